Background: an optimization exercise with open tools, aiming at small area. Do not read the settings as production practice. In this exercise RTL edits were held to simulation tests only and were not proved equivalent to the original. The runs stand in the order in which they began. Some may have run side by side, so a run need not build on the results above it, and the first need not be the original design. The series may have gaps, and a smaller design here may also do less where the tests do not look. In runs 6 to 10 the design's own scripts or RTL, not TritonCTS, make the clock network. The clock input has no modelled driver; a real chip could not lean on it and would need a root buffer or a full tree.

[config.mk]
export PLATFORM = sky130hd
export DESIGN_NAME = cpu
export DESIGN_NICKNAME = cpu
export VERILOG_FILES = /design/flow/design.v
export SDC_FILE = /design/flow/constraint.sdc
export NUM_CORES = 4
export LEC_CHECK = 0
export CAP_MARGIN = 20
export CORE_MARGIN = 2
export CORE_UTILIZATION = 40
export PLACE_DENSITY = 0.6
export SLEW_MARGIN = 20
[constraint.sdc]
create_clock -name core_clock -period 5.0 [get_ports {clk}]
set_input_delay 1.0000 -clock core_clock [delete_from_list [all_inputs] [get_ports {clk}]]
set_output_delay 1.0000 -clock core_clock [all_outputs]
set_load 0.01 [all_outputs]
[design.v]
`timescale 1ns/10ps
module cpu(clk,reset,memdata,memread,memwrite,adr,writedata,groundconstant);
input        clk;
input        reset;
input  [7:0] memdata;
input        groundconstant;
output       memread;
output       memwrite;
output [7:0] adr;
output [7:0] writedata;
localparam C_NOP = 3'd0, C_J = 3'd1, C_BEQ = 3'd2, C_SB = 3'd3, C_LB = 3'd4, C_R = 3'd5;
reg  [2:0] ph;       
reg  [1:0] rnd;      
reg  [2:0] cls;      
reg  [5:0] pc;       
reg  [7:0] ar;       
reg  [7:0] wd;       
reg  [2:0] f;        
reg        c;        
reg        z;        
reg  [7:0] rf [1:7];
wire last = (cls == C_NOP || cls == C_J) ? (rnd == 2'd0) :
            (cls == C_BEQ || cls == C_SB) ? (rnd == 2'd2) : (rnd == 2'd3);
wire upd  = last && ph == 3'd6;
wire opc  = last && ph == 3'd7;
wire       use_ar = rnd == 2'd2 && (cls == C_LB || (cls == C_SB && ph == 3'd0));
reg  [1:0] idx;
always @(*)
  if (ph == 3'd7 && last) idx = 2'd0;
  else if (rnd == 2'd0 && cls != C_NOP && cls != C_J) idx = 2'd1;
  else if (rnd == 2'd2 && cls == C_R) idx = 2'd2;
  else idx = 2'd3;
assign adr       = use_ar ? ar : {pc, idx};
assign memwrite  = cls == C_SB && rnd == 2'd2 && ph == 3'd0;
assign memread   = ~memwrite;
assign writedata = wd;
wire [2:0] ra = memdata[7:5];
wire       pa = (ra == 3'd0) ? 1'b0 : rf[ra][0];
wire       pb = (f == 3'd0) ? 1'b0 : rf[f][0];
wire       mb = memdata[ph];
wire [5:0] fn = memdata[5:0];
wire       r2    = cls == C_R && rnd == 2'd1;
wire       f_slt = fn == 6'b101010;
wire       f_sub = fn == 6'b100010 || f_slt;
wire       f_add = fn == 6'b100000;
wire       f_and = fn == 6'b100100;
wire       sub   = r2 && f_sub;
wire       lor   = r2 && !f_sub && !f_add && !f_and;
wire       land  = r2 && f_and;
wire       x  = (rnd == 2'd0) ? pa : ar[0];
wire       y  = (rnd == 2'd0) ? 1'b0 : (cls == C_R) ? pb : mb;
wire       yy = y ^ sub;
wire       ci = (ph == 3'd0) ? sub : c;
wire       s  = x ^ yy ^ ci;
wire       co = (x & yy) | (ci & (x ^ yy));
wire       res = land ? (x & y) : lor ? (x | y) : s;
wire       is_lb = cls == C_LB;
wire       we = rnd == 2'd2 && (is_lb || cls == C_R);
wire [2:0] wa = is_lb ? f : memdata[5:3];
wire       wb = is_lb ? mb : z ? (ph == 3'd0 && ar[7]) : ar[0];
wire       taken = (cls == C_BEQ && z) || cls == C_J;
wire [5:0] pcn = ((cls == C_J) ? 6'd0 : pc) + (taken ? memdata[5:0] : 6'd0) + {5'd0, cls != C_J};
integer i;
always @(posedge clk) begin
  for (i = 1; i < 8; i = i + 1)
    rf[i] <= {(we && wa == i) ? wb : rf[i][0], rf[i][7:1]};
  wd <= {pb, wd[7:1]};
  if (!(is_lb && rnd == 2'd2)) ar <= {res, ar[7:1]};
  c <= co;
  if (rnd == 2'd0) f <= memdata[2:0];
  if (r2) z <= f_slt;
  else if (cls == C_BEQ && rnd == 2'd1) z <= (ph == 3'd0 || z) && (ar[0] == pb);
  if (reset) begin
    ph  <= 3'd7;
    rnd <= 2'd0;
    cls <= C_NOP;
    pc  <= 6'd0;
  end else begin
    ph <= ph + 3'd1;
    if (upd) pc <= pcn;
    if (opc) begin
      rnd <= 2'd0;
      case (memdata[7:2])
        6'b100000: cls <= C_LB;
        6'b101000: cls <= C_SB;
        6'b000000: cls <= C_R;
        6'b000100: cls <= C_BEQ;
        6'b000010: cls <= C_J;
        default:   cls <= C_NOP;
      endcase
    end else if (ph == 3'd7)
      rnd <= rnd + 2'd1;
  end
end
endmodule
[run.sh]
#!/bin/bash
# synth_recipe.tcl (not shown) runs the flow's synth.tcl, then flattens the netlist and writes it again
# the make line also repeats each setting of config.mk as NAME=value (left out here)
make -C /OpenROAD-flow-scripts/flow DESIGN_CONFIG=/design/flow/config.mk WORK_HOME=/design/flow/orfs CLKGATE_MAP_FILE= SYNTH_SCRIPT=/design/flow/synth_recipe.tcl finish
==> Implementation_results.wiki, run 1 <==
{| class="wikitable"
! Metric !! Value
|-
| Routed wire per std cell || 14.8 um
|-
| Worst Path Arrival || 2.83 ns
|-
| Outcome || no timing/DRC/antenna violations
|-
| Vias after detailed routing || 2,296
|-
| Critical Path RT || 4.00 ns
|-
| Worst hold start || rf[6][3]$_DFF_P_
|-
| Syn nets || 331
|-
| Global-route wire length before repair || 11,200 um
|-
| Die Wd || 97.8 um
|-
| Vias in the first global route || 2,260
|-
| Pre-antenna DRT Iters || 4
|-
| Fraction of synthesized area in multiplexers || 0.0974
|-
| Launch point of the worst reg-to-reg path || cls[0]$_SDFFE_PP0P_
|-
| Number of antenna violations at the first check in global routing || 0
|-
| DRC violation count after routing || 0
|-
| Final instance area || 4090 um^2
|-
| Core box area || 8640 um^2
|-
| Total inserted antenna cells || 0
|-
| Gr ovfl total || 0
|-
| Number of rows created at floorplan || 34
|-
| # IOs || 29
|-
| Max Clock Freq || ~0.26 GHz
|-
| Worst-case headroom to the max-slew limit || 0.335
|-
| Clock buffer count from CTS || 9
|-
| Count of hold buffers inserted by post-cts repair || 0
|-
| Clock-pin slew reported for the worst setup and hold paths after clock tree synthesis || 0.10 ns
|-
| Type of the tightest min-delay check || flip-flop to flip-flop
|-
| Min Clock Period, post-route || 3.83 ns
|-
| FILL cells || 824
|-
| Post-synthesis sequential area ratio || 0.552
|-
| Synth-to-Final Area Change || 16.3%
|-
| Post-synthesis cell area || 3520 um^2
|-
| Final setup fails || 0
|-
| Unrepaired setup endpoints after global routing || no
|-
| Number of nets with antenna violations after routing || 0
|-
| CP Capture Type || output pin
|-
| Number of violations reported at the end of detailed-routing iteration 0 || 73
|-
| Cell area reported after detailed placement || 3890 um^2
|-
| Number of levels in the clock H-tree || 3
|-
| Post-Route Setup TNS || 0 ns
|-
| Starting Density || 0.407
|-
| Number of enable-type register cells in the synthesized netlist || 12
|-
| Post-Syn Area per Cell || 11.5 um^2
|-
| Cell at the root of the clock tree || sky130_fd_sc_hd__clkbuf_8
|-
| Most frequent cells in the layout || sky130_fd_sc_hd__dfxtp_1 (79), sky130_fd_sc_hd__clkdlybuf4s50_1 (27), sky130_fd_sc_hd__nand2_1 (19)
|-
| Buffer levels on the longest clock path || 2
|-
| Maximum Capacitance Violations || 0
|-
| Die height || slightly below 100 um
|-
| Crit path kind || flip-flop to output pin
|-
| Instance count of the mapped netlist || 305
|-
| Slew of the pin with the lowest slew margin || 0.997 ns
|-
| Top cell type's share of synthesized area || 0.450
|-
| Die area || about 9600 um^2
|-
| Maximum number of pins on one net before global-route repair || 20
|-
| Clk sink count || 91
|-
| Maximum clock skew at final layout || around 0.013 ns
|-
| Average via count per standard cell || approximately 5
|-
| Final layout net count || ~360
|-
| Worst-path maximum fanout || 9
|-
| Cell count of the worst reg-to-reg path || 10
|-
| Combinational family with the most area after synthesis || simple AND/OR/NAND/NOR gates
|-
| Top FF cell, synth || sky130_fd_sc_hd__dfxtp_1
|-
| Aggregate global-route resource usage || 0.147
|-
| Sort of element at the start of the critical path || flip-flop
|-
| Area fraction in and, or, nand and nor cells after synthesis || 0.173
|-
| Total count of max-transition violations in the final report || 0
|-
| Adder and majority gate portion of the synthesized area || 0.0597
|-
| Weighted congestion reported at the end of routability-driven placement || between 0.8 and 0.9
|-
| Count of state elements after synthesis || 91
|-
| Worst setup slack after placement || 0.951 ns
|-
| Synth Area in Compound Gates || 0.0829
|-
| Insertion delay of the later-clocked pin in the worst-skew pair || roughly 0.36 ns
|-
| Minimum setup slack among reg-to-reg paths || 1.96 ns
|-
| Wirelength, routed || 6630 um
|-
| Yosys warning count || 10
|-
| Number of buffer cells added on primary ports || 27
|-
| FFs w/ async S/R, synth || 0
|-
| Cell taking the most area after synthesis || sky130_fd_sc_hd__dfxtp_1
|-
| Most common library cell in the layout ignoring fill and taps || sky130_fd_sc_hd__dfxtp_1
|-
| CTS resizes || 0
|-
| End of the worst register-to-register path || pc[4]$_SDFFE_PP0P_
|-
| Post-CTS Setup Bufs || 0
|-
| Number of different library cells in the post-synthesis netlist || 56
|-
| Clock tree from TritonCTS || yes
|-
| Final worst-path cycle share || 0.765
|-
| Least setup slack across all paths after layout || 1.17 ns
|-
| Final count of hold timing violations || 0
|-
| Top cells by area in the synthesized netlist || sky130_fd_sc_hd__dfxtp_1 (45%), sky130_fd_sc_hd__edfxtp_1 (10%), sky130_fd_sc_hd__mux2_2 (5.4%)
|-
| Hold Path Depth || 0
|-
| Hold worst-path end || rf[6][2]$_DFF_P_
|-
| Total half-perimeter wirelength after legalization and detailed placement || 4660 um
|-
| Post-synthesis share of cell area spent on xor and xnor gates || 0.00747
|-
| Share of final-layout standard cells stronger than drive strength 1 || 0.152
|}
## through the flow
step / utilization / instances / hold WS (ns)
after global placement: 0.451 / 433 / 0.311
after detailed placement: 0.451 / 433 / 0.312
final: 0.474 / 449 / 0.328
after CTS: 0.474 / 449 / 0.321
after global routing: 0.474 / 449 / 0.332
after floorplan: - / 305 / 0.310
## cell usage after synthesis (2+ instances only)
master / number
sky130_fd_sc_hd__nand2b_1: 7
sky130_fd_sc_hd__and3b_2: 2
sky130_fd_sc_hd__xor2_1: 2
sky130_fd_sc_hd__nor2b_1: 10
sky130_fd_sc_hd__mux4_1: 3
sky130_fd_sc_hd__or2_2: 3
sky130_fd_sc_hd__nor3_1: 9
sky130_fd_sc_hd__inv_1: 13
sky130_fd_sc_hd__o21ai_0: 12
sky130_fd_sc_hd__and2_1: 9
sky130_fd_sc_hd__mux2_2: 17
sky130_fd_sc_hd__edfxtp_1: 12
sky130_fd_sc_hd__dfxtp_1: 79
sky130_fd_sc_hd__nand3_1: 4
sky130_fd_sc_hd__ha_1: 12
sky130_fd_sc_hd__buf_2: 2
sky130_fd_sc_hd__a31oi_1: 2
sky130_fd_sc_hd__o21bai_1: 2
sky130_fd_sc_hd__nand3b_1: 3
sky130_fd_sc_hd__fa_1: 3
sky130_fd_sc_hd__a21oi_1: 15
sky130_fd_sc_hd__mux2i_1: 5
sky130_fd_sc_hd__nor2_1: 18
sky130_fd_sc_hd__clkbuf_1: 4
sky130_fd_sc_hd__buf_4: 3
sky130_fd_sc_hd__nor3b_1: 4
sky130_fd_sc_hd__a211oi_1: 2
sky130_fd_sc_hd__or3b_2: 2
sky130_fd_sc_hd__nand2_1: 19
## state kept, by name, summed over array words and instances, names as in the netlist
register	count
f	3
ph	3
ar	8
rf	56
pc	6
c	1
cls	3
rnd	2
z	1
wd	8
## critical path: stages, from the launching register on
cell                              delay, ns
sky130_fd_sc_hd__dfxtp_1               0.38
sky130_fd_sc_hd__inv_1                 0.09
sky130_fd_sc_hd__ha_1                  0.34
sky130_fd_sc_hd__mux2_2                0.33
sky130_fd_sc_hd__o21ai_1               0.22
sky130_fd_sc_hd__nand2b_4              0.22
sky130_fd_sc_hd__o21ai_0               0.16
sky130_fd_sc_hd__a21oi_1               0.18
sky130_fd_sc_hd__clkdlybuf4s50_1       0.54
## how the worst max path moves through the flow
stage / startpoint / cells after the start / end
6_report: rnd[0]$_SDFFE_PP0N_ / 8 / adr[0]
5_1_grt: rnd[1]$_SDFFE_PP0N_ / 8 / adr[0]
4_1_cts: rnd[0]$_SDFFE_PP0N_ / 8 / adr[0]
3_5_place_dp: memdata[5] / 10 / ar[7]$_DFFE_PN_
3_3_place_gp: memdata[5] / 10 / ar[7]$_DFFE_PN_
2_1_floorplan: memdata[6] / 9 / ar[7]$_DFFE_PN_
## logic make-up (layout without fill, tap and decap cells)
kind of cell	after synthesis	count (layout)
AO/OA/AOI/OAI	46	46
XOR/XNOR	3	3
flip-flops	91	91
adder cells (fa/ha/maj)	15	15
AND/OR/NAND/NOR	102	102
multiplexers	26	26
buffers and inverters	22	58
## routing by layer
| metal | vias to the layer above | wire (um) | part of all wire | global-route usage |
|---|---|---|---|---|
| li1 | 1129 | - | - | - |
| met1 | 1104 | 3220 | 0.49 | 0.193 |
| met2 | 53 | 3020 | 0.46 | 0.232 |
| met3 | 10 | 304 | 0.046 | 0.0487 |
| met4 | 0 | 90 | 0.014 | 0.0470 |
| met5 | - | 0 | 0 | 0 |
## final cells by class
cell class | instances | area (um^2) | area share
clock buffer | 9 | 124 | 0.0303
clock inverter | 7 | 76.3 | 0.0187
inverter | 13 | 48.8 | 0.0119
multi-input combinational | 192 | 1480 | 0.362
sequential | 91 | 1940 | 0.475
tap | 108 | 135 | 0.0330
timing repair buffer | 29 | 285 | 0.0697
Power of run 1 is not shown: the default activity estimate is doubtful for this run.
==> inputs of run 2 (changes only) <==
==> design.v (replaced) <==
`timescale 1ns/10ps
module cpu(clk,reset,memdata,memread,memwrite,adr,writedata,groundconstant);
input        clk;
input        reset;
input  [7:0] memdata;
input        groundconstant;
output       memread;
output       memwrite;
output [7:0] adr;
output [7:0] writedata;
localparam C_NOP = 3'd0, C_J = 3'd1, C_BEQ = 3'd2, C_SB = 3'd3, C_LB = 3'd4, C_R = 3'd5;
reg  [2:0] ph;       
reg  [1:0] rnd;      
reg  [2:0] cls;      
reg  [5:0] pc;       
reg  [7:0] ar;       
reg  [7:0] wd;       
reg  [2:0] f;        
reg        c;        
reg        z;        
reg  [7:0] rf [1:7];
wire is_j = cls == C_J, is_beq = cls == C_BEQ, is_lb = cls == C_LB, is_r = cls == C_R;
wire last = (cls == C_NOP || is_j) ? (rnd == 2'd0) && !is_j || (rnd == 2'd1) && is_j :
            (is_beq || cls == C_SB) ? (rnd == 2'd2) : (rnd == 2'd3);
wire opc  = last && ph == 3'd7;
wire pcs  = last && (ph < 3'd6);    
wire r0   = rnd == 2'd0 && !last;   
wire       use_ar = rnd == 2'd2 && (is_lb || (cls == C_SB && ph == 3'd0));
reg  [1:0] idx;
always @(*)
  if (last) idx = 2'd0;
  else if (r0 && !is_j) idx = 2'd1;
  else if (rnd == 2'd2 && is_r) idx = 2'd2;
  else idx = 2'd3;
assign adr       = use_ar ? ar : {pc, idx};
assign memwrite  = cls == C_SB && rnd == 2'd2 && ph == 3'd0;
assign memread   = ~memwrite;
assign writedata = wd;
wire [2:0] ra = memdata[7:5];
wire       pa = (ra == 3'd0) ? 1'b0 : rf[ra][0];
wire       pb = (f == 3'd0) ? 1'b0 : rf[f][0];
wire       mb = memdata[ph];
wire [5:0] fn = memdata[5:0];
wire       r2    = is_r && rnd == 2'd1;
wire       f_slt = fn == 6'b101010;
wire       f_sub = fn == 6'b100010 || f_slt;
wire       f_add = fn == 6'b100000;
wire       f_and = fn == 6'b100100;
wire       sub   = r2 && f_sub;
wire       lor   = r2 && !f_sub && !f_add && !f_and;
wire       land  = r2 && f_and;
wire       x  = (is_j || is_beq && rnd == 2'd1) ? 1'b0 : last ? pc[0] : r0 ? pa : ar[0];
wire       y  = last ? ((is_j || is_beq && z) ? ar[0] : 1'b0) :
                r0 ? (is_j ? mb : 1'b0) : is_r ? pb : mb;
wire       yy = y ^ sub;
wire       ci = (ph == 3'd0) ? (sub || last && !is_j) : c;
wire       s  = x ^ yy ^ ci;
wire       co = (x & yy) | (ci & (x ^ yy));
wire       res = land ? (x & y) : lor ? (x | y) : s;
wire       we = rnd == 2'd2 && (is_lb || is_r);
wire [2:0] wa = is_lb ? f : memdata[5:3];
wire       wb = is_lb ? mb : c ? (ph == 3'd0 && ar[7]) : ar[0];
integer i;
always @(posedge clk) begin
  for (i = 1; i < 8; i = i + 1)
    rf[i] <= {(we && wa == i) ? wb : rf[i][0], rf[i][7:1]};
  wd <= {pb, wd[7:1]};
  if (!(is_lb && rnd == 2'd2)) ar <= {res, ar[7:1]};
  if (r2 && ph == 3'd7) c <= f_slt;
  else if (!(is_r && rnd == 2'd2)) c <= co;
  if (r0) f <= memdata[2:0];
  if (is_beq && rnd == 2'd1) z <= (ph == 3'd0 || z) && (ar[0] == pb);
  if (reset) begin
    ph  <= 3'd7;
    rnd <= 2'd0;
    cls <= C_NOP;
    pc  <= 6'd0;
  end else begin
    ph <= ph + 3'd1;
    if (pcs) pc <= {s, pc[5:1]};
    if (opc) begin
      rnd <= 2'd0;
      case (memdata[7:2])
        6'b100000: cls <= C_LB;
        6'b101000: cls <= C_SB;
        6'b000000: cls <= C_R;
        6'b000100: cls <= C_BEQ;
        6'b000010: cls <= C_J;
        default:   cls <= C_NOP;
      endcase
    end else if (ph == 3'd7)
      rnd <= rnd + 2'd1;
  end
end
endmodule
==> run 2 against run 1 <==
Clock skew fell by 0.0027 ns. Global-route usage is 0.57 points lower. First-iteration DRC count rose by 5.5%. Largest cell class unchanged.
==> Implementation_results.wiki, run 2 <==
{| class="wikitable"
! Metric !! Value
|-
| Commonest cells in the synthesized netlist || sky130_fd_sc_hd__dfxtp_1 (78), sky130_fd_sc_hd__nor2_1 (22), sky130_fd_sc_hd__nand2_1 (19) (was sky130_fd_sc_hd__dfxtp_1 (79), sky130_fd_sc_hd__nand2_1 (19), sky130_fd_sc_hd__nor2_1 (18))
|-
| Worst-case headroom to the max-slew limit || 0.569 (was 0.335)
|-
| Maximum cell stage delay along the critical path || 0.53 ns (was 0.54 ns)
|-
| Number of antenna violations at the first check in global routing || 0 (unchanged)
|-
| Final worst-path cycle share || 0.802 (was 0.765)
|-
| Number of enable-type register cells in the synthesized netlist || 13 (was 12)
|-
| Registers with the most flip-flops || rf: 56 flops, ar: 8 flops, wd: 8 flops (unchanged)
|-
| Least setup slack across all paths after layout || 0.989 ns (was 1.17 ns)
|-
| Cell at the root of the clock tree || sky130_fd_sc_hd__clkbuf_8 (unchanged)
|-
| Top cell type's share of synthesized area || 0.491 (was 0.450)
|-
| Number of rows created at floorplan || 32 (was 34)
|-
| # IOs || 29 (unchanged)
|-
| Clk sink count || 91 (unchanged)
|-
| CP Capture Type || output pin (unchanged)
|-
| Share of final-layout standard cells stronger than drive strength 1 || 0.133 (was 0.152)
|-
| Vias in the first global route || 1,866 (was 2,260)
|-
| DRC violation count after routing || 0 (unchanged)
|-
| Clock buffer count from CTS || 9 (unchanged)
|-
| Post-CTS Setup Bufs || 0 (unchanged)
|-
| Cell count of the worst reg-to-reg path || 10 (unchanged)
|-
| Worst setup slack after placement || 1.13 ns (was 0.951 ns)
|-
| Core box area || 7730 um^2 (was 8640 um^2)
|-
| End of the worst register-to-register path || ar[7]$_DFFE_PN_ (was pc[4]$_SDFFE_PP0P_)
|-
| Post-synthesis cell area || 3180 um^2 (was 3520 um^2)
|-
| Die Wd || 93.2 um (was 97.8 um)
|-
| Category of cells accounting for the largest share of critical-path delay || simple AND/OR/NAND/NOR gates (was buffers and inverters)
|-
| Die height || 93.2 um (was 97.8 um)
|-
| Top cells by area in the synthesized netlist || sky130_fd_sc_hd__dfxtp_1 (49%), sky130_fd_sc_hd__edfxtp_1 (12%), sky130_fd_sc_hd__mux2_1 (3.5%) (was sky130_fd_sc_hd__dfxtp_1 (45%), sky130_fd_sc_hd__edfxtp_1 (10%), sky130_fd_sc_hd__mux2_2 (5.4%))
|-
| Number of different library cells in the post-synthesis netlist || 46 (was 56)
|-
| FFs w/ async S/R, synth || 0 (unchanged)
|-
| Count of state elements after synthesis || 91 (unchanged)
|-
| Most common library cell in the layout ignoring fill and taps || sky130_fd_sc_hd__dfxtp_1 (unchanged)
|-
| Weighted congestion reported at the end of routability-driven placement || 0.827 (was 0.886)
|-
| Type of the tightest min-delay check || flip-flop to flip-flop (unchanged)
|-
| Largest Register || rf (unchanged)
|-
| Hold worst-path end || rf[6][3]$_DFF_P_ (was rf[6][2]$_DFF_P_)
|-
| Critical Path RT || 4.00 ns (about the same)
|-
| Worst hold start || rf[6][4]$_DFF_P_ (was rf[6][3]$_DFF_P_)
|-
| Average via count per standard cell || 4.78 (was 5.11)
|-
| Total count of max-transition violations in the final report || 0 (unchanged)
|-
| Min Clock Period, post-route || 4.01 ns (was 3.83 ns)
|-
| Yosys warning count || 10 (unchanged)
|-
| Launch point of the worst reg-to-reg path || rnd[0]$_SDFFE_PP0P_ (was cls[0]$_SDFFE_PP0P_)
|-
| Post-synthesis sequential area ratio || 0.613 (was 0.552)
|-
| Most frequent cells in the layout || sky130_fd_sc_hd__dfxtp_1 (78), sky130_fd_sc_hd__clkdlybuf4s50_1 (27), sky130_fd_sc_hd__nor2_1 (22) (was sky130_fd_sc_hd__dfxtp_1 (79), sky130_fd_sc_hd__clkdlybuf4s50_1 (27), sky130_fd_sc_hd__nand2_1 (19))
|-
| Cell taking the most area after synthesis || sky130_fd_sc_hd__dfxtp_1 (unchanged)
|-
| Clock-pin slew reported for the worst setup and hold paths after clock tree synthesis || 0.09 ns (was 0.10 ns)
|-
| CTS resizes || 0 (unchanged)
|-
| Clock tree from TritonCTS || yes (unchanged)
|-
| Routed wire per std cell || 13.8 um (was 14.8 um)
|-
| Insertion delay of the later-clocked pin in the worst-skew pair || 0.36 ns (about the same)
|-
| Starting Density || 0.412 (was 0.407)
|-
| Max Clock Freq || 0.249 GHz (was 0.261 GHz)
|-
| Final count of hold timing violations || 0 (unchanged)
|-
| Total inserted antenna cells || 0 (unchanged)
|-
| Unrepaired setup endpoints after global routing || no (unchanged)
|-
| Global-route wire length before repair || 9240 um (was 11,200 um)
|-
| Final instance area || 3770 um^2 (was 4090 um^2)
|-
| Gr ovfl total || 0 (unchanged)
|-
| Final setup fails || 0 (unchanged)
|-
| Post-Syn Area per Cell || 12.4 um^2 (was 11.5 um^2)
|-
| Wirelength, routed || 5440 um (was 6630 um)
|-
| Count of hold buffers inserted by post-cts repair || 0 (unchanged)
|-
| Buffer levels on the longest clock path || 2 (unchanged)
|-
| Die area || 8680 um^2 (was 9560 um^2)
|-
| Synth-to-Final Area Change || 18.5% (was 16.3%)
|-
| Hold Path Depth || 0 (unchanged)
|-
| Maximum Capacitance Violations || 0 (unchanged)
|-
| Outcome || no timing/DRC/antenna violations (unchanged)
|-
| Top FF cell, synth || sky130_fd_sc_hd__dfxtp_1 (unchanged)
|-
| Sort of element at the start of the critical path || flip-flop (unchanged)
|-
| Number of violations reported at the end of detailed-routing iteration 0 || 77 (was 73)
|-
| Final core utilization || 0.488 (was 0.474)
|-
| Minimum setup slack among reg-to-reg paths || 1.95 ns (was 1.96 ns)
|-
| Number of buffer cells added on primary ports || 27 (unchanged)
|-
| Pre-antenna DRT Iters || 4 (unchanged)
|-
| Most frequently used cell type in the post-synthesis netlist || sky130_fd_sc_hd__dfxtp_1 (unchanged)
|-
| Max reg flops || 56 (unchanged)
|-
| Number of nets with antenna violations after routing || 0 (unchanged)
|-
| Slew of the pin with the lowest slew margin || 0.645 ns (was 0.997 ns)
|-
| Slowest cell on the critical path || sky130_fd_sc_hd__clkdlybuf4s50_1 (unchanged)
|-
| Count of buffer and inverter cells on the critical path || 2 (unchanged)
|-
| Vias after detailed routing || 1,887 (was 2,296)
|-
| Instance count of the mapped netlist || 256 (was 305)
|-
| Maximum number of pins on one net before global-route repair || 19 (was 20)
|-
| Worst Path Arrival || 3.01 ns (was 2.83 ns)
|-
| Cell area reported after detailed placement || 3550 um^2 (was 3890 um^2)
|-
| Post-Route Setup TNS || 0 ns (unchanged)
|-
| Total half-perimeter wirelength after legalization and detailed placement || 3930 um (was 4660 um)
|-
| Cells traversed along the worst timing path || inv_1 -> ha_1 -> nand3b_1 -> or2_1 -> nand2_1 -> a211oi_1 -> a21o_1 -> clkdlybuf4s50_1 (was inv_1 -> ha_1 -> mux2_2 -> o21ai_1 -> nand2b_4 -> o21ai_0 -> a21oi_1 -> clkdlybuf4s50_1)
|-
| Number of levels in the clock H-tree || 3 (unchanged)
|-
| Aggregate global-route resource usage || 0.142 (was 0.147)
|-
| Crit path kind || flip-flop to output pin (unchanged)
|-
| Worst-path maximum fanout || 10 (was 9)
|-
| Final layout net count || 307 (was 362)
|-
| Syn nets || 275 (was 331)
|-
| Maximum clock skew at final layout || 0.00977 ns (was 0.0125 ns)
|}
[run 2: changes by cell type after synthesis, sizes merged, moves of 4 or more]
| cell | before | now |
|---|---|---|
| ha | 12 | 7 |
| mux2i | 5 | 10 |
| a21oi | 15 | 5 |
| inv | 13 | 8 |
| nor2 | 18 | 22 |
| and2 | 9 | 2 |
| nor2b | 10 | 5 |
| o21ai | 14 | 6 |
[run 2: cell families after synthesis]
logic type,synth area share
simple gates,0.132
compound gates,0.0669
buf+inv,0.0181
flops,0.613
fa+ha+maj,0.0338
xor+xnor,0.00551
mux,0.131
[run 2: stage by stage]
| stage | hold WS (ns) | cells |
|---|---|---|
| after floorplan | 0.310 | 256 |
| after global placement | 0.310 | 379 |
| after detailed placement | 0.312 | 379 |
| after CTS | 0.330 | 395 |
| after global routing | 0.330 | 395 |
| final | 0.325 | 395 |
[run 2: worst max path at each step]
stage | startpoint | end | slack, ns | cells after the start
finish | rnd[0]$_SDFFE_PP0P_ | adr[1] | 0.99 | 8
global route | rnd[0]$_SDFFE_PP0P_ | adr[1] | 0.73 | 8
CTS | rnd[0]$_SDFFE_PP0P_ | adr[1] | 0.95 | 8
detailed placement | memdata[5] | ar[7]$_DFFE_PN_ | 1.13 | 9
global placement | memdata[3] | ar[7]$_DFFE_PN_ | 1.17 | 9
floorplan | memdata[3] | ar[7]$_DFFE_PN_ | 1.76 | 9
[run 2: layout make-up]
class,instances,area (um^2)
repair buffers,27,270
multi-input cells,151,1170
inverters,8,30.0
clock buffers,9,124
flip-flops and latches,91,1950
well taps,102,128
clock inverters,7,95.1
fillers,705,3960
[run 2: worst reg2reg max path: stages (launching register included)]
cell and delay, ns:
sky130_fd_sc_hd__dfxtp_1 0.34, sky130_fd_sc_hd__inv_1 0.11, sky130_fd_sc_hd__ha_1 0.33, sky130_fd_sc_hd__mux2i_1 0.16, sky130_fd_sc_hd__a221oi_2 0.56, sky130_fd_sc_hd__nand4b_1 0.22
sky130_fd_sc_hd__o21ai_2 0.17, sky130_fd_sc_hd__xnor2_1 0.19, sky130_fd_sc_hd__fa_1 0.50, sky130_fd_sc_hd__o32ai_1 0.14, sky130_fd_sc_hd__nor3_1 0.07
[run 2: per-layer routing]
layer,vias up,track usage,routed length (um)
met1,880,0.201,2860
met4,0,0.0441,29
met2,42,0.196,2260
li1,963,-,-
met5,-,0,0
met3,2,0.0580,292
Power of run 2 is not shown: the default activity estimate is doubtful for this run.
==> inputs of run 3 (changes only) <==
==> design.v (replaced) <==
`timescale 1ns/10ps
module cpu(clk,reset,memdata,memread,memwrite,adr,writedata,groundconstant);
input        clk;
input        reset;
input  [7:0] memdata;
input        groundconstant;
output       memread;
output       memwrite;
output [7:0] adr;
output [7:0] writedata;
localparam C_NOP = 3'd0, C_J = 3'd1, C_BEQ = 3'd2, C_SB = 3'd3, C_LB = 3'd4, C_R = 3'd5;
reg  [2:0] ph;       
reg  [1:0] rnd;      
reg  [2:0] cls;      
reg  [5:0] pc;       
reg  [7:0] ar;       
reg  [7:0] wd;       
reg  [2:0] f;        
reg        c;        
reg        z;        
reg  [7:0] rf [1:7];
wire is_j = cls == C_J, is_beq = cls == C_BEQ, is_lb = cls == C_LB, is_r = cls == C_R, is_sb = cls == C_SB;
wire r0 = rnd == 2'd0, r1 = rnd == 2'd1, r2 = rnd == 2'd2, r3 = rnd == 2'd3;
wire       use_ar = r2 && (is_lb || (is_sb && ph == 3'd0));
wire [1:0] idx = r0 ? 2'd1 : r1 ? 2'd3 : r2 ? (is_r ? 2'd2 : 2'd3) : 2'd0;
assign adr       = use_ar ? ar : {pc, idx};
assign memwrite  = is_sb && r2 && ph == 3'd0;
assign memread   = ~memwrite;
assign writedata = wd;
wire [2:0] ra = r0 ? memdata[7:5] : f;
wire       pr = (ra == 3'd0) ? 1'b0 : rf[ra][0];
wire       mb = memdata[ph];
wire [5:0] fn = memdata[5:0];
wire       rr    = is_r && r1;
wire       f_slt = fn == 6'b101010;
wire       f_sub = fn == 6'b100010 || f_slt;
wire       f_add = fn == 6'b100000;
wire       f_and = fn == 6'b100100;
wire       sub   = rr && f_sub;
wire       lor   = rr && !f_sub && !f_add && !f_and;
wire       land  = rr && f_and;
wire       x  = r3 ? (!is_j && pc[0]) : r0 ? pr : (is_j || is_beq) ? 1'b0 : ar[0];
wire       y  = r0 ? 1'b0 : r3 ? ((is_j || is_beq && z) && ar[0]) : is_r ? pr : mb;
wire       yy = y ^ sub;
wire       ci = (ph == 3'd0) ? (sub || r3 && !is_j) : c;
wire       s  = x ^ yy ^ ci;
wire       co = (x & yy) | (ci & (x ^ yy));
wire       res = land ? (x & y) : lor ? (x | y) : s;
wire       we = r2 && (is_lb || is_r);
wire [2:0] wa = is_lb ? f : memdata[5:3];
wire       wb = is_lb ? mb : c ? (ph == 3'd0 && ar[7]) : ar[0];
integer i;
always @(posedge clk) begin
  for (i = 1; i < 8; i = i + 1)
    rf[i] <= {(we && wa == i) ? wb : rf[i][0], rf[i][7:1]};
  wd <= {pr, wd[7:1]};
  if (!(is_lb && r2)) ar <= {res, ar[7:1]};
  if (rr && ph == 3'd7) c <= f_slt;
  else if (!(is_r && r2)) c <= co;
  if (r0) f <= memdata[2:0];
  if (is_beq && r1) z <= (ph == 3'd0 || z) && (ar[0] == pr);
  if (reset) begin
    ph  <= 3'd7;
    rnd <= 2'd3;
    cls <= C_NOP;
    pc  <= 6'd0;
  end else begin
    {rnd, ph} <= {rnd, ph} + 5'd1;
    if (r3 && ph < 3'd6) pc <= {s, pc[5:1]};
    if (r3 && ph == 3'd7)
      case (memdata[7:2])
        6'b100000: cls <= C_LB;
        6'b101000: cls <= C_SB;
        6'b000000: cls <= C_R;
        6'b000100: cls <= C_BEQ;
        6'b000010: cls <= C_J;
        default:   cls <= C_NOP;
      endcase
  end
end
endmodule
--- a/config.mk
+++ b/config.mk
@@ -7,6 +7,6 @@
 export LEC_CHECK = 0
 export CAP_MARGIN = 20
 export CORE_MARGIN = 2
-export CORE_UTILIZATION = 40
-export PLACE_DENSITY = 0.6
+export CORE_UTILIZATION = 70
+export PLACE_DENSITY = 0.85
 export SLEW_MARGIN = 20
==> run 3 against run 2 <==
Global-route usage up 11 points. Fmax grew 0.92%. Non-clock buffer count stayed put. Sequential share of layout area rose by 2.2 points. Largest cell class unchanged. Final cell count down 15%. Still clean on timing, DRC and antenna.
==> Implementation_results.wiki, run 3 <==
{| class="wikitable"
! Metric !! Value
|-
| Outcome || no timing/DRC/antenna violations (unchanged)
|-
| Clock buffer count from CTS || 9 (unchanged)
|-
| Final setup fails || 0 (unchanged)
|-
| Crit path launch || rnd[0]$_SDFF_PP1_ (was rnd[0]$_SDFFE_PP0P_)
|-
| Slowest cell on the critical path || sky130_fd_sc_hd__clkdlybuf4s50_1 (unchanged)
|-
| Starting Density || 0.718 (was 0.412)
|-
| Cell at the root of the clock tree || sky130_fd_sc_hd__clkbuf_8 (unchanged)
|-
| Post-CTS Setup Bufs || 0 (unchanged)
|-
| CTS resizes || 0 (unchanged)
|-
| Worst setup slack after placement || 0.899 ns (was 1.13 ns)
|-
| Registers with the most flip-flops || rf: 56 flops, ar: 8 flops, wd: 8 flops (unchanged)
|-
| Top cell type's share of synthesized area || 0.507 (was 0.491)
|-
| Critical Path RT || 4.00 ns (about the same)
|-
| Core box area || 4290 um^2 (was 7730 um^2)
|-
| # IOs || 29 (unchanged)
|-
| Clock-pin slew reported for the worst setup and hold paths after clock tree synthesis || 0.10 ns (was 0.09 ns)
|-
| Synth-to-Final Area Change || 17.5% (was 18.5%)
|-
| Number of rows created at floorplan || 24 (was 32)
|-
| Final count of hold timing violations || 0 (unchanged)
|-
| Share of final-layout standard cells stronger than drive strength 1 || 0.151 (was 0.133)
|-
| Stages on worst setup path || 7 (was 8)
|-
| Number of enable-type register cells in the synthesized netlist || 13 (unchanged)
|-
| Wirelength, routed || 5760 um (was 5440 um)
|-
| Average via count per standard cell || 5.72 (was 4.78)
|-
| Launch point of the worst reg-to-reg path || rnd[0]$_SDFF_PP1_ (was rnd[0]$_SDFFE_PP0P_)
|-
| Crit path kind || flip-flop to output pin (unchanged)
|-
| Maximum clock skew at final layout || 0.0102 ns (was 0.00977 ns)
|-
| Syn nets || 264 (was 275)
|-
| Sort of element at the start of the critical path || flip-flop (unchanged)
|-
| Clk sink count || 91 (unchanged)
|-
| Post-synthesis sequential area ratio || 0.633 (was 0.613)
|-
| Die Wd || 70.4 um (was 93.2 um)
|-
| Total inserted antenna cells || 0 (unchanged)
|-
| Commonest cells in the synthesized netlist || sky130_fd_sc_hd__dfxtp_1 (78), sky130_fd_sc_hd__nor2_1 (20), sky130_fd_sc_hd__mux2_2 (15) (was sky130_fd_sc_hd__dfxtp_1 (78), sky130_fd_sc_hd__nor2_1 (22), sky130_fd_sc_hd__nand2_1 (19))
|-
| FFs w/ async S/R, synth || 0 (unchanged)
|-
| Most common library cell in the layout ignoring fill and taps || sky130_fd_sc_hd__dfxtp_1 (unchanged)
|-
| Number of nets with antenna violations after routing || 0 (unchanged)
|-
| Count of buffer and inverter cells on the critical path || 2 (unchanged)
|-
| Number of antenna violations at the first check in global routing || 0 (unchanged)
|-
| Insertion delay of the later-clocked pin in the worst-skew pair || 0.36 ns (about the same)
|-
| Top FF cell, synth || sky130_fd_sc_hd__dfxtp_1 (unchanged)
|-
| Pre-antenna DRT Iters || 4 (unchanged)
|-
| Final layout net count || 300 (was 307)
|-
| Count of hold buffers inserted by post-cts repair || 0 (unchanged)
|-
| Cell count of the worst reg-to-reg path || 11 (was 10)
|-
| Number of violations reported at the end of detailed-routing iteration 0 || 105 (was 77)
|-
| Minimum setup slack among reg-to-reg paths || 1.48 ns (was 1.95 ns)
|-
| Routed wire per std cell || 17.1 um (was 13.8 um)
|-
| Count of state elements after synthesis || 91 (unchanged)
|-
| Max reg flops || 56 (unchanged)
|-
| Most frequently used cell type in the post-synthesis netlist || sky130_fd_sc_hd__dfxtp_1 (unchanged)
|-
| Largest Register || rf (unchanged)
|-
| Number of buffer cells added on primary ports || 27 (unchanged)
|-
| Vias after detailed routing || 1,929 (was 1,887)
|-
| Type of the tightest min-delay check || flip-flop to flip-flop (unchanged)
|-
| Gr ovfl total || 0 (unchanged)
|-
| Least setup slack across all paths after layout || 1.03 ns (was 0.989 ns)
|-
| Most frequent cells in the layout || sky130_fd_sc_hd__dfxtp_1 (78), sky130_fd_sc_hd__clkdlybuf4s50_1 (27), sky130_fd_sc_hd__nor2_1 (20) (was sky130_fd_sc_hd__dfxtp_1 (78), sky130_fd_sc_hd__clkdlybuf4s50_1 (27), sky130_fd_sc_hd__nor2_1 (22))
|-
| Post-Syn Area per Cell || 12.6 um^2 (was 12.4 um^2)
|-
| Aggregate global-route resource usage || 0.253 (was 0.142)
|-
| Total half-perimeter wirelength after legalization and detailed placement || 4070 um (was 3930 um)
|-
| Buffer levels on the longest clock path || 2 (unchanged)
|-
| Final core utilization || 0.843 (was 0.488)
|-
| Maximum Capacitance Violations || 0 (unchanged)
|-
| Die area || 4950 um^2 (was 8680 um^2)
|-
| Cell taking the most area after synthesis || sky130_fd_sc_hd__dfxtp_1 (unchanged)
|-
| Number of levels in the clock H-tree || 3 (unchanged)
|-
| Max Clock Freq || 0.252 GHz (was 0.249 GHz)
|-
| Worst Path Arrival || 2.97 ns (was 3.01 ns)
|-
| Worst-case headroom to the max-slew limit || 0.460 (was 0.569)
|-
| Slew of the pin with the lowest slew margin || 0.808 ns (was 0.645 ns)
|-
| Cells traversed along the worst timing path || inv_1 -> ha_1 -> nand3b_1 -> or2_2 -> nand2_1 -> mux2_2 -> clkdlybuf4s50_1 (was inv_1 -> ha_1 -> nand3b_1 -> or2_1 -> nand2_1 -> a211oi_1 -> a21o_1 -> clkdlybuf4s50_1)
|-
| Top cells by area in the synthesized netlist || sky130_fd_sc_hd__dfxtp_1 (51%), sky130_fd_sc_hd__edfxtp_1 (13%), sky130_fd_sc_hd__mux2_2 (5.5%) (was sky130_fd_sc_hd__dfxtp_1 (49%), sky130_fd_sc_hd__edfxtp_1 (12%), sky130_fd_sc_hd__mux2_1 (3.5%))
|-
| Post-synthesis cell area || 3080 um^2 (was 3180 um^2)
|-
| Maximum cell stage delay along the critical path || 0.50 ns (was 0.53 ns)
|-
| Min Clock Period, post-route || 3.97 ns (was 4.01 ns)
|-
| Die height || 70.4 um (was 93.2 um)
|-
| Weighted congestion reported at the end of routability-driven placement || 0.880 (was 0.827)
|-
| Number of different library cells in the post-synthesis netlist || 42 (was 46)
|-
| Worst-path maximum fanout || 9 (was 10)
|-
| Unrepaired setup endpoints after global routing || no (unchanged)
|-
| Post-Route Setup TNS || 0 ns (unchanged)
|-
| Maximum number of pins on one net before global-route repair || 18 (was 19)
|-
| Clock tree from TritonCTS || yes (unchanged)
|-
| Category of cells accounting for the largest share of critical-path delay || simple AND/OR/NAND/NOR gates (unchanged)
|-
| End of the worst register-to-register path || ar[7]$_DFFE_PN_ (unchanged)
|-
| Final worst-path cycle share || 0.795 (was 0.802)
|-
| DRC violation count after routing || 0 (unchanged)
|-
| Hold Path Depth || 0 (unchanged)
|-
| CP endpoint || adr[4] (was adr[1])
|-
| CP Capture Type || output pin (unchanged)
|-
| Instance count of the mapped netlist || 244 (was 256)
|-
| Vias in the first global route || 1,935 (was 1,866)
|-
| Global-route wire length before repair || 9320 um (was 9240 um)
|-
| Yosys warning count || 10 (unchanged)
|-
| Total count of max-transition violations in the final report || 0 (unchanged)
|}
==> run 3: layer usage <==
metal  share of wire  vias up  track usage
met5               0        -            0
met2            0.50       69        0.414
met4           0.014        0        0.105
met1            0.43      921        0.304
met3           0.058        8       0.0895
li1                -      931            -
==> run 3: worst min path at each step <==
| stage | start | endpoint |
|---|---|---|
| 4_1_cts | rf[1][5]$_DFF_P_ | rf[1][4]$_DFF_P_ |
| 5_1_grt | rf[6][7]$_DFF_P_ | rf[6][6]$_DFF_P_ |
| 6_report | rf[1][5]$_DFF_P_ | rf[1][4]$_DFF_P_ |
| 3_5_place_dp | rf[3][5]$_DFF_P_ | rf[3][4]$_DFF_P_ |
| 2_1_floorplan | rf[1][1]$_DFF_P_ | rf[1][0]$_DFF_P_ |
| 3_3_place_gp | rf[6][6]$_DFF_P_ | rf[6][5]$_DFF_P_ |
==> run 3: cells by family after synthesis <==
kind of cell,Yosys count,synth area share
adders and majority gates,9,0.0390
AOI/OAI and AO/OA,26,0.0589
xor gates and xnor gates,5,0.0142
buffers and inverters,12,0.0150
DFF,91,0.633
and+or+nand+nor,70,0.118
muxes,31,0.121
==> run 3: area by class of cell <==
type / instances / area, um^2
Fill cell: 227 / 674
Clock inverter: 5 / 48.8
Tap cell: 52 / 65.1
Clock buffer: 11 / 163
Multi-Input combinational cell: 141 / 1080
Sequential cell: 91 / 1950
Timing Repair Buffer: 27 / 270
Inverter: 10 / 37.5
==> run 3: through the flow <==
stage	hold WS, ns	area (um^2)	std cells
finish	0.331	3620	337
detailed placement	0.312	3410	321
global route	0.339	3620	337
CTS	0.328	3620	337
global placement	0.311	3410	321
floorplan	0.310	3080	244
Power of run 3 is not shown: the default activity estimate is doubtful for this run.
==> inputs of run 4 (changes only) <==
--- a/design.v
+++ b/design.v
@@ -17,7 +17,6 @@
 reg  [7:0] wd;       
 reg  [2:0] f;        
 reg        c;        
-reg        z;        
 reg  [7:0] rf [1:7];
 wire is_j = cls == C_J, is_beq = cls == C_BEQ, is_lb = cls == C_LB, is_r = cls == C_R, is_sb = cls == C_SB;
 wire r0 = rnd == 2'd0, r1 = rnd == 2'd1, r2 = rnd == 2'd2, r3 = rnd == 2'd3;
@@ -28,7 +27,18 @@
 assign memread   = ~memwrite;
 assign writedata = wd;
 wire [2:0] ra = r0 ? memdata[7:5] : f;
-wire       pr = (ra == 3'd0) ? 1'b0 : rf[ra][0];
+reg        pr;
+always @(*)
+  case (ra)
+    3'd1: pr = rf[1][0];
+    3'd2: pr = rf[2][0];
+    3'd3: pr = rf[3][0];
+    3'd4: pr = rf[4][0];
+    3'd5: pr = rf[5][0];
+    3'd6: pr = rf[6][0];
+    3'd7: pr = rf[7][0];
+    default: pr = 1'b0;
+  endcase
 wire       mb = memdata[ph];
 wire [5:0] fn = memdata[5:0];
 wire       rr    = is_r && r1;
@@ -38,9 +48,9 @@
 wire       f_and = fn == 6'b100100;
 wire       sub   = rr && f_sub;
 wire       lor   = rr && !f_sub && !f_add && !f_and;
-wire       land  = rr && f_and;
-wire       x  = r3 ? (!is_j && pc[0]) : r0 ? pr : (is_j || is_beq) ? 1'b0 : ar[0];
-wire       y  = r0 ? 1'b0 : r3 ? ((is_j || is_beq && z) && ar[0]) : is_r ? pr : mb;
+wire       land  = rr && f_and || is_beq && r2;
+wire       x  = r3 ? (!is_j && pc[0]) : r0 ? pr : is_beq ? c : is_j ? 1'b0 : ar[0];
+wire       y  = r0 ? 1'b0 : r3 ? ((is_j || is_beq) && ar[0]) : is_r ? pr : mb;
 wire       yy = y ^ sub;
 wire       ci = (ph == 3'd0) ? (sub || r3 && !is_j) : c;
 wire       s  = x ^ yy ^ ci;
@@ -55,10 +65,10 @@
     rf[i] <= {(we && wa == i) ? wb : rf[i][0], rf[i][7:1]};
   wd <= {pr, wd[7:1]};
   if (!(is_lb && r2)) ar <= {res, ar[7:1]};
-  if (rr && ph == 3'd7) c <= f_slt;
-  else if (!(is_r && r2)) c <= co;
+  if (is_beq && r1) c <= (ph == 3'd0 || c) && (ar[0] == pr);
+  else if (rr && ph == 3'd7) c <= f_slt;
+  else if (!((is_r || is_beq) && r2)) c <= co;
   if (r0) f <= memdata[2:0];
-  if (is_beq && r1) z <= (ph == 3'd0 || z) && (ar[0] == pr);
   if (reset) begin
     ph  <= 3'd7;
     rnd <= 2'd3;
==> flow/run.sh (new file) <==
#!/bin/bash
set -euo pipefail
here=$(pwd)
sed "s#log_cmd abc {\*}\$abc_args#log_cmd abc -script $here/flow/abc_area.script {*}\$lib_args {*}\$lib_dont_use_args -constr \$::env(OBJECTS_DIR)/abc.constr#" \
  "$FLOW_HOME/scripts/synth.tcl" > synth_core.tcl
grep -q "flow/abc_area.script" synth_core.tcl
sed "s#source \$::env(SCRIPTS_DIR)/synth.tcl#source $here/synth_core.tcl#" synth_recipe.tcl > my_synth.tcl
grep -q "synth_core.tcl" my_synth.tcl
sed "s#SYNTH_SCRIPT=[^ ]*#SYNTH_SCRIPT=$here/my_synth.tcl#" standard.sh > my_standard.sh
grep -q "my_synth.tcl" my_standard.sh
export BUFFER_PORTS_ARGS="-buffer_cell sky130_fd_sc_hd__buf_1"
export CTS_ARGS="-sink_clustering_enable -repair_clock_nets -dont_use_dummy_load"
bash my_standard.sh > standard.log 2>&1
==> flow/abc_area.script (new file) <==
strash
dch
map -a
topo
==> standard.sh (new file) <==
#!/bin/bash
# synth_recipe.tcl (not shown) runs the flow's synth.tcl, then flattens the netlist and writes it again
# the make line also repeats each setting of config.mk as NAME=value (left out here)
make -C /OpenROAD-flow-scripts/flow DESIGN_CONFIG=/design/flow/config.mk WORK_HOME=/design/flow/orfs CLKGATE_MAP_FILE= SYNTH_SCRIPT=/design/flow/synth_recipe.tcl "${@:-finish}"
--- a/config.mk
+++ b/config.mk
@@ -7,6 +7,6 @@
 export LEC_CHECK = 0
 export CAP_MARGIN = 20
 export CORE_MARGIN = 2
-export CORE_UTILIZATION = 70
-export PLACE_DENSITY = 0.85
+export CORE_UTILIZATION = 75
+export PLACE_DENSITY = 0.9
 export SLEW_MARGIN = 20
removed: run.sh
==> run 4 against run 3 <==
First-iteration DRC count grew 91%. Hold slack lost 0.024 ns. Sequential share of layout area grew 4.8 points. Global-route usage grew 11 points. Final cell count grew 15%. Synthesized cell count grew 24%. Via count grew 24%. Cell area shrank 9.6%.
==> Implementation_results.wiki, run 4 <==
{| class="wikitable"
! Metric !! Value
|-
| Share of final-layout standard cells stronger than drive strength 1 || 0.0444 (was 0.151)
|-
| DRC violation count after routing || 0 (unchanged)
|-
| Minimum setup slack among reg-to-reg paths || 0.75 ns (was 1.48 ns)
|-
| Global-route wire length before repair || 11,300 um (was 9320 um)
|-
| Total count of max-transition violations in the final report || 0 (unchanged)
|-
| Post-synthesis cell area || 2990 um^2 (was 3080 um^2)
|-
| Pre-antenna DRT Iters || 5 (was 4)
|-
| Insertion delay of the later-clocked pin in the worst-skew pair || 0.37 ns (was 0.36 ns)
|-
| Starting Density || 0.797 (was 0.718)
|-
| Hold worst-path end || rf[7][6]$_DFF_P_ (was rf[1][4]$_DFF_P_)
|-
| Clk sink count || 90 (was 91)
|-
| Die height || 67.1 um (was 70.4 um)
|-
| Number of levels in the clock H-tree || 3 (unchanged)
|-
| Vias in the first global route || 2,259 (was 1,935)
|-
| Total half-perimeter wirelength after legalization and detailed placement || 4420 um (was 4070 um)
|-
| Instance count of the mapped netlist || 302 (was 244)
|-
| Maximum Capacitance Violations || 0 (unchanged)
|-
| Max Clock Freq || 0.235 GHz (was 0.252 GHz)
|-
| Maximum clock skew at final layout || 0.0302 ns (was 0.0102 ns)
|-
| CTS resizes || 0 (unchanged)
|-
| Worst Path Arrival || 4.33 ns (was 2.97 ns)
|-
| Number of violations reported at the end of detailed-routing iteration 0 || 201 (was 105)
|-
| Number of buffer cells added on primary ports || 27 (unchanged)
|-
| Worst hold start || rf[7][7]$_DFF_P_ (was rf[1][5]$_DFF_P_)
|-
| Top cells by area in the synthesized netlist || sky130_fd_sc_hd__dfxtp_1 (52%), sky130_fd_sc_hd__edfxtp_1 (12%), sky130_fd_sc_hd__clkinv_1 (5.0%) (was sky130_fd_sc_hd__dfxtp_1 (51%), sky130_fd_sc_hd__edfxtp_1 (13%), sky130_fd_sc_hd__mux2_2 (5.5%))
|-
| Number of nets with antenna violations after routing || 0 (unchanged)
|-
| Clock tree from TritonCTS || yes (unchanged)
|-
| Largest Register || rf (unchanged)
|-
| Post-Route Setup TNS || 0 ns (unchanged)
|-
| Number of antenna violations at the first check in global routing || 0 (unchanged)
|-
| Registers with the most flip-flops || rf: 56 flops, ar: 8 flops, wd: 8 flops (unchanged)
|-
| Crit path kind || flip-flop to flip-flop (was flip-flop to output pin)
|-
| Cell at the root of the clock tree || sky130_fd_sc_hd__clkbuf_8 (unchanged)
|-
| Final non-filler cell total || 386 (was 337)
|-
| Total inserted antenna cells || 0 (unchanged)
|-
| Cell count of the worst reg-to-reg path || 17 (was 11)
|-
| Top cell type's share of synthesized area || 0.523 (was 0.507)
|-
| Hold Path Depth || 0 (unchanged)
|-
| Yosys warning count || 2 (was 10)
|-
| Most frequently used cell type in the post-synthesis netlist || sky130_fd_sc_hd__dfxtp_1 (unchanged)
|-
| Final worst-path cycle share || 0.849 (was 0.795)
|-
| Clock buffer count from CTS || 9 (unchanged)
|-
| Outcome || no timing/DRC/antenna violations (unchanged)
|-
| FFs w/ async S/R, synth || 0 (unchanged)
|-
| Number of cells after detailed placement || 377 (was 321)
|-
| Number of enable-type register cells in the synthesized netlist || 12 (was 13)
|-
| Commonest cells in the synthesized netlist || sky130_fd_sc_hd__dfxtp_1 (78), sky130_fd_sc_hd__clkinv_1 (40), sky130_fd_sc_hd__nor2_1 (37) (was sky130_fd_sc_hd__dfxtp_1 (78), sky130_fd_sc_hd__nor2_1 (20), sky130_fd_sc_hd__mux2_2 (15))
|-
| Slew of the pin with the lowest slew margin || 0.828 ns (was 0.808 ns)
|-
| Top FF cell, synth || sky130_fd_sc_hd__dfxtp_1 (unchanged)
|-
| Post-CTS Setup Bufs || 0 (unchanged)
|-
| Critical Path RT || 5.08 ns (was 4.00 ns)
|-
| Final count of hold timing violations || 0 (unchanged)
|-
| Post-Syn Area per Cell || 9.89 um^2 (was 12.6 um^2)
|-
| Vias after detailed routing || 2,383 (was 1,929)
|-
| Count of hold buffers inserted by post-cts repair || 0 (unchanged)
|-
| # IOs || 29 (unchanged)
|-
| Aggregate global-route resource usage || 0.360 (was 0.253)
|-
| Core box area || 3740 um^2 (was 4290 um^2)
|-
| Clock-pin slew reported for the worst setup and hold paths after clock tree synthesis || 0.09 ns (was 0.10 ns)
|-
| Worst-case headroom to the max-slew limit || 0.444 (was 0.460)
|-
| Weighted congestion reported at the end of routability-driven placement || 0.899 (was 0.880)
|-
| Average via count per standard cell || 6.17 (was 5.72)
|-
| Number of different library cells in the post-synthesis netlist || 29 (was 42)
|-
| Type of the tightest min-delay check || flip-flop to flip-flop (unchanged)
|-
| Routed wire per std cell || 17.9 um (was 17.1 um)
|-
| Most frequent cells in the layout || sky130_fd_sc_hd__dfxtp_1 (78), sky130_fd_sc_hd__clkinv_1 (40), sky130_fd_sc_hd__nor2_1 (37) (was sky130_fd_sc_hd__dfxtp_1 (78), sky130_fd_sc_hd__clkdlybuf4s50_1 (27), sky130_fd_sc_hd__nor2_1 (20))
|-
| Syn nets || 321 (was 264)
|-
| Maximum number of pins on one net before global-route repair || 16 (was 18)
|-
| Max reg flops || 56 (unchanged)
|-
| Count of state elements after synthesis || 90 (was 91)
|-
| Die area || 4500 um^2 (was 4950 um^2)
|-
| Final layout net count || 359 (was 300)
|-
| CP Capture Type || flip-flop (was output pin)
|-
| Wirelength, routed || 6900 um (was 5760 um)
|-
| Cell taking the most area after synthesis || sky130_fd_sc_hd__dfxtp_1 (unchanged)
|-
| Post-synthesis sequential area ratio || 0.644 (was 0.633)
|-
| Unrepaired setup endpoints after global routing || no (unchanged)
|-
| Most common library cell in the layout ignoring fill and taps || sky130_fd_sc_hd__dfxtp_1 (unchanged)
|-
| Die Wd || 67.1 um (was 70.4 um)
|-
| Sort of element at the start of the critical path || flip-flop (unchanged)
|-
| Number of rows created at floorplan || 22 (was 24)
|-
| End of the worst register-to-register path || ar[7]$_DFFE_PN_ (unchanged)
|-
| Gr ovfl total || 0 (unchanged)
|-
| Synth-to-Final Area Change || 9.56% (was 17.5%)
|-
| Final setup fails || 0 (unchanged)
|-
| Launch point of the worst reg-to-reg path || rnd[0]$_SDFF_PP1_ (unchanged)
|-
| Buffer levels on the longest clock path || 2 (unchanged)
|-
| Worst-path maximum fanout || 9 (unchanged)
|-
| Min Clock Period, post-route || 4.25 ns (was 3.97 ns)
|}
run 4: critical path, stage by stage, from the launching register on:
cell and delay [ns]:
sky130_fd_sc_hd__dfxtp_1 0.35, sky130_fd_sc_hd__clkinv_1 0.10, sky130_fd_sc_hd__ha_1 0.36, sky130_fd_sc_hd__clkinv_1 0.26, sky130_fd_sc_hd__a21boi_0 0.50, sky130_fd_sc_hd__clkinv_1 0.24, sky130_fd_sc_hd__nor2_1 0.23, sky130_fd_sc_hd__nand2_1 0.08
sky130_fd_sc_hd__a211oi_1 0.27, sky130_fd_sc_hd__nor2_1 0.13, sky130_fd_sc_hd__clkinv_1 0.11, sky130_fd_sc_hd__a21oi_1 0.07, sky130_fd_sc_hd__o22ai_1 0.17, sky130_fd_sc_hd__nand2_1 0.13, sky130_fd_sc_hd__xor2_1 0.20, sky130_fd_sc_hd__fa_1 0.48
sky130_fd_sc_hd__o21ai_0 0.18, sky130_fd_sc_hd__o32ai_1 0.10
run 4: worst max path at each step:
stage,end,slack [ns],startpoint
after floorplan,ar[7]$_DFFE_PN_,1.63,memdata[5]
after global placement,ar[7]$_DFFE_PN_,1.21,memdata[5]
after detailed placement,ar[7]$_DFFE_PN_,0.95,memdata[5]
after CTS,adr[1],0.91,cls[2]$_SDFFE_PP0P_
after global routing,ar[7]$_DFFE_PN_,0.47,rnd[0]$_SDFF_PP1_
final,ar[7]$_DFFE_PN_,0.75,rnd[0]$_SDFF_PP1_
run 4: cells by family after synthesis:
logic type	synth area share
compound gates	0.130
mux	0.00377
buf+inv	0.0503
fa+ha+maj	0.0360
xor+xnor	0.00293
flops	0.644
simple gates	0.134
run 4: layer usage:
metal / track usage / part of all wire / vias up
li1: - / - / 1085
met1: 0.433 / 0.38 / 1076
met2: 0.592 / 0.47 / 177
met3: 0.130 / 0.11 / 45
met4: 0.133 / 0.044 / 0
met5: 0 / 0 / -
run 4: stage by stage:
stage | util | hold slack, ns | setup slack (ns) | instance area [um^2]
CTS | 0.874 | 0.309 | 0.912 | 3270
detailed placement | 0.841 | 0.312 | 0.954 | 3150
global route | 0.874 | 0.303 | 0.475 | 3270
global placement | 0.841 | 0.310 | 1.21 | 3150
floorplan | - | 0.310 | 1.63 | 2990
finish | 0.874 | 0.306 | 0.754 | 3270
run 4: area by class of cell:
type,count,area [um^2]
Inverter,40,150
Timing Repair Buffer,27,101
Fill cell,177,473
Multi-Input combinational cell,172,913
Clock buffer,9,124
Sequential cell,90,1920
Tap cell,48,60.1
Power of run 4 is not shown: the default activity estimate is doubtful for this run.
==> inputs of run 5 (changes only) <==
--- a/design.v
+++ b/design.v
@@ -20,7 +20,7 @@
 reg  [7:0] rf [1:7];
 wire is_j = cls == C_J, is_beq = cls == C_BEQ, is_lb = cls == C_LB, is_r = cls == C_R, is_sb = cls == C_SB;
 wire r0 = rnd == 2'd0, r1 = rnd == 2'd1, r2 = rnd == 2'd2, r3 = rnd == 2'd3;
-wire       use_ar = r2 && (is_lb || (is_sb && ph == 3'd0));
+wire       use_ar = r2 && (is_lb || is_sb);
 wire [1:0] idx = r0 ? 2'd1 : r1 ? 2'd3 : r2 ? (is_r ? 2'd2 : 2'd3) : 2'd0;
 assign adr       = use_ar ? ar : {pc, idx};
 assign memwrite  = is_sb && r2 && ph == 3'd0;
@@ -69,23 +69,22 @@
   else if (rr && ph == 3'd7) c <= f_slt;
   else if (!((is_r || is_beq) && r2)) c <= co;
   if (r0) f <= memdata[2:0];
+  if (r3 && ph == 3'd7)
+    case (memdata[7:2])
+      6'b100000: cls <= C_LB;
+      6'b101000: cls <= C_SB;
+      6'b000000: cls <= C_R;
+      6'b000100: cls <= C_BEQ;
+      6'b000010: cls <= C_J;
+      default:   cls <= C_NOP;
+    endcase
   if (reset) begin
     ph  <= 3'd7;
     rnd <= 2'd3;
-    cls <= C_NOP;
     pc  <= 6'd0;
   end else begin
     {rnd, ph} <= {rnd, ph} + 5'd1;
     if (r3 && ph < 3'd6) pc <= {s, pc[5:1]};
-    if (r3 && ph == 3'd7)
-      case (memdata[7:2])
-        6'b100000: cls <= C_LB;
-        6'b101000: cls <= C_SB;
-        6'b000000: cls <= C_R;
-        6'b000100: cls <= C_BEQ;
-        6'b000010: cls <= C_J;
-        default:   cls <= C_NOP;
-      endcase
   end
 end
 endmodule
==> flow/abc_area.script (replaced) <==
strash
dch
amap
topo
==> run 5 against run 4 <==
Largest cell class unchanged. Utilization down 1.1 points. Clock skew down 0.0039 ns. Register-to-register slack worse by 0.38 ns.
==> Implementation_results.wiki, run 5 <==
{| class="wikitable"
! Metric !! Value
|-
| Most frequent cells in the layout || sky130_fd_sc_hd__dfxtp_1 (75), sky130_fd_sc_hd__nor2_1 (32), sky130_fd_sc_hd__clkinv_1 (29) (was sky130_fd_sc_hd__dfxtp_1 (78), sky130_fd_sc_hd__clkinv_1 (40), sky130_fd_sc_hd__nor2_1 (37))
|-
| Clock-pin slew reported for the worst setup and hold paths after clock tree synthesis || 0.08 ns (was 0.09 ns)
|-
| Aggregate global-route resource usage || 0.321 (was 0.360)
|-
| Synth-to-Final Area Change || 9.77% (was 9.56%)
|-
| Maximum cell stage delay along the critical path || 0.50 ns (about the same)
|-
| Number of rows created at floorplan || 22 (unchanged)
|-
| Final worst-path cycle share || 0.925 (was 0.849)
|-
| Number of buffer cells added on primary ports || 27 (unchanged)
|-
| Cell area reported after detailed placement || 3080 um^2 (was 3150 um^2)
|-
| Cells traversed along the worst timing path || clkinv_1 -> ha_1 -> clkinv_1 -> o22ai_1 -> clkinv_1 -> and3_1 -> a311oi_1 -> o2111ai_1 -> clkinv_1 -> a21oi_1 -> o21ai_0 -> nor2_1 -> a21oi_1 -> fa_1 -> o211ai_1 -> o31ai_1 (was clkinv_1 -> ha_1 -> clkinv_1 -> a21boi_0 -> clkinv_1 -> nor2_1 -> nand2_1 -> a211oi_1 -> nor2_1 -> clkinv_1 -> a21oi_1 -> o22ai_1 -> nand2_1 -> xor2_1 -> fa_1 -> o21ai_0 -> o32ai_1)
|-
| Cell taking the most area after synthesis || sky130_fd_sc_hd__dfxtp_1 (unchanged)
|-
| Number of different library cells in the post-synthesis netlist || 34 (was 29)
|-
| Worst-path maximum fanout || 8 (was 9)
|-
| Vias in the first global route || 2,065 (was 2,259)
|-
| Number of nets with antenna violations after routing || 0 (unchanged)
|-
| Max reg flops || 56 (unchanged)
|-
| Clock tree from TritonCTS || yes (unchanged)
|-
| Weighted congestion reported at the end of routability-driven placement || 0.953 (was 0.899)
|-
| Post-Route Setup TNS || 0 ns (unchanged)
|-
| Most common library cell in the layout ignoring fill and taps || sky130_fd_sc_hd__dfxtp_1 (unchanged)
|-
| Total inserted antenna cells || 0 (unchanged)
|-
| Slowest cell on the critical path || sky130_fd_sc_hd__o22ai_1 (was sky130_fd_sc_hd__a21boi_0)
|-
| Final count of hold timing violations || 0 (unchanged)
|-
| Count of state elements after synthesis || 90 (unchanged)
|-
| Clk sink count || 90 (unchanged)
|-
| CTS resizes || 0 (unchanged)
|-
| Vias after detailed routing || 2,237 (was 2,383)
|-
| Final layout net count || 319 (was 359)
|-
| Cell count of the worst reg-to-reg path || 16 (was 17)
|-
| Post-CTS Setup Bufs || 0 (unchanged)
|-
| Buffer levels on the longest clock path || 2 (unchanged)
|-
| Most frequent cell on the critical path || sky130_fd_sc_hd__clkinv_1 (unchanged)
|-
| Yosys warning count || 2 (unchanged)
|-
| Syn nets || 281 (was 321)
|-
| Die height || 66.4 um (was 67.1 um)
|-
| Die Wd || 66.4 um (was 67.1 um)
|-
| Maximum clock skew at final layout || 0.0263 ns (was 0.0302 ns)
|-
| Routed wire per std cell || 18.6 um (was 17.9 um)
|-
| Number of enable-type register cells in the synthesized netlist || 15 (was 12)
|-
| Average via count per standard cell || 6.47 (was 6.17)
|-
| Type of the tightest min-delay check || flip-flop to flip-flop (unchanged)
|-
| Largest Register || rf (unchanged)
|-
| Post-synthesis cell area || 2920 um^2 (was 2990 um^2)
|-
| Maximum Capacitance Violations || 0 (unchanged)
|-
| Starting Density || 0.786 (was 0.797)
|-
| Wirelength, routed || 6440 um (was 6900 um)
|-
| Top FF cell, synth || sky130_fd_sc_hd__dfxtp_1 (unchanged)
|-
| Min Clock Period, post-route || 4.63 ns (was 4.25 ns)
|-
| Crit path kind || flip-flop to flip-flop (unchanged)
|-
| Worst-case headroom to the max-slew limit || 0.306 (was 0.444)
|-
| Maximum number of pins on one net before global-route repair || 15 (was 16)
|-
| Unrepaired setup endpoints after global routing || no (unchanged)
|-
| Max Clock Freq || 0.216 GHz (was 0.235 GHz)
|-
| Post-synthesis sequential area ratio || 0.668 (was 0.644)
|-
| Registers with the most flip-flops || rf: 56 flops, ar: 8 flops, wd: 8 flops (unchanged)
|-
| Final instance area || 3210 um^2 (was 3270 um^2)
|-
| Critical Path RT || 5.08 ns (about the same)
|-
| Gr ovfl total || 0 (unchanged)
|-
| FFs w/ async S/R, synth || 0 (unchanged)
|-
| Hold Path Depth || 0 (unchanged)
|-
| Final setup fails || 0 (unchanged)
|-
| Die area || 4410 um^2 (was 4500 um^2)
|-
| Insertion delay of the later-clocked pin in the worst-skew pair || 0.34 ns (was 0.37 ns)
|-
| Top cell type's share of synthesized area || 0.514 (was 0.523)
|-
| Most frequently used cell type in the post-synthesis netlist || sky130_fd_sc_hd__dfxtp_1 (unchanged)
|-
| Total count of max-transition violations in the final report || 0 (unchanged)
|-
| CP Capture Type || flip-flop (unchanged)
|-
| Fin Hold WS || 0.311 ns (was 0.306 ns)
|-
| Top cells by area in the synthesized netlist || sky130_fd_sc_hd__dfxtp_1 (51%), sky130_fd_sc_hd__edfxtp_1 (15%), sky130_fd_sc_hd__nor2_1 (4.1%) (was sky130_fd_sc_hd__dfxtp_1 (52%), sky130_fd_sc_hd__edfxtp_1 (12%), sky130_fd_sc_hd__clkinv_1 (5.0%))
|-
| Post-Syn Area per Cell || 11.1 um^2 (was 9.89 um^2)
|-
| Share of final-layout standard cells stronger than drive strength 1 || 0.0302 (was 0.0444)
|-
| Least setup slack across all paths after layout || 0.373 ns (was 0.754 ns)
|-
| Slew of the pin with the lowest slew margin || 1.03 ns (was 0.828 ns)
|-
| Commonest cells in the synthesized netlist || sky130_fd_sc_hd__dfxtp_1 (75), sky130_fd_sc_hd__nor2_1 (32), sky130_fd_sc_hd__clkinv_1 (29) (was sky130_fd_sc_hd__dfxtp_1 (78), sky130_fd_sc_hd__clkinv_1 (40), sky130_fd_sc_hd__nor2_1 (37))
|-
| Worst Path Arrival || 4.71 ns (was 4.33 ns)
|-
| Number of antenna violations at the first check in global routing || 0 (unchanged)
|-
| Clock buffer count from CTS || 9 (unchanged)
|-
| DRC violation count after routing || 0 (unchanged)
|-
| # IOs || 29 (unchanged)
|-
| Outcome || no timing/DRC/antenna violations (unchanged)
|-
| Worst setup slack after placement || 0.493 ns (was 0.954 ns)
|-
| Global-route wire length before repair || 10,000 um (was 11,300 um)
|-
| Total half-perimeter wirelength after legalization and detailed placement || 4490 um (was 4420 um)
|-
| Number of violations reported at the end of detailed-routing iteration 0 || 228 (was 201)
|-
| Number of levels in the clock H-tree || 3 (unchanged)
|-
| Core box area || 3720 um^2 (was 3740 um^2)
|-
| Pre-antenna DRT Iters || 5 (unchanged)
|-
| Instance count of the mapped netlist || 262 (was 302)
|-
| Sort of element at the start of the critical path || flip-flop (unchanged)
|-
| Cell at the root of the clock tree || sky130_fd_sc_hd__clkbuf_8 (unchanged)
|-
| Count of hold buffers inserted by post-cts repair || 0 (unchanged)
|}
run 5: cell types whose count changed after synthesis, sizes merged, moves of 5 or more:
cell / previous run / this run
o21ai: 30 / 8
nand2: 35 / 14
clkinv: 40 / 29
a21oi: 18 / 12
a22o: 0 / 6
nor2: 37 / 32
o22ai: 2 / 7
run 5: final timing paths:
path / from / to / slack (ns)
max: rnd[1]$_SDFF_PP1_ / ar[7]$_DFFE_PN_ / 0.37
min: rf[6][6]$_DFF_P_ / rf[6][5]$_DFF_P_ / 0.31
max reg2reg: rnd[1]$_SDFF_PP1_ / ar[7]$_DFFE_PN_ / 0.37
min reg2reg: rf[6][6]$_DFF_P_ / rf[6][5]$_DFF_P_ / 0.31
run 5: cells by family after synthesis:
kind of cell,synth area share
flip-flops,0.668
AND/OR/NAND/NOR,0.121
AO/OA/AOI/OAI,0.136
buffers and inverters,0.0373
adder cells (fa/ha/maj),0.0368
run 5: critical path, delay by kind of cell, from the launching register on:
family / cells / cell delay (ns)
buffers and inverters: 4 / 0.75
adder cells (fa/ha/maj): 2 / 0.86
AND/OR/NAND/NOR: 2 / 0.30
flip-flops: 1 / 0.36
AO/OA/AOI/OAI: 8 / 2.09
run 5: metrics by stage:
step / instances / utilization
after floorplan: 262 / -
after global placement: 337 / 0.829
after detailed placement: 337 / 0.829
after CTS: 346 / 0.863
after global routing: 346 / 0.863
final: 346 / 0.863
run 5: layer usage:
metal  part of all wire  vias to the layer above  track usage
li1                   -                     1002            -
met1               0.38                     1021        0.381
met2               0.49                      185        0.534
met3              0.098                       29       0.0784
met4              0.033                        0        0.179
met5                  0                        -            0
run 5: layout make-up:
cell class,count,area (um^2)
well taps,48,60.1
inverters,29,109
repair buffers,27,101
fillers,182,510
clock buffers,9,124
flip-flops and latches,90,1950
multi-input cells,143,860
Power of run 5 is not shown: the default activity estimate is doubtful for this run.
==> inputs of run 6 (changes only) <==
--- a/design.v
+++ b/design.v
@@ -83,7 +83,10 @@
     rnd <= 2'd3;
     pc  <= 6'd0;
   end else begin
-    {rnd, ph} <= {rnd, ph} + 5'd1;
+    ph[0] <= ~ph[0];
+    ph[1] <= ph[1] ^ ph[0];
+    ph[2] <= ph[2] ^ (ph[1] & ph[0]);
+    if (ph == 3'd7) rnd <= {rnd[1] ^ rnd[0], ~rnd[0]};
     if (r3 && ph < 3'd6) pc <= {s, pc[5:1]};
   end
 end
--- a/flow/run.sh
+++ b/flow/run.sh
@@ -9,5 +9,7 @@
 sed "s#SYNTH_SCRIPT=[^ ]*#SYNTH_SCRIPT=$here/my_synth.tcl#" standard.sh > my_standard.sh
 grep -q "my_synth.tcl" my_standard.sh
 export BUFFER_PORTS_ARGS="-buffer_cell sky130_fd_sc_hd__buf_1"
-export CTS_ARGS="-sink_clustering_enable -repair_clock_nets -dont_use_dummy_load"
+export PRE_CTS_TCL="$here/flow/cts_grid.tcl"
+export CLK_COLS=3 CLK_ROWS=2
+export CLK_LEAF_BUF=sky130_fd_sc_hd__clkbuf_8 CLK_ROOT_BUF=sky130_fd_sc_hd__clkbuf_4
 bash my_standard.sh > standard.log 2>&1
==> flow/cts_grid.tcl (new file) <==
# Replace TritonCTS with a two-level clock tree.  The flip-flops are split
# into CLK_COLS x CLK_ROWS groups of equal size (by x, then by y within each
# column); each group is driven by one CLK_LEAF_BUF at its centre, and one
# CLK_ROOT_BUF at the centre of those buffers drives them from the clock
# port.  Every flip-flop is two buffers from the clock port.
rename clock_tree_synthesis __tritoncts
proc clock_tree_synthesis {args} {
  set block [ord::get_db_block]
  set dbu [$block getDbUnitsPerMicron]
  set sinks {}
  foreach it [[$block findNet clk] getITerms] {
    set inst [$it getInst]
    set bb [$inst getBBox]
    lappend sinks [list "[$inst getName]/[[$it getMTerm] getName]" \
      [expr {([$bb xMin] + [$bb xMax]) / 2.0 / $dbu}] \
      [expr {([$bb yMin] + [$bb yMax]) / 2.0 / $dbu}]]
  }
  set n [llength $sinks]
  set cols $::env(CLK_COLS); set rows $::env(CLK_ROWS)
  set byx [lsort -real -index 1 $sinks]
  set groups {}
  for {set c 0} {$c < $cols} {incr c} {
    set a [expr {$c * $n / $cols}]; set b [expr {($c + 1) * $n / $cols - 1}]
    set col [lsort -real -index 2 [lrange $byx $a $b]]
    set m [llength $col]
    for {set r 0} {$r < $rows} {incr r} {
      lappend groups [lrange $col [expr {$r * $m / $rows}] [expr {($r + 1) * $m / $rows - 1}]]
    }
  }
  set j 0; set sx 0.0; set sy 0.0; set nl 0
  foreach g $groups {
    if {[llength $g] == 0} continue
    set gx 0.0; set gy 0.0; set pins {}
    foreach s $g {
      set gx [expr {$gx + [lindex $s 1]}]; set gy [expr {$gy + [lindex $s 2]}]
      lappend pins [get_pins [lindex $s 0]]
    }
    set gx [expr {$gx / [llength $g]}]; set gy [expr {$gy / [llength $g]}]
    puts "clock leaf $j: [llength $g] sinks at $gx $gy"
    insert_buffer -buffer_cell $::env(CLK_LEAF_BUF) -net clk -load_pins $pins \
      -location [list $gx $gy] -buffer_name clkleaf$j -net_name clknet_leaf$j
    set sx [expr {$sx + $gx}]; set sy [expr {$sy + $gy}]; incr nl; incr j
  }
  insert_buffer -buffer_cell $::env(CLK_ROOT_BUF) -net clk \
    -location [list [expr {$sx / $nl}] [expr {$sy / $nl}]] -buffer_name clkroot -net_name clknet_root
  foreach it [[$block findNet clk] getITerms] {
    set rn [[[$it getInst] findITerm X] getNet]
    $rn setSigType CLOCK
    foreach lt [$rn getITerms] {
      set o [[$lt getInst] findITerm X]
      if {$o ne "NULL" && [$o getNet] ne "NULL"} { [$o getNet] setSigType CLOCK }
    }
  }
  set_propagated_clock [all_clocks]
}
==> run 6 against run 5 <==
Clock skew shrank 0.016 ns. Worst setup slack better by 0.11 ns. Via count is 0.98% lower. Critical endpoint unchanged. Utilization shrank 0.51 points.
==> Implementation_results.wiki, run 6 <==
{| class="wikitable"
! Metric !! Value
|-
| Cell area reported after detailed placement || 3070 um^2 (was 3080 um^2)
|-
| Die area || 4400 um^2 (was 4410 um^2)
|-
| Maximum Capacitance Violations || 0 (unchanged)
|-
| Adder and majority gate portion of the synthesized area || 0.0370 (was 0.0368)
|-
| Clock-pin slew reported for the worst setup and hold paths after clock tree synthesis || 0.09 ns (was 0.08 ns)
|-
| Critical Path RT || 5.16 ns (was 5.08 ns)
|-
| Fraction of synthesized area in multiplexers || 0 (unchanged)
|-
| Final worst-path cycle share || 0.904 (was 0.925)
|-
| Post-synthesis sequential area ratio || 0.670 (was 0.668)
|-
| Global-route wire length before repair || 10,300 um (was 10,000 um)
|-
| FILL cells || 182 (unchanged)
|-
| Count of buffer and inverter cells on the critical path || 4 (unchanged)
|-
| Category of cells accounting for the largest share of critical-path delay || compound AO/OA/AOI/OAI gates (unchanged)
|-
| Number of rows created at floorplan || 22 (unchanged)
|-
| Most frequent cells in the layout || sky130_fd_sc_hd__dfxtp_1 (75), sky130_fd_sc_hd__nor2_1 (33), sky130_fd_sc_hd__clkinv_1 (29) (was sky130_fd_sc_hd__dfxtp_1 (75), sky130_fd_sc_hd__nor2_1 (32), sky130_fd_sc_hd__clkinv_1 (29))
|-
| Sort of element at the start of the critical path || flip-flop (unchanged)
|-
| Crit path kind || flip-flop to flip-flop (unchanged)
|-
| Aggregate global-route resource usage || 0.308 (was 0.321)
|-
| Top cell type's share of synthesized area || 0.516 (was 0.514)
|-
| Share of final-layout standard cells stronger than drive strength 1 || 0.0237 (was 0.0302)
|-
| Maximum clock skew at final layout || 0.0104 ns (was 0.0263 ns)
|-
| Post-Route Setup TNS || 0 ns (unchanged)
|-
| Insertion delay of the later-clocked pin in the worst-skew pair || 0.41 ns (was 0.34 ns)
|-
| Number of violations reported at the end of detailed-routing iteration 0 || 194 (was 228)
|-
| Post-synthesis share of cell area spent on xor and xnor gates || 0 (unchanged)
|-
| Number of buffer cells added on primary ports || 27 (unchanged)
|-
| Die height || 66.3 um (was 66.4 um)
|-
| Die Wd || 66.3 um (was 66.4 um)
|-
| Worst-case headroom to the max-slew limit || 0.326 (was 0.306)
|-
| Registers with the most flip-flops || rf: 56 flops, ar: 8 flops, wd: 8 flops (unchanged)
|-
| Number of enable-type register cells in the synthesized netlist || 15 (unchanged)
|-
| Total count of max-transition violations in the final report || 0 (unchanged)
|-
| Syn nets || 280 (was 281)
|-
| Min Clock Period, post-route || 4.52 ns (was 4.63 ns)
|-
| Slew of the pin with the lowest slew margin || 1.00 ns (was 1.03 ns)
|-
| Total inserted antenna cells || 0 (unchanged)
|-
| Most frequently used cell type in the post-synthesis netlist || sky130_fd_sc_hd__dfxtp_1 (unchanged)
|-
| Starting Density || 0.789 (was 0.786)
|-
| Top FF cell, synth || sky130_fd_sc_hd__dfxtp_1 (unchanged)
|-
| Number of different library cells in the post-synthesis netlist || 31 (was 34)
|-
| Wirelength, routed || 6210 um (was 6440 um)
|-
| Type of the tightest min-delay check || flip-flop to flip-flop (unchanged)
|-
| Largest Register || rf (unchanged)
|-
| Maximum cell stage delay along the critical path || 0.57 ns (was 0.50 ns)
|-
| Combinational family with the most area after synthesis || compound AO/OA/AOI/OAI gates (unchanged)
|-
| Pre-antenna DRT Iters || 6 (was 5)
|-
| CP Capture Type || flip-flop (unchanged)
|-
| Weighted congestion reported at the end of routability-driven placement || 0.920 (was 0.953)
|-
| Worst Path Arrival || 4.68 ns (was 4.71 ns)
|-
| Post-synthesis cell area || 2910 um^2 (was 2920 um^2)
|-
| Max Clock Freq || 0.221 GHz (was 0.216 GHz)
|-
| Vias after detailed routing || 2,215 (was 2,237)
|-
| Final count of hold timing violations || 0 (unchanged)
|-
| Cell taking the most area after synthesis || sky130_fd_sc_hd__dfxtp_1 (unchanged)
|-
| FFs w/ async S/R, synth || 0 (unchanged)
|-
| Synth-to-Final Area Change || 8.64% (was 9.77%)
|-
| Post-CTS Setup Bufs || 0 (unchanged)
|-
| Number of nets with antenna violations after routing || 0 (unchanged)
|-
| Number of antenna violations at the first check in global routing || 0 (unchanged)
|-
| Final setup fails || 0 (unchanged)
|-
| Outcome || no timing/DRC/antenna violations (unchanged)
|-
| Area fraction in and, or, nand and nor cells after synthesis || 0.112 (was 0.121)
|-
| Synth Area in Compound Gates || 0.143 (was 0.136)
|-
| Post-Syn Area per Cell || 11.2 um^2 (was 11.1 um^2)
|-
| Final instance area || 3160 um^2 (was 3210 um^2)
|-
| Cells traversed along the worst timing path || clkinv_1 -> ha_1 -> clkinv_1 -> o22ai_1 -> clkinv_1 -> and3_1 -> a311oi_1 -> o2111ai_1 -> clkinv_1 -> a21oi_1 -> o21ai_0 -> nor2_1 -> a21oi_1 -> fa_1 -> o21ai_0 -> o32ai_1 (was clkinv_1 -> ha_1 -> clkinv_1 -> o22ai_1 -> clkinv_1 -> and3_1 -> a311oi_1 -> o2111ai_1 -> clkinv_1 -> a21oi_1 -> o21ai_0 -> nor2_1 -> a21oi_1 -> fa_1 -> o211ai_1 -> o31ai_1)
|-
| DRC violation count after routing || 0 (unchanged)
|-
| Maximum number of pins on one net before global-route repair || 16 (was 15)
|-
| Final layout net count || 316 (was 319)
|-
| Routed wire per std cell || 18.1 um (was 18.6 um)
|-
| Final core utilization || 0.858 (was 0.863)
|-
| Commonest cells in the synthesized netlist || sky130_fd_sc_hd__dfxtp_1 (75), sky130_fd_sc_hd__nor2_1 (33), sky130_fd_sc_hd__clkinv_1 (29) (was sky130_fd_sc_hd__dfxtp_1 (75), sky130_fd_sc_hd__nor2_1 (32), sky130_fd_sc_hd__clkinv_1 (29))
|-
| Slowest cell on the critical path || sky130_fd_sc_hd__o22ai_1 (unchanged)
|-
| Vias in the first global route || 2,180 (was 2,065)
|-
| Count of hold buffers inserted by post-cts repair || 0 (unchanged)
|-
| Total half-perimeter wirelength after legalization and detailed placement || 4660 um (was 4490 um)
|-
| Instance count of the mapped netlist || 261 (was 262)
|-
| Worst-path maximum fanout || 9 (was 8)
|-
| Core box area || 3690 um^2 (was 3720 um^2)
|-
| Max reg flops || 56 (unchanged)
|-
| Fin Hold WS || 0.321 ns (was 0.311 ns)
|-
| Count of state elements after synthesis || 90 (unchanged)
|-
| Average via count per standard cell || 6.46 (was 6.47)
|-
| Unrepaired setup endpoints after global routing || no (unchanged)
|-
| Most common library cell in the layout ignoring fill and taps || sky130_fd_sc_hd__dfxtp_1 (unchanged)
|-
| Gr ovfl total || 0 (unchanged)
|-
| Most frequent cell on the critical path || sky130_fd_sc_hd__clkinv_1 (unchanged)
|-
| Yosys warning count || 2 (unchanged)
|-
| Top cells by area in the synthesized netlist || sky130_fd_sc_hd__dfxtp_1 (52%), sky130_fd_sc_hd__edfxtp_1 (15%), sky130_fd_sc_hd__nor2_1 (4.3%) (was sky130_fd_sc_hd__dfxtp_1 (51%), sky130_fd_sc_hd__edfxtp_1 (15%), sky130_fd_sc_hd__nor2_1 (4.1%))
|-
| # IOs || 29 (unchanged)
|-
| CTS resizes || 0 (unchanged)
|}
run 6: cell type report, clock buffers not listed:
type | count | area (um^2) | area share
tap | 48 | 60.1 | 0.0190
timing repair buffer | 27 | 101 | 0.0320
multi-input combinational | 142 | 851 | 0.269
sequential | 90 | 1950 | 0.617
inverter | 29 | 109 | 0.0344
run 6: cell families (layout without fill, tap and decap cells):
kind of cell / after synthesis / count (layout)
flip-flops: 90 / 90
AND/OR/NAND/NOR: 72 / 72
AO/OA/AOI/OAI: 62 / 62
buffers and inverters: 29 / 63
adder cells (fa/ha/maj): 8 / 8
run 6: per-stage QoR:
step                      std cells  setup slack (ns)
after floorplan                 261              1.26
after global placement          336             0.744
after detailed placement        336             0.424
after CTS                       343             0.620
after global routing            343             0.170
final                           343             0.482
run 6: path summary, 6_finish.rpt:
check,end,from,slack (ns),cells past startpoint
hold / removal,rf[1][0]$_DFF_P_,rf[1][1]$_DFF_P_,0.32,0
hold reg to reg,rf[1][0]$_DFF_P_,rf[1][1]$_DFF_P_,0.32,0
setup / recovery,ar[7]$_DFFE_PN_,rnd[1]$_SDFFE_PP1P_,0.48,16
setup reg to reg,ar[7]$_DFFE_PN_,rnd[1]$_SDFFE_PP1P_,0.48,16
run 6: per-layer routing:
metal / up-vias / share of wire / global-route usage
met3: 34 / 0.095 / 0.0460
met2: 166 / 0.51 / 0.549
li1: 994 / - / -
met5: - / 0 / 0
met1: 1021 / 0.36 / 0.377
met4: 0 / 0.041 / 0.112
run 6: worst reg2reg max path, cell delays in order (launching register included):
cell	delay, ns
sky130_fd_sc_hd__dfxtp_1	0.34
sky130_fd_sc_hd__clkinv_1	0.11
sky130_fd_sc_hd__ha_1	0.43
sky130_fd_sc_hd__clkinv_1	0.31
sky130_fd_sc_hd__o22ai_1	0.57
sky130_fd_sc_hd__clkinv_1	0.22
sky130_fd_sc_hd__and3_1	0.23
sky130_fd_sc_hd__a311oi_1	0.24
sky130_fd_sc_hd__o2111ai_1	0.23
sky130_fd_sc_hd__clkinv_1	0.14
sky130_fd_sc_hd__a21oi_1	0.08
sky130_fd_sc_hd__o21ai_0	0.34
sky130_fd_sc_hd__nor2_1	0.07
sky130_fd_sc_hd__a21oi_1	0.20
sky130_fd_sc_hd__fa_1	0.47
sky130_fd_sc_hd__o21ai_0	0.19
sky130_fd_sc_hd__o32ai_1	0.09
Power of run 6 is not shown: the default activity estimate is doubtful for this run.
==> inputs of run 7 (changes only) <==
--- a/flow/run.sh
+++ b/flow/run.sh
@@ -1,9 +1,11 @@
 #!/bin/bash
 set -euo pipefail
 here=$(pwd)
-sed "s#log_cmd abc {\*}\$abc_args#log_cmd abc -script $here/flow/abc_area.script {*}\$lib_args {*}\$lib_dont_use_args -constr \$::env(OBJECTS_DIR)/abc.constr#" \
+sed -e "s#\[env_var_exists_and_non_empty ADDER_MAP_FILE\] &&#0 \&\&#" \
+  -e "s#log_cmd abc {\*}\$abc_args#log_cmd abc -script $here/flow/abc_area.script {*}\$lib_args {*}\$lib_dont_use_args -constr \$::env(OBJECTS_DIR)/abc.constr#" \
   "$FLOW_HOME/scripts/synth.tcl" > synth_core.tcl
 grep -q "flow/abc_area.script" synth_core.tcl
+grep -q "^  0 &&" synth_core.tcl
 sed "s#source \$::env(SCRIPTS_DIR)/synth.tcl#source $here/synth_core.tcl#" synth_recipe.tcl > my_synth.tcl
 grep -q "synth_core.tcl" my_synth.tcl
 sed "s#SYNTH_SCRIPT=[^ ]*#SYNTH_SCRIPT=$here/my_synth.tcl#" standard.sh > my_standard.sh
==> run 7 against run 6 <==
Utilization shrank 1.1 points. Cell area shrank 2.0%. Flip-flop and latch count is the same. Worst setup slack gained 0.35 ns. Synthesized cell count grew 0.77%. Final cell count grew 0.58%. Fmax grew 8.5%. First-iteration DRC count shrank 11%. Critical path depth grew 1. Hold slack gained 0.0066 ns. Critical path type unchanged.
==> Implementation_results.wiki, run 7 <==
{| class="wikitable"
! Metric !! Value
|-
| CTS resizes || 0 (unchanged)
|-
| Critical Path RT || 5.15 ns (was 5.16 ns)
|-
| Vias after detailed routing || 2,076 (was 2,215)
|-
| Worst Path Arrival || 4.32 ns (was 4.68 ns)
|-
| Count of state elements after synthesis || 90 (unchanged)
|-
| Top cells by area in the synthesized netlist || sky130_fd_sc_hd__dfxtp_1 (53%), sky130_fd_sc_hd__edfxtp_1 (16%), sky130_fd_sc_hd__nor2_1 (6.1%) (was sky130_fd_sc_hd__dfxtp_1 (52%), sky130_fd_sc_hd__edfxtp_1 (15%), sky130_fd_sc_hd__nor2_1 (4.3%))
|-
| Die Wd || 65.6 um (was 66.3 um)
|-
| Global-route wire length before repair || 8800 um (was 10,300 um)
|-
| Number of enable-type register cells in the synthesized netlist || 15 (unchanged)
|-
| Adder and majority gate portion of the synthesized area || 0 (was 0.0370)
|-
| # IOs || 29 (unchanged)
|-
| Final non-filler cell total || 345 (was 343)
|-
| Top cell type's share of synthesized area || 0.527 (was 0.516)
|-
| Final count of hold timing violations || 0 (unchanged)
|-
| Minimum setup slack among reg-to-reg paths || 0.84 ns (was 0.48 ns)
|-
| Type of the tightest min-delay check || flip-flop to flip-flop (unchanged)
|-
| Yosys warning count || 2 (unchanged)
|-
| Area taken by multi-input logic gates || 795 um^2 (was 851 um^2)
|-
| Routed wire per std cell || 16.0 um (was 18.1 um)
|-
| Pre-antenna DRT Iters || 4 (was 6)
|-
| Largest Register || rf (unchanged)
|-
| Post-CTS Setup Bufs || 0 (unchanged)
|-
| Starting Density || 0.778 (was 0.789)
|-
| Max Clock Freq || 0.240 GHz (was 0.221 GHz)
|-
| Aggregate global-route resource usage || 0.266 (was 0.308)
|-
| Total count of max-transition violations in the final report || 0 (unchanged)
|-
| Commonest cells in the synthesized netlist || sky130_fd_sc_hd__dfxtp_1 (75), sky130_fd_sc_hd__nor2_1 (46), sky130_fd_sc_hd__clkinv_1 (27) (was sky130_fd_sc_hd__dfxtp_1 (75), sky130_fd_sc_hd__nor2_1 (33), sky130_fd_sc_hd__clkinv_1 (29))
|-
| Vias in the first global route || 1,887 (was 2,180)
|-
| Synth Area in Compound Gates || 0.151 (was 0.143)
|-
| Min Clock Period, post-route || 4.16 ns (was 4.52 ns)
|-
| Outcome || no timing/DRC/antenna violations (unchanged)
|-
| Total half-perimeter wirelength after legalization and detailed placement || 4020 um (was 4660 um)
|-
| Launch point of the worst reg-to-reg path || rnd[0]$_SDFFE_PP1P_ (was rnd[1]$_SDFFE_PP1P_)
|-
| Wirelength, routed || 5520 um (was 6210 um)
|-
| FFs w/ async S/R, synth || 0 (unchanged)
|-
| Registers with the most flip-flops || rf: 56 flops, ar: 8 flops, wd: 8 flops (unchanged)
|-
| Synth-to-Final Area Change || 8.83% (was 8.64%)
|-
| Cell count of the worst reg-to-reg path || 17 (was 16)
|-
| Area fraction in and, or, nand and nor cells after synthesis || 0.128 (was 0.112)
|-
| Weighted congestion reported at the end of routability-driven placement || 0.897 (was 0.920)
|-
| Worst-path maximum fanout || 8 (was 9)
|-
| CP Capture Type || flip-flop (unchanged)
|-
| Total inserted antenna cells || 0 (unchanged)
|-
| Number of violations reported at the end of detailed-routing iteration 0 || 173 (was 194)
|-
| Most frequently used cell type in the post-synthesis netlist || sky130_fd_sc_hd__dfxtp_1 (unchanged)
|-
| Final setup fails || 0 (unchanged)
|-
| Worst setup slack after placement || 0.729 ns (was 0.424 ns)
|-
| Number of buffer cells added on primary ports || 27 (unchanged)
|-
| Max reg flops || 56 (unchanged)
|-
| Least setup slack across all paths after layout || 0.836 ns (was 0.482 ns)
|-
| Slew of the pin with the lowest slew margin || 1.01 ns (was 1.00 ns)
|-
| Final instance area || 3100 um^2 (was 3160 um^2)
|-
| Post-synthesis sequential area ratio || 0.685 (was 0.670)
|-
| Share of final-layout standard cells stronger than drive strength 1 || 0.0236 (was 0.0237)
|-
| Crit path kind || flip-flop to flip-flop (unchanged)
|-
| Fraction of synthesized area in multiplexers || 0 (unchanged)
|-
| Maximum number of pins on one net before global-route repair || 16 (unchanged)
|-
| Maximum clock skew at final layout || 0.00738 ns (was 0.0104 ns)
|-
| Top FF cell, synth || sky130_fd_sc_hd__dfxtp_1 (unchanged)
|-
| Final layout net count || 310 (was 316)
|-
| Die height || 65.6 um (was 66.3 um)
|-
| Cell taking the most area after synthesis || sky130_fd_sc_hd__dfxtp_1 (unchanged)
|-
| Syn nets || 274 (was 280)
|-
| Unrepaired setup endpoints after global routing || no (unchanged)
|-
| Post-Syn Area per Cell || 10.8 um^2 (was 11.2 um^2)
|-
| End of the worst register-to-register path || ar[7]$_DFFE_PN_ (unchanged)
|-
| Combinational family with the most area after synthesis || compound AO/OA/AOI/OAI gates (unchanged)
|-
| FILL cells || 189 (was 182)
|-
| DRC violation count after routing || 0 (unchanged)
|-
| Average via count per standard cell || 6.02 (was 6.46)
|-
| Worst-case headroom to the max-slew limit || 0.317 (was 0.326)
|-
| Core box area || 3660 um^2 (was 3690 um^2)
|-
| Number of cells after detailed placement || 338 (was 336)
|-
| Sort of element at the start of the critical path || flip-flop (unchanged)
|-
| Die area || 4310 um^2 (was 4400 um^2)
|-
| CP endpoint || ar[7]$_DFFE_PN_ (unchanged)
|-
| Instance count of the mapped netlist || 263 (was 261)
|-
| Maximum Capacitance Violations || 0 (unchanged)
|-
| Count of hold buffers inserted by post-cts repair || 0 (unchanged)
|-
| FF+latch area || 1950 um^2 (unchanged)
|-
| Clock-pin slew reported for the worst setup and hold paths after clock tree synthesis || 0.09 ns (about the same)
|-
| Number of different library cells in the post-synthesis netlist || 32 (was 31)
|-
| Insertion delay of the later-clocked pin in the worst-skew pair || 0.40 ns (was 0.41 ns)
|-
| Final worst-path cycle share || 0.833 (was 0.904)
|-
| Crit path launch || rnd[0]$_SDFFE_PP1P_ (was rnd[1]$_SDFFE_PP1P_)
|-
| Number of nets with antenna violations after routing || 0 (unchanged)
|-
| Number of antenna violations at the first check in global routing || 0 (unchanged)
|-
| Cell area reported after detailed placement || 3010 um^2 (was 3070 um^2)
|-
| Most common library cell in the layout ignoring fill and taps || sky130_fd_sc_hd__dfxtp_1 (unchanged)
|-
| Post-synthesis share of cell area spent on xor and xnor gates || 0 (unchanged)
|-
| Number of rows created at floorplan || 22 (unchanged)
|-
| Most frequent cells in the layout || sky130_fd_sc_hd__dfxtp_1 (75), sky130_fd_sc_hd__nor2_1 (46), sky130_fd_sc_hd__clkinv_1 (27), sky130_fd_sc_hd__buf_1 (27), sky130_fd_sc_hd__nand2_1 (16) (was sky130_fd_sc_hd__dfxtp_1 (75), sky130_fd_sc_hd__nor2_1 (33), sky130_fd_sc_hd__clkinv_1 (29))
|-
| Gr ovfl total || 0 (unchanged)
|-
| Post-synthesis cell area || 2850 um^2 (was 2910 um^2)
|-
| Post-Route Setup TNS || 0 ns (unchanged)
|}
-- run 7: cell count changes after synthesis, moves of 3 or more --
cell,before,now
sky130_fd_sc_hd__o221ai_1,3,0
sky130_fd_sc_hd__ha_1,7,0
sky130_fd_sc_hd__nor2_1,33,46
sky130_fd_sc_hd__a22oi_1,7,4
sky130_fd_sc_hd__o221a_1,0,5
-- run 7: area by class of cell, clock buffers not listed --
class                   instances  area share
repair buffers                 27      0.0327
multi-input cells             146       0.256
flip-flops and latches         90       0.630
well taps                      48      0.0194
inverters                      27      0.0327
-- run 7: per-layer routing --
layer	share of wire	vias to the layer above	GRT usage
met5	0	-	0
met3	0.080	23	0.0291
met2	0.47	117	0.436
met1	0.41	931	0.369
met4	0.036	0	0.0990
li1	-	1005	-
-- run 7: worst max-delay path, cell delays in order (launching register included) --
cell and delay (ns):
sky130_fd_sc_hd__dfxtp_1 0.37, sky130_fd_sc_hd__nor2_1 0.52, sky130_fd_sc_hd__clkinv_1 0.23, sky130_fd_sc_hd__o22ai_1 0.50
sky130_fd_sc_hd__clkinv_1 0.20, sky130_fd_sc_hd__and3_1 0.22, sky130_fd_sc_hd__a311oi_1 0.30, sky130_fd_sc_hd__o2111ai_1 0.27
sky130_fd_sc_hd__clkinv_1 0.13, sky130_fd_sc_hd__a211oi_1 0.07, sky130_fd_sc_hd__a21oi_1 0.28, sky130_fd_sc_hd__nor2_1 0.08
sky130_fd_sc_hd__a21oi_1 0.17, sky130_fd_sc_hd__nand2_1 0.09, sky130_fd_sc_hd__o21a_1 0.12, sky130_fd_sc_hd__o21a_1 0.19
sky130_fd_sc_hd__nor2_1 0.08, sky130_fd_sc_hd__o32ai_1 0.08
-- run 7: kinds of logic after synthesis --
logic type	after synthesis
buf+inv	27
flops	90
simple gates	84
compound gates	62
-- run 7: how the worst min path moves through the flow --
stage | start | to | slack (ns) | cells past startpoint
5_1_grt | rf[6][3]$_DFF_P_ | rf[6][2]$_DFF_P_ | 0.33 | 0
2_1_floorplan | rf[1][1]$_DFF_P_ | rf[1][0]$_DFF_P_ | 0.31 | 0
4_1_cts | rf[6][3]$_DFF_P_ | rf[6][2]$_DFF_P_ | 0.33 | 0
6_report | rf[7][7]$_DFF_P_ | rf[7][6]$_DFF_P_ | 0.33 | 0
3_5_place_dp | rf[6][3]$_DFF_P_ | rf[6][2]$_DFF_P_ | 0.31 | 0
3_3_place_gp | rf[3][1]$_DFF_P_ | rf[3][0]$_DFF_P_ | 0.31 | 0
-- run 7: stage by stage --
| stage | utilization | hold WS [ns] |
|---|---|---|
| floorplan | - | 0.310 |
| global placement | 0.822 | 0.311 |
| detailed placement | 0.822 | 0.313 |
| CTS | 0.847 | 0.329 |
| global route | 0.847 | 0.334 |
| finish | 0.847 | 0.328 |
Power of run 7 is not shown: the default activity estimate is doubtful for this run.
==> inputs of run 8 (changes only) <==
--- a/design.v
+++ b/design.v
@@ -8,7 +8,7 @@
 output       memwrite;
 output [7:0] adr;
 output [7:0] writedata;
-localparam C_NOP = 3'd0, C_J = 3'd1, C_BEQ = 3'd2, C_SB = 3'd3, C_LB = 3'd4, C_R = 3'd5;
+localparam C_NOP = 3'd2, C_J = 3'd1, C_BEQ = 3'd3, C_SB = 3'd6, C_LB = 3'd4, C_R = 3'd0;
 reg  [2:0] ph;       
 reg  [1:0] rnd;      
 reg  [2:0] cls;      
@@ -59,6 +59,8 @@
 wire       we = r2 && (is_lb || is_r);
 wire [2:0] wa = is_lb ? f : memdata[5:3];
 wire       wb = is_lb ? mb : c ? (ph == 3'd0 && ar[7]) : ar[0];
+wire [5:0] op = memdata[7:2];
+wire       op_ok = !op[4] && !op[0] && (op[5] ? !op[2] && !op[1] : !op[3] && !(op[2] && op[1]));
 integer i;
 always @(posedge clk) begin
   for (i = 1; i < 8; i = i + 1)
@@ -70,14 +72,7 @@
   else if (!((is_r || is_beq) && r2)) c <= co;
   if (r0) f <= memdata[2:0];
   if (r3 && ph == 3'd7)
-    case (memdata[7:2])
-      6'b100000: cls <= C_LB;
-      6'b101000: cls <= C_SB;
-      6'b000000: cls <= C_R;
-      6'b000100: cls <= C_BEQ;
-      6'b000010: cls <= C_J;
-      default:   cls <= C_NOP;
-    endcase
+    cls <= op_ok ? {op[5], op[3] | op[2], op[2] | op[1]} : C_NOP;
   if (reset) begin
     ph  <= 3'd7;
     rnd <= 2'd3;
==> run 8 against run 7 <==
Still clean. Flip-flop and latch count unchanged. Critical path depth grew 2. Wire length up 6.6%. Synthesized cell count down 1.1%. Hold slack lost 0.0060 ns. Fmax down 1.4%. Register-to-register slack lost 0.06 ns. Clock skew up 0.0042 ns. Final cell count fell by 0.58%. Highest routed layer unchanged.
==> Implementation_results.wiki, run 8 <==
{| class="wikitable"
! Metric !! Value
|-
| Gr ovfl total || 0 (unchanged)
|-
| Total inserted antenna cells || 0 (unchanged)
|-
| Vias in the first global route || 2,028 (was 1,887)
|-
| Max Clock Freq || 0.237 GHz (was 0.240 GHz)
|-
| Worst Path Arrival || 4.36 ns (was 4.32 ns)
|-
| Die Wd || 65.3 um (was 65.6 um)
|-
| Most frequently used cell type in the post-synthesis netlist || sky130_fd_sc_hd__dfxtp_1 (unchanged)
|-
| Post-synthesis cell area || 2810 um^2 (was 2850 um^2)
|-
| Instance count of the mapped netlist || 260 (was 263)
|-
| Syn nets || 271 (was 274)
|-
| Max reg flops || 56 (unchanged)
|-
| Wirelength, routed || 5880 um (was 5520 um)
|-
| Type of the tightest min-delay check || flip-flop to flip-flop (unchanged)
|-
| Yosys warning count || 2 (unchanged)
|-
| Cells traversed along the worst timing path || nor2_1 -> clkinv_1 -> o22ai_1 -> clkinv_1 -> nor2_1 -> a32o_1 -> a311oi_1 -> o2111ai_1 -> clkinv_1 -> a211oi_1 -> a31oi_1 -> nand2_1 -> o21ai_0 -> nor2_1 -> a21oi_1 -> nand2_1 -> a22oi_1 -> a41oi_1 -> o32ai_1 (was nor2_1 -> clkinv_1 -> o22ai_1 -> clkinv_1 -> and3_1 -> a311oi_1 -> o2111ai_1 -> clkinv_1 -> a211oi_1 -> a21oi_1 -> nor2_1 -> a21oi_1 -> nand2_1 -> o21a_1 -> o21a_1 -> nor2_1 -> o32ai_1)
|-
| Pre-antenna DRT Iters || 5 (was 4)
|-
| Number of buffer cells added on primary ports || 27 (unchanged)
|-
| Most frequent cells in the layout || sky130_fd_sc_hd__dfxtp_1 (75), sky130_fd_sc_hd__nor2_1 (46), sky130_fd_sc_hd__clkinv_1 (29) (was sky130_fd_sc_hd__dfxtp_1 (75), sky130_fd_sc_hd__nor2_1 (46), sky130_fd_sc_hd__clkinv_1 (27), sky130_fd_sc_hd__buf_1 (27), sky130_fd_sc_hd__nand2_1 (16))
|-
| Final worst-path cycle share || 0.845 (was 0.833)
|-
| Outcome || no timing/DRC/antenna violations (unchanged)
|-
| Crit path kind || flip-flop to flip-flop (unchanged)
|-
| Number of rows created at floorplan || 22 (unchanged)
|-
| Post-Syn Area per Cell || 10.8 um^2 (about the same)
|-
| Core box area || 3630 um^2 (was 3660 um^2)
|-
| Count of buffer and inverter cells on the critical path || 3 (unchanged)
|-
| Number of nets with antenna violations after routing || 0 (unchanged)
|-
| Final setup fails || 0 (unchanged)
|-
| Number of antenna violations at the first check in global routing || 0 (unchanged)
|-
| Critical Path RT || 5.14 ns (was 5.15 ns)
|-
| # IOs || 29 (unchanged)
|-
| Commonest cells in the synthesized netlist || sky130_fd_sc_hd__dfxtp_1 (75), sky130_fd_sc_hd__nor2_1 (46), sky130_fd_sc_hd__clkinv_1 (29) (was sky130_fd_sc_hd__dfxtp_1 (75), sky130_fd_sc_hd__nor2_1 (46), sky130_fd_sc_hd__clkinv_1 (27))
|-
| Clock-pin slew reported for the worst setup and hold paths after clock tree synthesis || 0.09 ns (about the same)
|-
| Largest Register || rf (unchanged)
|-
| DRC violation count after routing || 0 (unchanged)
|-
| Unrepaired setup endpoints after global routing || no (unchanged)
|-
| Min Clock Period, post-route || 4.22 ns (was 4.16 ns)
|-
| Worst-path maximum fanout || 8 (unchanged)
|-
| Top FF cell, synth || sky130_fd_sc_hd__dfxtp_1 (unchanged)
|-
| Share of final-layout standard cells stronger than drive strength 1 || 0.0271 (was 0.0236)
|-
| Die area || 4260 um^2 (was 4310 um^2)
|-
| Synth-to-Final Area Change || 9.20% (was 8.83%)
|-
| Total count of max-transition violations in the final report || 0 (unchanged)
|-
| Top cell type's share of synthesized area || 0.534 (was 0.527)
|-
| Sort of element at the start of the critical path || flip-flop (unchanged)
|-
| Category of cells accounting for the largest share of critical-path delay || compound AO/OA/AOI/OAI gates (unchanged)
|-
| Aggregate global-route resource usage || 0.287 (was 0.266)
|-
| Count of hold buffers inserted by post-cts repair || 0 (unchanged)
|-
| Weighted congestion reported at the end of routability-driven placement || 0.858 (was 0.897)
|-
| Slowest cell on the critical path || sky130_fd_sc_hd__nor2_1 (unchanged)
|-
| Number of enable-type register cells in the synthesized netlist || 15 (unchanged)
|-
| Starting Density || 0.774 (was 0.778)
|-
| Number of violations reported at the end of detailed-routing iteration 0 || 152 (was 173)
|-
| Maximum Capacitance Violations || 0 (unchanged)
|-
| Routed wire per std cell || 17.1 um (was 16.0 um)
|-
| Fin Hold WS || 0.322 ns (was 0.328 ns)
|-
| FFs w/ async S/R, synth || 0 (unchanged)
|-
| Registers with the most flip-flops || rf: 56 flops, ar: 8 flops, wd: 8 flops (unchanged)
|-
| CTS resizes || 0 (unchanged)
|-
| Average via count per standard cell || 6.22 (was 6.02)
|-
| Post-synthesis sequential area ratio || 0.694 (was 0.685)
|-
| Worst-case headroom to the max-slew limit || 0.348 (was 0.317)
|-
| Post-Route Setup TNS || 0 ns (unchanged)
|-
| Die height || 65.3 um (was 65.6 um)
|-
| Global-route wire length before repair || 9430 um (was 8800 um)
|-
| Insertion delay of the later-clocked pin in the worst-skew pair || 0.40 ns (about the same)
|-
| Number of different library cells in the post-synthesis netlist || 29 (was 32)
|-
| Cell taking the most area after synthesis || sky130_fd_sc_hd__dfxtp_1 (unchanged)
|-
| Maximum number of pins on one net before global-route repair || 16 (unchanged)
|-
| Vias after detailed routing || 2,132 (was 2,076)
|-
| Top cells by area in the synthesized netlist || sky130_fd_sc_hd__dfxtp_1 (53%), sky130_fd_sc_hd__edfxtp_1 (16%), sky130_fd_sc_hd__nor2_1 (6.1%) (unchanged)
|-
| Count of state elements after synthesis || 90 (unchanged)
|-
| CP Capture Type || flip-flop (unchanged)
|-
| Final count of hold timing violations || 0 (unchanged)
|-
| Total half-perimeter wirelength after legalization and detailed placement || 4060 um (was 4020 um)
|-
| Maximum clock skew at final layout || 0.0116 ns (was 0.00738 ns)
|-
| Post-CTS Setup Bufs || 0 (unchanged)
|-
| Final layout net count || 308 (was 310)
|-
| Maximum cell stage delay along the critical path || 0.53 ns (was 0.52 ns)
|-
| Most common library cell in the layout ignoring fill and taps || sky130_fd_sc_hd__dfxtp_1 (unchanged)
|-
| Slew of the pin with the lowest slew margin || 0.967 ns (was 1.01 ns)
|}
run 8: final cells by class, clock buffers not listed:
cell class | instances | area, um^2
fillers | 200 | 561
inverters | 29 | 109
multi-input cells | 141 | 753
flip-flops and latches | 90 | 1950
well taps | 48 | 60.1
repair buffers | 28 | 109
run 8: per-layer routing:
metal	GRT usage	routed length, um	up-vias
met5	0	0	-
met3	0.0377	491	24
met1	0.357	2280	984
met2	0.508	2880	135
li1	-	-	989
met4	0.117	233	0
run 8: metrics by stage:
stage	setup WS (ns)	utilization	cells	cell area (um^2)
after global routing	0.328	0.846	343	3070
after floorplan	1.66	-	260	2810
after CTS	0.915	0.846	343	3070
after detailed placement	0.905	0.821	336	2980
after global placement	1.13	0.821	336	2980
final	0.777	0.846	343	3070
run 8: worst register-to-register path, stage by stage, from the launching register on:
cell and delay [ns]:
sky130_fd_sc_hd__dfxtp_1 0.35, sky130_fd_sc_hd__nor2_1 0.53, sky130_fd_sc_hd__clkinv_1 0.26, sky130_fd_sc_hd__o22ai_1 0.33, sky130_fd_sc_hd__clkinv_1 0.23, sky130_fd_sc_hd__nor2_1 0.14, sky130_fd_sc_hd__a32o_1 0.13, sky130_fd_sc_hd__a311oi_1 0.04
sky130_fd_sc_hd__o2111ai_1 0.42, sky130_fd_sc_hd__clkinv_1 0.17, sky130_fd_sc_hd__a211oi_1 0.23, sky130_fd_sc_hd__a31oi_1 0.11, sky130_fd_sc_hd__nand2_1 0.10, sky130_fd_sc_hd__o21ai_0 0.12, sky130_fd_sc_hd__nor2_1 0.18, sky130_fd_sc_hd__a21oi_1 0.08
sky130_fd_sc_hd__nand2_1 0.14, sky130_fd_sc_hd__a22oi_1 0.07, sky130_fd_sc_hd__a41oi_1 0.23, sky130_fd_sc_hd__o32ai_1 0.11
run 8: cell families after synthesis:
group / synth area share
DFF: 0.694
and+or+nand+nor: 0.121
AOI/OAI and AO/OA: 0.147
buffers and inverters: 0.0387
run 8: final timing paths:
| path | startpoint | endpoint | slack (ns) | cells after the start |
|---|---|---|---|---|
| setup / recovery | rnd[1]$_SDFFE_PP1P_ | c$_DFFE_PP_ | 0.78 | 19 |
| hold / removal | rf[1][3]$_DFF_P_ | rf[1][2]$_DFF_P_ | 0.32 | 0 |
| setup reg to reg | rnd[1]$_SDFFE_PP1P_ | c$_DFFE_PP_ | 0.78 | 19 |
| hold reg to reg | rf[1][3]$_DFF_P_ | rf[1][2]$_DFF_P_ | 0.32 | 0 |
Power of run 8 is not shown: the default activity estimate is doubtful for this run.
==> inputs of run 9 (changes only) <==
--- a/flow/run.sh
+++ b/flow/run.sh
@@ -12,6 +12,6 @@
 grep -q "my_synth.tcl" my_standard.sh
 export BUFFER_PORTS_ARGS="-buffer_cell sky130_fd_sc_hd__buf_1"
 export PRE_CTS_TCL="$here/flow/cts_grid.tcl"
-export CLK_COLS=3 CLK_ROWS=2
-export CLK_LEAF_BUF=sky130_fd_sc_hd__clkbuf_8 CLK_ROOT_BUF=sky130_fd_sc_hd__clkbuf_4
+export CLK_ROWS="2 1 2"
+export CLK_LEAF_BUF=sky130_fd_sc_hd__clkbuf_8 CLK_ROOT_BUF=sky130_fd_sc_hd__clkbuf_2
 bash my_standard.sh > standard.log 2>&1
--- a/flow/cts_grid.tcl
+++ b/flow/cts_grid.tcl
@@ -1,6 +1,6 @@
 # Replace TritonCTS with a two-level clock tree.  The flip-flops are split
-# into CLK_COLS x CLK_ROWS groups of equal size (by x, then by y within each
-# column); each group is driven by one CLK_LEAF_BUF at its centre, and one
+# into groups of equal size (by x into columns, then by y within each
+# column; CLK_ROWS lists the groups in each column); each group is driven by one CLK_LEAF_BUF at its centre, and one
 # CLK_ROOT_BUF at the centre of those buffers drives them from the clock
 # port.  Every flip-flop is two buffers from the clock port.
 rename clock_tree_synthesis __tritoncts
@@ -16,11 +16,14 @@
       [expr {([$bb yMin] + [$bb yMax]) / 2.0 / $dbu}]]
   }
   set n [llength $sinks]
-  set cols $::env(CLK_COLS); set rows $::env(CLK_ROWS)
+  # CLK_ROWS lists the number of groups in each column
+  set rowl $::env(CLK_ROWS)
+  set k 0; foreach r $rowl { incr k $r }
   set byx [lsort -real -index 1 $sinks]
   set groups {}
-  for {set c 0} {$c < $cols} {incr c} {
-    set a [expr {$c * $n / $cols}]; set b [expr {($c + 1) * $n / $cols - 1}]
+  set done 0
+  foreach rows $rowl {
+    set a [expr {$done * $n / $k}]; incr done $rows; set b [expr {$done * $n / $k - 1}]
     set col [lsort -real -index 2 [lrange $byx $a $b]]
     set m [llength $col]
     for {set r 0} {$r < $rows} {incr r} {
==> run 9 against run 8 <==
Still clean. Utilization is 0.45 points lower. Critical path depth stayed put. Hold slack better by 0.011 ns. Synthesized cell count stayed put. Die area stayed put. Critical endpoint unchanged. Largest cell class unchanged.
==> Implementation_results.wiki, run 9 <==
{| class="wikitable"
! Metric !! Value
|-
| Die Wd || 65.3 um (unchanged)
|-
| Instance count of the mapped netlist || 260 (unchanged)
|-
| Worst Path Arrival || 4.36 ns (about the same)
|-
| Number of enable-type register cells in the synthesized netlist || 15 (unchanged)
|-
| Die height || 65.3 um (unchanged)
|-
| Core box area || 3630 um^2 (unchanged)
|-
| FFs w/ async S/R, synth || 0 (unchanged)
|-
| Critical Path RT || 5.19 ns (was 5.14 ns)
|-
| Post-Syn Area per Cell || 10.8 um^2 (unchanged)
|-
| Slew of the pin with the lowest slew margin || 0.902 ns (was 0.967 ns)
|-
| Insertion delay of the later-clocked pin in the worst-skew pair || 0.44 ns (was 0.40 ns)
|-
| Clock-pin slew reported for the worst setup and hold paths after clock tree synthesis || 0.11 ns (was 0.09 ns)
|-
| Weighted congestion reported at the end of routability-driven placement || 0.858 (unchanged)
|-
| Vias in the first global route || 1,908 (was 2,028)
|-
| Final count of hold timing violations || 0 (unchanged)
|-
| Maximum Capacitance Violations || 0 (unchanged)
|-
| Synth-to-Final Area Change || 8.63% (was 9.20%)
|-
| Post-synthesis sequential area ratio || 0.694 (unchanged)
|-
| Number of different library cells in the post-synthesis netlist || 29 (unchanged)
|-
| Most frequent cells in the layout || sky130_fd_sc_hd__dfxtp_1 (75), sky130_fd_sc_hd__nor2_1 (46), sky130_fd_sc_hd__clkinv_1 (29) (unchanged)
|-
| Count of state elements after synthesis || 90 (unchanged)
|-
| Cell taking the most area after synthesis || sky130_fd_sc_hd__dfxtp_1 (unchanged)
|-
| Sort of element at the start of the critical path || flip-flop (unchanged)
|-
| Maximum number of pins on one net before global-route repair || 19 (was 16)
|-
| DRC violation count after routing || 0 (unchanged)
|-
| Syn nets || 271 (unchanged)
|-
| Routed wire per std cell || 16.3 um (was 17.1 um)
|-
| Top FF cell, synth || sky130_fd_sc_hd__dfxtp_1 (unchanged)
|-
| Hold Path Depth || 0 (unchanged)
|-
| Total count of max-transition violations in the final report || 0 (unchanged)
|-
| Launch point of the worst reg-to-reg path || rnd[1]$_SDFFE_PP1P_ (unchanged)
|-
| Number of rows created at floorplan || 22 (unchanged)
|-
| Post-synthesis cell area || 2810 um^2 (unchanged)
|-
| Count of hold buffers inserted by post-cts repair || 0 (unchanged)
|-
| Cells traversed along the worst timing path || nor2_1 -> clkinv_1 -> o22ai_1 -> clkinv_1 -> nor2_1 -> a32o_1 -> a311oi_1 -> o2111ai_1 -> clkinv_1 -> a211oi_1 -> a31oi_1 -> nand2_1 -> o21ai_0 -> nor2_1 -> a21oi_1 -> nand2_1 -> a22oi_1 -> a41oi_1 -> o32ai_1 (unchanged)
|-
| CTS resizes || 0 (unchanged)
|-
| Post-CTS Setup Bufs || 0 (unchanged)
|-
| Min Clock Period, post-route || 4.18 ns (was 4.22 ns)
|-
| Max reg flops || 56 (unchanged)
|-
| Total inserted antenna cells || 0 (unchanged)
|-
| Share of final-layout standard cells stronger than drive strength 1 || 0.0238 (was 0.0271)
|-
| Total half-perimeter wirelength after legalization and detailed placement || 4060 um (unchanged)
|-
| Outcome || no timing/DRC/antenna violations (unchanged)
|-
| Aggregate global-route resource usage || 0.266 (was 0.287)
|-
| Largest Register || rf (unchanged)
|-
| Hold worst-path end || rf[3][4]$_DFF_P_ (was rf[1][2]$_DFF_P_)
|-
| Number of antenna violations at the first check in global routing || 0 (unchanged)
|-
| Most frequently used cell type in the post-synthesis netlist || sky130_fd_sc_hd__dfxtp_1 (unchanged)
|-
| Top cell type's share of synthesized area || 0.534 (unchanged)
|-
| Top cells by area in the synthesized netlist || sky130_fd_sc_hd__dfxtp_1 (53%), sky130_fd_sc_hd__edfxtp_1 (16%), sky130_fd_sc_hd__nor2_1 (6.1%) (unchanged)
|-
| End of the worst register-to-register path || c$_DFFE_PP_ (unchanged)
|-
| Global-route wire length before repair || 8870 um (was 9430 um)
|-
| Number of cells after detailed placement || 336 (unchanged)
|-
| Number of buffer cells added on primary ports || 27 (unchanged)
|-
| CP Capture Type || flip-flop (unchanged)
|-
| Cell count of the worst reg-to-reg path || 19 (unchanged)
|-
| Worst-case headroom to the max-slew limit || 0.392 (was 0.348)
|-
| Final non-filler cell total || 342 (was 343)
|-
| Pre-antenna DRT Iters || 5 (unchanged)
|-
| Unrepaired setup endpoints after global routing || no (unchanged)
|-
| Minimum setup slack among reg-to-reg paths || 0.82 ns (was 0.78 ns)
|-
| Registers with the most flip-flops || rf: 56 flops, ar: 8 flops, wd: 8 flops (unchanged)
|-
| Vias after detailed routing || 2,070 (was 2,132)
|-
| Gr ovfl total || 0 (unchanged)
|-
| Maximum clock skew at final layout || 0.0101 ns (was 0.0116 ns)
|-
| Starting Density || 0.774 (unchanged)
|-
| Number of nets with antenna violations after routing || 0 (unchanged)
|-
| Most common library cell in the layout ignoring fill and taps || sky130_fd_sc_hd__dfxtp_1 (unchanged)
|-
| Final setup fails || 0 (unchanged)
|-
| Number of violations reported at the end of detailed-routing iteration 0 || 155 (was 152)
|-
| Average via count per standard cell || 6.05 (was 6.22)
|-
| Max Clock Freq || 0.239 GHz (was 0.237 GHz)
|-
| Fin Hold WS || 0.333 ns (was 0.322 ns)
|-
| # IOs || 29 (unchanged)
|-
| Maximum cell stage delay along the critical path || 0.50 ns (was 0.53 ns)
|-
| Crit path kind || flip-flop to flip-flop (unchanged)
|-
| Slowest cell on the critical path || sky130_fd_sc_hd__nor2_1 (unchanged)
|-
| Post-Route Setup TNS || 0 ns (unchanged)
|-
| Die area || 4260 um^2 (unchanged)
|-
| Type of the tightest min-delay check || flip-flop to flip-flop (unchanged)
|-
| Wirelength, routed || 5570 um (was 5880 um)
|-
| Final worst-path cycle share || 0.835 (was 0.845)
|-
| FILL cells || 203 (was 200)
|-
| Commonest cells in the synthesized netlist || sky130_fd_sc_hd__dfxtp_1 (75), sky130_fd_sc_hd__nor2_1 (46), sky130_fd_sc_hd__clkinv_1 (29) (unchanged)
|-
| Yosys warning count || 2 (unchanged)
|-
| Worst-path maximum fanout || 8 (unchanged)
|-
| Worst hold start || rf[3][5]$_DFF_P_ (was rf[1][3]$_DFF_P_)
|-
| Final layout net count || 307 (was 308)
|}
[run 9: cell types whose count changed in the layout (fill, tap and decap cells not counted), sizes merged]
cell,change
clkbuf,-1
[run 9: kinds of logic (layout without fill, tap and decap cells)]
logic type,after synthesis,in the layout,share of synthesized area
AO/OA/AOI/OAI,62,62,0.147
buffers and inverters,29,63,0.0387
AND/OR/NAND/NOR,79,79,0.121
flip-flops,90,90,0.694
[run 9: critical path, delay by kind of cell (launching register included)]
kind            cells  cell delay, ns
flops               1            0.35
buf+inv             3            0.65
simple gates        5            1.04
compound gates     11            1.89
[run 9: worst max path at each step]
stage,from,to
2_1_floorplan,memdata[6],c$_DFFE_PP_
3_3_place_gp,memdata[5],c$_DFFE_PP_
3_5_place_dp,memdata[5],c$_DFFE_PP_
4_1_cts,rnd[1]$_SDFFE_PP1P_,c$_DFFE_PP_
5_1_grt,rnd[0]$_SDFFE_PP1P_,c$_DFFE_PP_
6_report,rnd[1]$_SDFFE_PP1P_,c$_DFFE_PP_
[run 9: per-layer routing]
| layer | routed length (um) | vias up | track usage |
|---|---|---|---|
| met5 | 0 | - | 0 |
| met2 | 2760 | 108 | 0.491 |
| li1 | - | 981 | - |
| met4 | 80 | 0 | 0.0469 |
| met3 | 459 | 13 | 0.0308 |
| met1 | 2270 | 968 | 0.342 |
[run 9: area by class of cell, clock buffers not listed]
type,count,area [um^2],share of cell area
inverter,29,109,0.0356
multi-input combinational,141,753,0.246
sequential,90,1950,0.639
tap,48,60.1,0.0196
timing repair buffer,28,109,0.0356
[run 9: through the flow]
| stage | area, um^2 | utilization | setup WS (ns) |
|---|---|---|---|
| 6_report | 3060 | 0.841 | 0.824 |
| 5_1_grt | 3060 | 0.841 | 0.401 |
| 4_1_cts | 3060 | 0.841 | 0.934 |
| 3_5_place_dp | 2980 | 0.821 | 0.905 |
| 3_3_place_gp | 2980 | 0.821 | 1.13 |
| 2_1_floorplan | 2810 | - | 1.66 |
Power of run 9 is not shown: the default activity estimate is doubtful for this run.
==> inputs of run 10 (changes only) <==
==> flow/abc_area.script (replaced) <==
strash
dch -f
amap
topo
==> run 10 against run 9 <==
Fmax up 0.41%. Cell area down 0.29%. Critical path depth down 1. Global-route usage up 2.3 points. Highest routed layer unchanged. Synthesized cell count down 3.5%. Critical endpoint unchanged. Still clean.
==> Implementation_results.wiki, run 10 <==
{| class="wikitable"
! Metric !! Value
|-
| Max reg flops || 56 (unchanged)
|-
| Weighted congestion reported at the end of routability-driven placement || 0.903 (was 0.858)
|-
| Maximum number of pins on one net before global-route repair || 19 (unchanged)
|-
| Syn nets || 262 (was 271)
|-
| Max Clock Freq || 0.240 GHz (was 0.239 GHz)
|-
| Critical Path RT || 5.21 ns (was 5.19 ns)
|-
| CTS resizes || 0 (unchanged)
|-
| Routed wire per std cell || 17.2 um (was 16.3 um)
|-
| Registers with the most flip-flops || rf: 56 flops, ar: 8 flops, wd: 8 flops (unchanged)
|-
| FF+latch area || 1950 um^2 (unchanged)
|-
| Post-synthesis sequential area ratio || 0.696 (was 0.694)
|-
| Worst Path Arrival || 4.37 ns (was 4.36 ns)
|-
| Met1 Routed Length || 2310 um (was 2270 um)
|-
| Outcome || no timing/DRC/antenna violations (unchanged)
|-
| Top routing layer in use || met4 (unchanged)
|-
| Number of nets with antenna violations after routing || 0 (unchanged)
|-
| CP Capture Type || flip-flop (unchanged)
|-
| FILL cells || 186 (was 203)
|-
| Starting Density || 0.772 (was 0.774)
|-
| FFs w/ async S/R, synth || 0 (unchanged)
|-
| Most frequently used cell type in the post-synthesis netlist || sky130_fd_sc_hd__dfxtp_1 (unchanged)
|-
| Number of antenna violations at the first check in global routing || 0 (unchanged)
|-
| Slowest cell on the critical path || sky130_fd_sc_hd__nor2_1 (unchanged)
|-
| Unrepaired setup endpoints after global routing || no (unchanged)
|-
| DRC violation count after routing || 0 (unchanged)
|-
| Synth-to-Final Area Change || 8.65% (was 8.63%)
|-
| Worst-case headroom to the max-slew limit || 0.349 (was 0.392)
|-
| Total half-perimeter wirelength after legalization and detailed placement || 4140 um (was 4060 um)
|-
| Gr ovfl total || 0 (unchanged)
|-
| Final setup fails || 0 (unchanged)
|-
| Number of different library cells in the post-synthesis netlist || 31 (was 29)
|-
| Maximum clock skew at final layout || 0.0118 ns (was 0.0101 ns)
|-
| Yosys warning count || 2 (unchanged)
|-
| Top cells by area in the synthesized netlist || sky130_fd_sc_hd__dfxtp_1 (54%), sky130_fd_sc_hd__edfxtp_1 (16%), sky130_fd_sc_hd__nor2_1 (5.2%) (was sky130_fd_sc_hd__dfxtp_1 (53%), sky130_fd_sc_hd__edfxtp_1 (16%), sky130_fd_sc_hd__nor2_1 (6.1%))
|-
| Clock-pin slew reported for the worst setup and hold paths after clock tree synthesis || 0.11 ns (about the same)
|-
| Wirelength, routed || 5730 um (was 5570 um)
|-
| # IOs || 29 (unchanged)
|-
| Post-CTS Setup Bufs || 0 (unchanged)
|-
| Number of violations reported at the end of detailed-routing iteration 0 || 170 (was 155)
|-
| Wire length on met3 || 423 um (was 459 um)
|-
| Total inserted antenna cells || 0 (unchanged)
|-
| Vias after detailed routing || 2,026 (was 2,070)
|-
| Min Clock Period, post-route || 4.16 ns (was 4.18 ns)
|-
| Sort of element at the start of the critical path || flip-flop (unchanged)
|-
| Final count of hold timing violations || 0 (unchanged)
|-
| Worst hold start || rf[3][2]$_DFF_P_ (was rf[3][5]$_DFF_P_)
|-
| Die height || 65.2 um (was 65.3 um)
|-
| Most frequent cell on the critical path || sky130_fd_sc_hd__clkinv_1
|-
| Commonest cells in the synthesized netlist || sky130_fd_sc_hd__dfxtp_1 (75), sky130_fd_sc_hd__nor2_1 (39), sky130_fd_sc_hd__clkinv_1 (28) (was sky130_fd_sc_hd__dfxtp_1 (75), sky130_fd_sc_hd__nor2_1 (46), sky130_fd_sc_hd__clkinv_1 (29))
|-
| Post-Route Setup TNS || 0 ns (unchanged)
|-
| Pre-antenna DRT Iters || 4 (was 5)
|-
| Most frequent cells in the layout || sky130_fd_sc_hd__dfxtp_1 (75), sky130_fd_sc_hd__nor2_1 (39), sky130_fd_sc_hd__clkinv_1 (28) (was sky130_fd_sc_hd__dfxtp_1 (75), sky130_fd_sc_hd__nor2_1 (46), sky130_fd_sc_hd__clkinv_1 (29))
|-
| Instance count of the mapped netlist || 251 (was 260)
|-
| Top cell type's share of synthesized area || 0.535 (was 0.534)
|-
| Crit path launch || rnd[1]$_SDFFE_PP1P_ (unchanged)
|-
| Number of rows created at floorplan || 22 (unchanged)
|-
| Hold Path Depth || 0 (unchanged)
|-
| Type of the tightest min-delay check || flip-flop to flip-flop (unchanged)
|-
| Final worst-path cycle share || 0.832 (was 0.835)
|-
| Count of buffer and inverter cells on the critical path || 4 (was 3)
|-
| Cell count of the worst reg-to-reg path || 18 (was 19)
|-
| Aggregate global-route resource usage || 0.289 (was 0.266)
|-
| Post-Syn Area per Cell || 11.2 um^2 (was 10.8 um^2)
|-
| Stages on worst setup path || 18 (was 19)
|-
| Number of buffer cells added on primary ports || 27 (unchanged)
|-
| Post-synthesis cell area || 2810 um^2 (about the same)
|-
| Cells traversed along the worst timing path || nor2_1 -> clkinv_1 -> o22ai_1 -> clkinv_1 -> a32o_1 -> a311oi_1 -> o2111ai_1 -> clkinv_1 -> a221oi_1 -> a31oi_1 -> clkinv_1 -> o22ai_1 -> nand2_1 -> o21a_1 -> nand2_1 -> a22oi_1 -> a31oi_1 -> o32ai_1 (was nor2_1 -> clkinv_1 -> o22ai_1 -> clkinv_1 -> nor2_1 -> a32o_1 -> a311oi_1 -> o2111ai_1 -> clkinv_1 -> a211oi_1 -> a31oi_1 -> nand2_1 -> o21ai_0 -> nor2_1 -> a21oi_1 -> nand2_1 -> a22oi_1 -> a41oi_1 -> o32ai_1)
|-
| Launch point of the worst reg-to-reg path || rnd[1]$_SDFFE_PP1P_ (unchanged)
|-
| Global-route wire length before repair || 9470 um (was 8870 um)
|-
| Detail Route met2 WL || 2880 um (was 2760 um)
|-
| Final layout net count || 298 (was 307)
|-
| Top FF cell, synth || sky130_fd_sc_hd__dfxtp_1 (unchanged)
|-
| Share of final-layout standard cells stronger than drive strength 1 || 0.0246 (was 0.0238)
|-
| Cell taking the most area after synthesis || sky130_fd_sc_hd__dfxtp_1 (unchanged)
|-
| Total count of max-transition violations in the final report || 0 (unchanged)
|-
| Category of cells accounting for the largest share of critical-path delay || compound AO/OA/AOI/OAI gates (unchanged)
|-
| Most common library cell in the layout ignoring fill and taps || sky130_fd_sc_hd__dfxtp_1 (unchanged)
|-
| Worst-path maximum fanout || 8 (unchanged)
|-
| Core box area || 3630 um^2 (unchanged)
|-
| Largest Register || rf (unchanged)
|-
| Slew of the pin with the lowest slew margin || 0.966 ns (was 0.902 ns)
|-
| Vias in the first global route || 1,961 (was 1,908)
|-
| Count of hold buffers inserted by post-cts repair || 0 (unchanged)
|-
| Insertion delay of the later-clocked pin in the worst-skew pair || 0.46 ns (was 0.44 ns)
|-
| Number of enable-type register cells in the synthesized netlist || 15 (unchanged)
|-
| Crit path kind || flip-flop to flip-flop (unchanged)
|-
| Average via count per standard cell || 6.08 (was 6.05)
|-
| Die area || 4250 um^2 (was 4260 um^2)
|-
| Maximum cell stage delay along the critical path || 0.49 ns (was 0.50 ns)
|-
| Maximum Capacitance Violations || 0 (unchanged)
|-
| Count of state elements after synthesis || 90 (unchanged)
|-
| Die Wd || 65.2 um (was 65.3 um)
|-
| Area taken by multi-input logic gates || 748 um^2 (was 753 um^2)
|}
[run 10: changes by cell type after synthesis, sizes merged, moves of 3 or more]
cell	before	now
nor2	46	39
nand2	14	10
o22a	0	7
o21ai	15	11
a22o	5	0
a221oi	0	3
[run 10: final timing paths]
check | slack, ns | to
worst max-delay path | 0.84 | c$_DFFE_PP_
worst min-delay path | 0.33 | rf[3][1]$_DFF_P_
worst max register to register | 0.84 | c$_DFFE_PP_
worst min register to register | 0.33 | rf[3][1]$_DFF_P_
[run 10: final cells by class, clock buffers not listed]
cell class              count  area share
multi-input cells         133       0.245
well taps                  48      0.0197
inverters                  28      0.0345
flip-flops and latches     90       0.640
repair buffers             28      0.0357
[run 10: metal layers]
metal  vias to the layer above  global-route usage
li1                        965                   -
met1                       942               0.388
met2                       108               0.506
met3                        11              0.0377
met4                         0              0.0703
met5                         -                   0
[run 10: logic make-up after synthesis]
kind of cell,Yosys count,share of synthesized area
DFF,90,0.696
and+or+nand+nor,70,0.110
AOI/OAI and AO/OA,63,0.157
buffers and inverters,28,0.0375
[run 10: metrics by stage]
| stage | utilization | setup WS [ns] | hold slack, ns | area, um^2 | cells |
|---|---|---|---|---|---|
| global route | 0.839 | 0.385 | 0.335 | 3050 | 333 |
| CTS | 0.839 | 0.886 | 0.334 | 3050 | 333 |
| floorplan | - | 1.57 | 0.310 | 2810 | 251 |
| global placement | 0.819 | 1.10 | 0.311 | 2970 | 327 |
| detailed placement | 0.819 | 0.924 | 0.312 | 2970 | 327 |
| finish | 0.839 | 0.841 | 0.328 | 3050 | 333 |
Power of run 10 is not shown: the default activity estimate is doubtful for this run.

## static timing again, ports no longer ideal
The flow's constraints put no driver on any port. The routed layouts listed below were extracted and timed again, unchanged, in two steps. Step 1 (the two cells are an assumption about what drives the block):
set clk [get_ports {clk}]
set_driving_cell -lib_cell sky130_fd_sc_hd__clkbuf_16 $clk
set_driving_cell -lib_cell sky130_fd_sc_hd__buf_2 [delete_from_list [all_inputs] $clk]
Step 2 adds t to the input delays and takes it off the output delays; t is the mean of the earliest and latest rising clock arrival at the registers after step 1. Input paths then give back, and output paths get back, about the clock's delay inside the block. Slacks: ideal ports / drivers / drivers and shift; pairs: ideal ports / drivers.
| run | shift t [ns] | slack for setup (ns) | worst data-port slew with drivers (ns) |
|---|---|---|---|
| run 1 | 0.385 | 1.175 / 1.145 / 0.961 | 0.04 |
| run 2 | 0.386 | 0.989 / 0.959 / 1.103 | 0.03 |
| run 3 | 0.384 | 1.025 / 0.998 / 0.842 | 0.03 |
| run 4 | 0.382 | 0.754 / 0.754 / 0.615 | 0.03 |
| run 5 | 0.355 | 0.373 / 0.373 / 0.201 | 0.03 |
| run 6 | 0.432 | 0.482 / 0.482 / 0.300 | 0.03 |
| run 7 | 0.417 | 0.836 / 0.836 / 0.612 | 0.03 |
| run 8 | 0.417 | 0.777 / 0.777 / 0.755 | 0.03 |
| run 9 | 0.460 | 0.824 / 0.824 / 0.773 | 0.03 |
| run 10 | 0.485 | 0.841 / 0.841 / 0.814 | 0.03 |
After both steps every run listed still meets setup and hold. The setup slack of run 7, which loses most, moves by 0.000 ns with the drivers and by -0.224 ns with both steps.
